Background: an optimization exercise with open tools, aiming at small area. Do not read the settings as production practice. Only simulation tests tie the RTL to the original design; equivalence was not proved. Runs are listed by start time; runs that overlapped did not see each other's results, and the first one shown may already differ from the original design. Some runs may be left out. An edit can pass the tests and still lose a function that they never use. Power and IR drop assume default switching activity.

$ cat design/flow/design.v
`timescale 1 ns / 1 ps
module aurora_pe_FD
(
    input      D,
    input      C,
    output reg Q
);
    always @(posedge C)
        Q <= D;
endmodule
module aurora_pe_FDR
(
    input      D,
    input      C,
    input      R,
    output reg Q
);
    always @(posedge C)
        if (R) Q <= 1'b0;
        else   Q <= D;
endmodule
module aurora_pe_SRL16
(
    input      R,
    input      A0,
    input      A1,
    input      A2,
    input      A3,
    input      CLK,
    input      D,
    output     Q
);
    reg [15:0] sr;
    always @(posedge CLK)
        if (R) sr <= 16'h0000;
        else   sr <= {sr[14:0], D};
    assign Q = sr[{A3, A2, A1, A0}];
endmodule
`timescale 1 ns / 1 ps
module aurora_8b10b_CHBOND_COUNT_DEC_4BYTE (
    RX_STATUS,
    CHANNEL_BOND_LOAD,
    USER_CLK
);
    parameter CHANNEL_BOND_LOAD_CODE = 6'b100111;   
    input   [5:0]   RX_STATUS;
    output          CHANNEL_BOND_LOAD;
    input           USER_CLK;
    reg             CHANNEL_BOND_LOAD;
   always @(posedge USER_CLK)
        CHANNEL_BOND_LOAD <= (RX_STATUS == CHANNEL_BOND_LOAD_CODE);
endmodule
`timescale 1 ns / 1 ps
module aurora_8b10b_ERR_DETECT_4BYTE #
(
   parameter ENABLE_SOFT_ERR_MONITOR  =  1
)
(
    ENABLE_ERR_DETECT,
    HARD_ERR_RESET,
    SOFT_ERR,
    HARD_ERR,
    RX_BUF_ERR,
    RX_DISP_ERR,
    RX_NOT_IN_TABLE,
    TX_BUF_ERR,
    RX_REALIGN,
    USER_CLK
);
    input           ENABLE_ERR_DETECT;
    output          HARD_ERR_RESET;
    output  [1:0]   SOFT_ERR;
    output          HARD_ERR;
    input           RX_BUF_ERR;
    input   [3:0]   RX_DISP_ERR;
    input   [3:0]   RX_NOT_IN_TABLE;
    input           TX_BUF_ERR;
    input           RX_REALIGN;
    input           USER_CLK;
    reg     [1:0]   SOFT_ERR;
    reg             hard_err_gt;
    reg     [2:0]   err_cnt_r;
    reg     [3:0]   good_cnt_r;
    reg             start_r;    
    reg             cnt_soft_err_r;
    reg             cnt_good_code_r;   
    wire            next_start_c; 
    wire            next_soft_err_c;
    wire            next_good_code_c;
    reg     [3:0]   soft_err_r;
    reg             hard_err_frm_soft_err;
    always @(posedge USER_CLK)
    begin
        soft_err_r[3] <=     ENABLE_ERR_DETECT & (RX_DISP_ERR[3]|RX_NOT_IN_TABLE[3]);
        soft_err_r[2] <=     ENABLE_ERR_DETECT & (RX_DISP_ERR[2]|RX_NOT_IN_TABLE[2]);
        soft_err_r[1] <=     ENABLE_ERR_DETECT & (RX_DISP_ERR[1]|RX_NOT_IN_TABLE[1]);
        soft_err_r[0] <=     ENABLE_ERR_DETECT & (RX_DISP_ERR[0]|RX_NOT_IN_TABLE[0]);
    end
    always @(posedge USER_CLK)
    begin
        SOFT_ERR[1]  <=      |soft_err_r[3:2];
        SOFT_ERR[0]  <=      |soft_err_r[1:0];
    end
    always @(posedge USER_CLK)
        if(ENABLE_ERR_DETECT)
            hard_err_gt  <=      (RX_BUF_ERR | TX_BUF_ERR | RX_REALIGN);
        else
            hard_err_gt  <=      1'b0;
generate
  if(ENABLE_SOFT_ERR_MONITOR == 1)
    begin
      assign HARD_ERR        = hard_err_gt || (err_cnt_r[2] && !hard_err_frm_soft_err);
    end
  else
    begin
      assign HARD_ERR        = hard_err_gt;
    end
endgenerate
    assign HARD_ERR_RESET  = HARD_ERR;
    always @ (posedge USER_CLK)
      if(!ENABLE_ERR_DETECT)
        hard_err_frm_soft_err  <=    1'b0;
      else
        hard_err_frm_soft_err  <=    err_cnt_r[2];
    always @ (posedge USER_CLK)
      if(!ENABLE_ERR_DETECT)
        begin
          start_r          <=    1'b1;
          cnt_soft_err_r   <=    1'b0;
	  cnt_good_code_r  <=    1'b0;
        end
      else
        begin
          start_r          <=    next_start_c;
          cnt_soft_err_r   <=    next_soft_err_c;
	  cnt_good_code_r  <=    next_good_code_c;
        end  		
  assign  next_start_c      =  start_r && !(|soft_err_r) ||
	                       cnt_good_code_r && !(|soft_err_r) && (&good_cnt_r);	
  assign  next_soft_err_c   =  start_r && |soft_err_r ||
	                       cnt_soft_err_r && |soft_err_r ||
			       cnt_good_code_r && |soft_err_r ;
  assign  next_good_code_c  =  cnt_good_code_r && !(|soft_err_r) && !(&good_cnt_r) ||
	                       cnt_soft_err_r && !(|soft_err_r) ;
  always @ (posedge USER_CLK)
    if(!ENABLE_ERR_DETECT)	 
      err_cnt_r  <=    3'b000;
    else if(err_cnt_r[2] || (((good_cnt_r==4'b0100) || (good_cnt_r==4'b1000) || (good_cnt_r==4'b1100)) && (cnt_soft_err_r)))
      err_cnt_r  <=    err_cnt_r;
    else if((|err_cnt_r) && ((good_cnt_r==4'b0100) || (good_cnt_r==4'b1000) || (good_cnt_r==4'b1100)))
      err_cnt_r  <=    err_cnt_r - 1'b1;
    else if(cnt_soft_err_r)
      err_cnt_r  <=    err_cnt_r + 1'b1;
  always @ (posedge USER_CLK)
    if(!ENABLE_ERR_DETECT || cnt_soft_err_r || start_r)	 
      good_cnt_r  <=    4'b0000;
    else if(cnt_good_code_r)
      good_cnt_r  <=    good_cnt_r + 1'b1;
    else
      good_cnt_r  <=    4'b0000;
endmodule
`timescale 1 ns / 1 ps
module aurora_8b10b_LANE_INIT_SM_4BYTE
(
    RX_NOT_IN_TABLE,
    RX_DISP_ERR,
    RX_CHAR_IS_COMMA,
    RX_REALIGN,
    RX_RESET,
    TX_RESET,
    RX_POLARITY,
    ENA_COMMA_ALIGN,
    GEN_SP,
    GEN_SPA,
    RX_SP,
    RX_SPA,
    RX_NEG,
    DO_WORD_ALIGN,
    ENABLE_ERR_DETECT,
    HARD_ERR_RESET,
    LANE_UP,
    USER_CLK,
    RESET
);
    input   [3:0]   RX_NOT_IN_TABLE;      
    input   [3:0]   RX_DISP_ERR;          
    input   [3:0]   RX_CHAR_IS_COMMA;     
    input           RX_REALIGN;           
    output          RX_RESET;             
    output          TX_RESET;             
    output          RX_POLARITY;          
    output          ENA_COMMA_ALIGN;      
    output          GEN_SP;               
    output          GEN_SPA;              
    input           RX_SP;                
    input           RX_SPA;               
    input           RX_NEG;               
    output          DO_WORD_ALIGN;        
    input           HARD_ERR_RESET;     
    output          ENABLE_ERR_DETECT;  
    output          LANE_UP;              
    input           USER_CLK;             
    input           RESET;                
    reg             ENABLE_ERR_DETECT;
    reg   [3:0]     RX_CHAR_IS_COMMA_R;     
    reg     [7:0]   counter1_r;
    reg     [15:0]  counter2_r;
    reg     [3:0]   counter3_r;
    reg     [15:0]  counter4_r;
    reg     [15:0]  counter5_r;
    reg             rx_polarity_r;
    reg             prev_char_was_comma_r;
    reg             consecutive_commas_r;
    reg             prev_count_128d_done_r;
    reg             do_watchdog_count_r;
    reg     [31:0]  extend_r;
    reg             extend_n_r;   
    reg             reset_count_r;
    reg             begin_r;      
    reg             rst_r;           
    reg             align_r;         
    reg             realign_r;       
    reg             polarity_r;      
    reg             ack_r;           
    reg             ready_r;         
    wire            count_8d_done_r;
    wire            count_32d_done_r;
    wire            count_128d_done_r;
    wire            symbol_err_c;
    wire            txack_16d_done_r;
    wire            rxack_4d_done_r;
    wire            sp_polarity_c;
    wire            inc_count_c;
    wire            change_in_state_c;
    wire            watchdog_done_r;
    wire            extend_n_c;   
    wire            remote_reset_watchdog_done_r;
    wire            next_begin_c;
    wire            next_rst_c;
    wire            next_align_c;
    wire            next_realign_c;
    wire            next_polarity_c;
    wire            next_ack_c;
    wire            next_ready_c;
    always @(posedge USER_CLK)
        if(RESET|HARD_ERR_RESET)
            {begin_r,rst_r,align_r,realign_r,polarity_r,ack_r,ready_r}  <=      7'b1000000;
        else
        begin
            begin_r     <=      next_begin_c;
            rst_r       <=      next_rst_c;
            align_r     <=      next_align_c;
            realign_r   <=      next_realign_c;
            polarity_r  <=      next_polarity_c;
            ack_r       <=      next_ack_c;
            ready_r     <=      next_ready_c;
        end
   assign next_begin_c      =   (realign_r & RX_REALIGN)  |
                                (polarity_r & !sp_polarity_c)|
                                (ack_r & watchdog_done_r)|
                                (ready_r & remote_reset_watchdog_done_r);
    assign  next_rst_c      =   (rst_r & !count_8d_done_r)|begin_r;
    assign  next_align_c    =   (rst_r & count_8d_done_r)|
                                (align_r & !count_128d_done_r);
    assign  next_realign_c  =   (align_r & count_128d_done_r)|
                                (realign_r & !count_32d_done_r & !RX_REALIGN);
    assign  next_polarity_c =   (realign_r & count_32d_done_r & !RX_REALIGN);
    assign  next_ack_c      =   (polarity_r & sp_polarity_c)|
                                (ack_r & (!txack_16d_done_r|!rxack_4d_done_r) & !watchdog_done_r);
    assign  next_ready_c    =   (ack_r & txack_16d_done_r & rxack_4d_done_r & !watchdog_done_r)|
                                (ready_r & !remote_reset_watchdog_done_r);
    assign  ENA_COMMA_ALIGN =   align_r;
    assign  RX_RESET        =   rst_r;
    assign  TX_RESET        =   rst_r;
    aurora_pe_FDR lane_up_flop_i
    (
        .D(ready_r),
        .C(USER_CLK),
        .R(RESET),
        .Q(LANE_UP)
    );
    always @(posedge USER_CLK)
        ENABLE_ERR_DETECT <=      ack_r | ready_r;
    assign  GEN_SP   =   !(ack_r | ready_r);
    assign  GEN_SPA  =   ack_r;
    assign  DO_WORD_ALIGN   =   align_r || ready_r;
    always @(posedge USER_CLK)
        if(reset_count_r || ready_r)           counter1_r   <=      8'd1;
        else if(inc_count_c)        counter1_r   <=      counter1_r + 8'd1;
    assign  count_8d_done_r     =   counter1_r[3];
    assign  count_32d_done_r    =   counter1_r[5];
    assign  count_128d_done_r   =   counter1_r[7];
    always @(posedge USER_CLK)
        reset_count_r <=  RESET | change_in_state_c | (!rst_r & (symbol_err_c |!consecutive_commas_r));
    assign  change_in_state_c   =   rst_r != next_rst_c;
    assign  symbol_err_c  =   (RX_DISP_ERR != 4'h0) | (RX_NOT_IN_TABLE != 4'h0);
    always @(posedge USER_CLK)
        RX_CHAR_IS_COMMA_R <=      RX_CHAR_IS_COMMA;
    always @(posedge USER_CLK)
        prev_char_was_comma_r <=      (RX_CHAR_IS_COMMA_R[3] | RX_CHAR_IS_COMMA_R[2] |
                                           RX_CHAR_IS_COMMA_R[1] | RX_CHAR_IS_COMMA_R[0]);
    always @(posedge USER_CLK)
        consecutive_commas_r <=    (RX_CHAR_IS_COMMA_R[3] | RX_CHAR_IS_COMMA_R[2] |
                                        RX_CHAR_IS_COMMA_R[1] | RX_CHAR_IS_COMMA_R[0]) | !align_r;
    assign  inc_count_c =   !align_r | (align_r & (RX_CHAR_IS_COMMA_R[3] | RX_CHAR_IS_COMMA_R[2] |
                                                   RX_CHAR_IS_COMMA_R[1] | RX_CHAR_IS_COMMA_R[0]));
    always @(posedge USER_CLK)
        counter2_r  <=      {ack_r,counter2_r[15:1]};
    assign txack_16d_done_r = counter2_r[0];
    always @(posedge USER_CLK)
        if(RX_SPA|!ack_r)   counter3_r  <=      {ack_r,counter3_r[3:1]};
    assign rxack_4d_done_r = counter3_r[0];
    always @(posedge USER_CLK)
        if(RX_SP|!ready_r)  counter4_r  <=      {ready_r,counter4_r[15:1]};
    assign remote_reset_watchdog_done_r = counter4_r[0];
    always @(posedge USER_CLK)
        if(do_watchdog_count_r|!ack_r)  counter5_r  <=      {ack_r,counter5_r[15:1]};
    always @(posedge USER_CLK)
        prev_count_128d_done_r  <=      count_128d_done_r;
    always @(posedge USER_CLK)
            do_watchdog_count_r <=      count_128d_done_r & !prev_count_128d_done_r;
    assign watchdog_done_r = counter5_r[0];
    assign  sp_polarity_c   =   !RX_NEG;
    always @(posedge USER_CLK)
        if(RESET)                        rx_polarity_r <=      1'b0;
        else if(polarity_r & !sp_polarity_c)  rx_polarity_r <=      ~rx_polarity_r;
    assign  RX_POLARITY =   rx_polarity_r;
endmodule
`timescale 1 ns / 1 ps
module aurora_8b10b_SYM_DEC_4BYTE
(
    RX_PAD,
    RX_PE_DATA,
    RX_PE_DATA_V,
    RX_SCP,
    RX_ECP,
    DO_WORD_ALIGN,
    LANE_UP,
    RX_SP,
    RX_SPA,
    RX_NEG,
    GOT_A,
    GOT_V,
    RX_CC,
    RX_DATA,
    RX_CHAR_IS_K,
    RX_CHAR_IS_COMMA,
    USER_CLK,
    RESET
);
    parameter       K_CHAR_0        =   4'hb;
    parameter       K_CHAR_1        =   4'hc;
    parameter       SP_DATA_0       =   4'h4;
    parameter       SP_DATA_1       =   4'ha;
    parameter       SPA_DATA_0      =   4'h2;
    parameter       SPA_DATA_1      =   4'hc;
    parameter       SP_NEG_DATA_0   =   4'hb;
    parameter       SP_NEG_DATA_1   =   4'h5;
    parameter       SPA_NEG_DATA_0  =   4'hd;
    parameter       SPA_NEG_DATA_1  =   4'h3;
    parameter       PAD_0           =   4'h9;
    parameter       PAD_1           =   4'hc;
    parameter       SCP_0           =   4'h5;
    parameter       SCP_1           =   4'hc;
    parameter       SCP_2           =   4'hf;
    parameter       SCP_3           =   4'hb;
    parameter       ECP_0           =   4'hf;
    parameter       ECP_1           =   4'hd;
    parameter       ECP_2           =   4'hf;
    parameter       ECP_3           =   4'he;
    parameter       A_CHAR_0        =   4'h7;
    parameter       A_CHAR_1        =   4'hc;
    parameter       VER_DATA_0      =   4'he;
    parameter       VER_DATA_1      =   4'h8;
    parameter       CC_CHAR_0       =   4'hf;
    parameter       CC_CHAR_1       =   4'h7;
    output  [1:0]   RX_PAD;            
    output  [31:0]  RX_PE_DATA;        
    output  [1:0]   RX_PE_DATA_V;      
    output  [1:0]   RX_SCP;            
    output  [1:0]   RX_ECP;            
    input           DO_WORD_ALIGN;     
    input           LANE_UP;           
    output          RX_SP;             
    output          RX_SPA;            
    output          RX_NEG;            
    output  [3:0]   GOT_A;             
    output          GOT_V;             
    output          RX_CC;             
    input   [31:0]  RX_DATA;           
    input   [3:0]   RX_CHAR_IS_K;      
    input   [3:0]   RX_CHAR_IS_COMMA;  
    input           USER_CLK;          
    input           RESET;
    reg     [31:0]  RX_PE_DATA;
    reg     [1:0]   RX_PAD;
    reg     [1:0]   RX_PE_DATA_V;
    reg     [1:0]   RX_SCP;
    reg     [1:0]   RX_ECP;
    reg             RX_SP;
    reg             RX_SPA;
    reg             RX_NEG;
    reg     [3:0]   GOT_A;
    reg             GOT_V;
    reg             RX_CC;
    reg     [1:0]   left_align_select_r;
    reg     [23:0]  previous_cycle_data_r;
    reg     [2:0]   previous_cycle_control_r;
    reg     [31:0]  word_aligned_data_r;
    reg     [3:0]   word_aligned_control_bits_r;
    reg     [31:0]  rx_pe_data_r;
    reg     [3:0]   rx_pe_control_r;
    reg     [3:0]   rx_pad_d_r;
    reg     [7:0]   rx_scp_d_r;
    reg     [7:0]   rx_ecp_d_r;
    reg     [7:0]   rx_sp_r;
    reg     [7:0]   rx_spa_r;
    reg     [1:0]   rx_sp_neg_d_r;
    reg     [1:0]   rx_spa_neg_d_r;
    reg     [7:0]   rx_v_d_r;
    reg     [7:0]   got_a_d_r;
    reg             first_v_received_r;
    reg     [7:0]   rx_cc_r;
    wire            got_v_c;
    always @(posedge USER_CLK)
        if(RESET)
            left_align_select_r  <=      2'b00;
        else if(DO_WORD_ALIGN & !first_v_received_r)
            case(RX_CHAR_IS_K)
                4'b1000   :   left_align_select_r  <=      2'b00;
                4'b0100   :   left_align_select_r  <=      2'b01;
                4'b0010   :   left_align_select_r  <=      2'b10;
                4'b1100   :   left_align_select_r  <=      2'b01;
                4'b1110   :   left_align_select_r  <=      2'b10;
                4'b0001   :   left_align_select_r  <=      2'b11;
                default :     left_align_select_r  <=      left_align_select_r;
            endcase
    always @(posedge USER_CLK)
        previous_cycle_data_r       <=    RX_DATA[23:0];
    always @(posedge USER_CLK)
        previous_cycle_control_r    <=    RX_CHAR_IS_K[2:0];
    always @(posedge USER_CLK)
        case(left_align_select_r)
            2'b00   :   word_aligned_data_r[31:24]  <=      RX_DATA[31:24];
            2'b01   :   word_aligned_data_r[31:24]  <=      previous_cycle_data_r[23:16];
            2'b10   :   word_aligned_data_r[31:24]  <=      previous_cycle_data_r[15:8];
            2'b11   :   word_aligned_data_r[31:24]  <=      previous_cycle_data_r[7:0];
            default :   word_aligned_data_r[31:24]  <=      8'b00000000;
        endcase
    always @(posedge USER_CLK)
        case(left_align_select_r)
            2'b00   :   word_aligned_data_r[23:16]  <=      RX_DATA[23:16];
            2'b01   :   word_aligned_data_r[23:16]  <=      previous_cycle_data_r[15:8];
            2'b10   :   word_aligned_data_r[23:16]  <=      previous_cycle_data_r[7:0];
            2'b11   :   word_aligned_data_r[23:16]  <=      RX_DATA[31:24];
            default :   word_aligned_data_r[23:16]  <=      8'b00000000;
        endcase
    always @(posedge USER_CLK)
        case(left_align_select_r)
            2'b00   :   word_aligned_data_r[15:8]  <=      RX_DATA[15:8];
            2'b01   :   word_aligned_data_r[15:8]  <=      previous_cycle_data_r[7:0];
            2'b10   :   word_aligned_data_r[15:8]  <=      RX_DATA[31:24];
            2'b11   :   word_aligned_data_r[15:8]  <=      RX_DATA[23:16];
            default :   word_aligned_data_r[15:8]  <=      8'b00000000;
        endcase
    always @(posedge USER_CLK)
        case(left_align_select_r)
            2'b00   :   word_aligned_data_r[7:0]  <=      RX_DATA[7:0];
            2'b01   :   word_aligned_data_r[7:0]  <=      RX_DATA[31:24];
            2'b10   :   word_aligned_data_r[7:0]  <=      RX_DATA[23:16];
            2'b11   :   word_aligned_data_r[7:0]  <=      RX_DATA[15:8];
            default :   word_aligned_data_r[7:0]  <=      8'b00000000;
        endcase
    always @(posedge USER_CLK)
        case(left_align_select_r)
            2'b00   :   word_aligned_control_bits_r[3]  <=      RX_CHAR_IS_K[3];
            2'b01   :   word_aligned_control_bits_r[3]  <=      previous_cycle_control_r[2];
            2'b10   :   word_aligned_control_bits_r[3]  <=      previous_cycle_control_r[1];
            2'b11   :   word_aligned_control_bits_r[3]  <=      previous_cycle_control_r[0];
            default :   word_aligned_control_bits_r[3]  <=      1'b0;
        endcase
    always @(posedge USER_CLK)
        case(left_align_select_r)
            2'b00   :   word_aligned_control_bits_r[2]  <=      RX_CHAR_IS_K[2];
            2'b01   :   word_aligned_control_bits_r[2]  <=      previous_cycle_control_r[1];
            2'b10   :   word_aligned_control_bits_r[2]  <=      previous_cycle_control_r[0];
            2'b11   :   word_aligned_control_bits_r[2]  <=      RX_CHAR_IS_K[3];
            default :   word_aligned_control_bits_r[2]  <=      1'b0;
        endcase
    always @(posedge USER_CLK)
        case(left_align_select_r)
            2'b00   :   word_aligned_control_bits_r[1]  <=      RX_CHAR_IS_K[1];
            2'b01   :   word_aligned_control_bits_r[1]  <=      previous_cycle_control_r[0];
            2'b10   :   word_aligned_control_bits_r[1]  <=      RX_CHAR_IS_K[3];
            2'b11   :   word_aligned_control_bits_r[1]  <=      RX_CHAR_IS_K[2];
            default :   word_aligned_control_bits_r[1]  <=      1'b0;
        endcase
    always @(posedge USER_CLK)
        case(left_align_select_r)
            2'b00   :   word_aligned_control_bits_r[0]  <=      RX_CHAR_IS_K[0];
            2'b01   :   word_aligned_control_bits_r[0]  <=      RX_CHAR_IS_K[3];
            2'b10   :   word_aligned_control_bits_r[0]  <=      RX_CHAR_IS_K[2];
            2'b11   :   word_aligned_control_bits_r[0]  <=      RX_CHAR_IS_K[1];
            default :   word_aligned_control_bits_r[0]  <=      1'b0;
        endcase
    always @(posedge USER_CLK)
        rx_pe_data_r   <=      word_aligned_data_r;
    always @(posedge USER_CLK)
        RX_PE_DATA  <=    rx_pe_data_r;
    always @(posedge USER_CLK)
        rx_pe_control_r     <=      word_aligned_control_bits_r;
    always @(posedge USER_CLK)
    begin
        rx_pad_d_r[3]   <=      (word_aligned_data_r[23:20]     ==  PAD_0);
        rx_pad_d_r[2]   <=      (word_aligned_data_r[19:16]    ==  PAD_1);
        rx_pad_d_r[1]   <=      (word_aligned_data_r[7:4]    ==  PAD_0);
        rx_pad_d_r[0]   <=      (word_aligned_data_r[3:0]    ==  PAD_1);
    end
    always @(posedge USER_CLK)
    begin
        RX_PAD[1]      <=    (rx_pad_d_r[3:2]== 2'b11) & (rx_pe_control_r[3:2] == 2'b01);
        RX_PAD[0]      <=    (rx_pad_d_r[1:0]== 2'b11) & (rx_pe_control_r[1:0] == 2'b01);
    end
    always @(posedge USER_CLK)
    begin
        RX_PE_DATA_V[1]     <=      !rx_pe_control_r[3];
        RX_PE_DATA_V[0]     <=      !rx_pe_control_r[1];
    end
    always @(posedge USER_CLK)
    begin
        rx_scp_d_r[7]   <=      (word_aligned_data_r[31:28]   ==  SCP_0);
        rx_scp_d_r[6]   <=      (word_aligned_data_r[27:24]   ==  SCP_1);
        rx_scp_d_r[5]   <=      (word_aligned_data_r[23:20]  ==  SCP_2);
        rx_scp_d_r[4]   <=      (word_aligned_data_r[19:16] ==  SCP_3);
        rx_scp_d_r[3]   <=      (word_aligned_data_r[15:12] ==  SCP_0);
        rx_scp_d_r[2]   <=      (word_aligned_data_r[11:8] ==  SCP_1);
        rx_scp_d_r[1]   <=      (word_aligned_data_r[7:4] ==  SCP_2);
        rx_scp_d_r[0]   <=      (word_aligned_data_r[3:0] ==  SCP_3);
    end
    always @(posedge USER_CLK)
    begin
        RX_SCP[1]   <=      &{rx_pe_control_r[3:2], rx_scp_d_r[7:4]};
        RX_SCP[0]   <=      &{rx_pe_control_r[1:0], rx_scp_d_r[3:0]};
    end
    always @(posedge USER_CLK)
    begin
        rx_ecp_d_r[7]   <=      (word_aligned_data_r[31:28]   ==  ECP_0);
        rx_ecp_d_r[6]   <=      (word_aligned_data_r[27:24]   ==  ECP_1);
        rx_ecp_d_r[5]   <=      (word_aligned_data_r[23:20]  ==  ECP_2);
        rx_ecp_d_r[4]   <=      (word_aligned_data_r[19:16] ==  ECP_3);
        rx_ecp_d_r[3]   <=      (word_aligned_data_r[15:12] ==  ECP_0);
        rx_ecp_d_r[2]   <=      (word_aligned_data_r[11:8] ==  ECP_1);
        rx_ecp_d_r[1]   <=      (word_aligned_data_r[7:4] ==  ECP_2);
        rx_ecp_d_r[0]   <=      (word_aligned_data_r[3:0] ==  ECP_3);
    end
    always @(posedge USER_CLK)
    begin
        RX_ECP[1]   <=      &{rx_pe_control_r[3:2], rx_ecp_d_r[7:4]};
        RX_ECP[0]   <=      &{rx_pe_control_r[1:0], rx_ecp_d_r[3:0]};
    end
    always @(posedge USER_CLK)
    begin
        rx_sp_r[7]   <=      (word_aligned_data_r[31:28]   ==  K_CHAR_0);
        rx_sp_r[6]   <=      (word_aligned_data_r[27:24]   ==  K_CHAR_1);
        rx_sp_r[5]   <=      (word_aligned_data_r[23:20]  ==  SP_DATA_0)|
                                   (word_aligned_data_r[23:20]  ==  SP_NEG_DATA_0);
        rx_sp_r[4]   <=      (word_aligned_data_r[19:16] ==  SP_DATA_1)|
                                   (word_aligned_data_r[19:16] ==  SP_NEG_DATA_1);
        rx_sp_r[3]   <=      (word_aligned_data_r[15:12]   ==  SP_DATA_0)|
                                   (word_aligned_data_r[15:12]   ==  SP_NEG_DATA_0);
        rx_sp_r[2]   <=      (word_aligned_data_r[11:8]   ==  SP_DATA_1)|
                                   (word_aligned_data_r[11:8]   ==  SP_NEG_DATA_1);
        rx_sp_r[1]   <=      (word_aligned_data_r[7:4]  ==  SP_DATA_0)|
                                   (word_aligned_data_r[7:4]  ==  SP_NEG_DATA_0);
        rx_sp_r[0]   <=      (word_aligned_data_r[3:0] ==  SP_DATA_1)|
                                   (word_aligned_data_r[3:0] ==  SP_NEG_DATA_1);
    end
    always @(posedge USER_CLK)
        RX_SP   <=    (rx_pe_control_r == 4'b1000) & (rx_sp_r == 8'hFF);
    always @(posedge USER_CLK)
    begin
        rx_spa_r[7]   <=      (word_aligned_data_r[31:28]   ==  K_CHAR_0);
        rx_spa_r[6]   <=      (word_aligned_data_r[27:24]   ==  K_CHAR_1);
        rx_spa_r[5]   <=      (word_aligned_data_r[23:20]  ==  SPA_DATA_0);
        rx_spa_r[4]   <=      (word_aligned_data_r[19:16] ==  SPA_DATA_1);
        rx_spa_r[3]   <=      (word_aligned_data_r[15:12] ==  SPA_DATA_0);
        rx_spa_r[2]   <=      (word_aligned_data_r[11:8] ==  SPA_DATA_1);
        rx_spa_r[1]   <=      (word_aligned_data_r[7:4] ==  SPA_DATA_0);
        rx_spa_r[0]   <=      (word_aligned_data_r[3:0] ==  SPA_DATA_1);
    end
    always @(posedge USER_CLK)
        RX_SPA   <=    (rx_pe_control_r == 4'b1000) & (rx_spa_r == 8'hFF);
    always @(posedge USER_CLK)
    begin
        rx_sp_neg_d_r[1]   <=      (word_aligned_data_r[23:20]   ==  SP_NEG_DATA_0);
        rx_sp_neg_d_r[0]   <=      (word_aligned_data_r[19:16]  ==  SP_NEG_DATA_1);
        rx_spa_neg_d_r[1]   <=      (word_aligned_data_r[23:20]  ==  SPA_NEG_DATA_0);
        rx_spa_neg_d_r[0]   <=      (word_aligned_data_r[19:16] ==  SPA_NEG_DATA_1);
    end
    always @(posedge USER_CLK)
        RX_NEG   <=    !rx_pe_control_r[2] &
                           ((rx_sp_neg_d_r == 2'b11)|
                            (rx_spa_neg_d_r == 2'b11));
    always @(posedge USER_CLK)
    begin
        got_a_d_r[7]   <=      (RX_DATA[31:28]  ==  A_CHAR_0);
        got_a_d_r[6]   <=      (RX_DATA[27:24]  ==  A_CHAR_1);
        got_a_d_r[5]   <=      (RX_DATA[23:20]  ==  A_CHAR_0);
        got_a_d_r[4]   <=      (RX_DATA[19:16]  ==  A_CHAR_1);
        got_a_d_r[3]   <=      (RX_DATA[15:12]  ==  A_CHAR_0);
        got_a_d_r[2]   <=      (RX_DATA[11:8]   ==  A_CHAR_1);
        got_a_d_r[1]   <=      (RX_DATA[7:4]    ==  A_CHAR_0);
        got_a_d_r[0]   <=      (RX_DATA[3:0]    ==  A_CHAR_1);
    end
    always @(posedge USER_CLK)
    begin
        GOT_A[3]    <=   RX_CHAR_IS_K[3] & (got_a_d_r[7:6] == 2'b11);
        GOT_A[2]    <=   RX_CHAR_IS_K[2] & (got_a_d_r[5:4] == 2'b11);
        GOT_A[1]    <=   RX_CHAR_IS_K[1] & (got_a_d_r[3:2] == 2'b11);
        GOT_A[0]    <=   RX_CHAR_IS_K[0] & (got_a_d_r[1:0] == 2'b11);
    end
    always @(posedge USER_CLK)
    begin
        rx_v_d_r[7]     <=      (word_aligned_data_r[31:28]   ==  K_CHAR_0);
        rx_v_d_r[6]     <=      (word_aligned_data_r[27:24]   ==  K_CHAR_1);
        rx_v_d_r[5]     <=      (word_aligned_data_r[23:20]  ==  VER_DATA_0);
        rx_v_d_r[4]     <=      (word_aligned_data_r[19:16] ==  VER_DATA_1);
        rx_v_d_r[3]     <=      (word_aligned_data_r[15:12] ==  VER_DATA_0);
        rx_v_d_r[2]     <=      (word_aligned_data_r[11:8] ==  VER_DATA_1);
        rx_v_d_r[1]     <=      (word_aligned_data_r[7:4] ==  VER_DATA_0);
        rx_v_d_r[0]     <=      (word_aligned_data_r[3:0] ==  VER_DATA_1);
    end
    assign got_v_c  =   (rx_pe_control_r == 4'b1000) & (rx_v_d_r == 8'hFF);
    always @(posedge USER_CLK)
    begin
        GOT_V   <=      got_v_c;
    end
    always @(posedge USER_CLK)
        if(!LANE_UP)        first_v_received_r  <=      1'b0;
        else if(got_v_c)    first_v_received_r  <=      1'b1;
    always @(posedge USER_CLK)
    begin
        rx_cc_r[7]   <=       (word_aligned_data_r[31:28]   ==  CC_CHAR_0);
        rx_cc_r[6]   <=       (word_aligned_data_r[27:24]   ==  CC_CHAR_1);
        rx_cc_r[5]   <=       (word_aligned_data_r[23:20]  ==  CC_CHAR_0);
        rx_cc_r[4]   <=       (word_aligned_data_r[19:16] ==  CC_CHAR_1);
        rx_cc_r[3]   <=       (word_aligned_data_r[15:12] ==  CC_CHAR_0);
        rx_cc_r[2]   <=       (word_aligned_data_r[11:8] ==  CC_CHAR_1);
        rx_cc_r[1]   <=       (word_aligned_data_r[7:4] ==  CC_CHAR_0);
        rx_cc_r[0]   <=       (word_aligned_data_r[3:0] ==  CC_CHAR_1);
    end
    always @(posedge USER_CLK)
        RX_CC   <=     (rx_pe_control_r == 4'b1111) & (rx_cc_r == 8'hFF);
endmodule
`timescale 1 ns / 1 ps
module aurora_8b10b_SYM_GEN_4BYTE
(
    GEN_SCP,
    GEN_ECP,
    GEN_PAD,
    TX_PE_DATA,
    TX_PE_DATA_V,
    GEN_CC,
    GEN_A,
    GEN_K,
    GEN_R,
    GEN_V,
    GEN_SP,
    GEN_SPA,
    TX_CHAR_IS_K,
    TX_DATA,
    USER_CLK,
    RESET
);
    input   [1:0]   GEN_SCP;         
    input   [1:0]   GEN_ECP;         
    input   [1:0]   GEN_PAD;         
    input   [31:0]  TX_PE_DATA;      
    input   [1:0]   TX_PE_DATA_V;    
    input           GEN_CC;          
    input           GEN_A;           
    input   [3:0]   GEN_K;           
    input   [3:0]   GEN_R;           
    input   [3:0]   GEN_V;           
    input           GEN_SP;          
    input           GEN_SPA;         
    output  [3:0]   TX_CHAR_IS_K;    
    output  [31:0]  TX_DATA;         
    input           USER_CLK;        
    input           RESET;           
    reg     [31:0]  TX_DATA;
    reg     [3:0]   TX_CHAR_IS_K;
    reg     [1:0]   gen_scp_r;
    reg     [1:0]   gen_ecp_r;
    reg     [1:0]   gen_pad_r;
    reg     [31:0]  tx_pe_data_r;
    reg     [1:0]   tx_pe_data_v_r;
    reg             gen_cc_r;
    reg             gen_a_r;
    reg     [3:0]   gen_k_r;
    reg     [3:0]   gen_r_r;
    reg     [3:0]   gen_v_r;
    reg             gen_sp_r;
    reg             gen_spa_r;
    wire    [3:0]   idle_c;
    always @(posedge USER_CLK)
    begin
        gen_scp_r       <=      GEN_SCP;
        gen_ecp_r       <=      GEN_ECP;
        gen_pad_r       <=      GEN_PAD;
        tx_pe_data_r    <=      TX_PE_DATA;
        tx_pe_data_v_r  <=      TX_PE_DATA_V;
        gen_cc_r        <=      GEN_CC;
        gen_a_r         <=      GEN_A;
        gen_k_r         <=      GEN_K;
        gen_r_r         <=      GEN_R;
        gen_v_r         <=      GEN_V;
        gen_sp_r        <=      GEN_SP;
        gen_spa_r       <=      GEN_SPA;
    end
    assign  idle_c[3]   =   !(gen_scp_r[1]      |
                              gen_ecp_r[1]      |
                              tx_pe_data_v_r[1] |
                              gen_cc_r          |
                              gen_sp_r          |
                              gen_spa_r         |
                              gen_v_r[3]);
    always @ (posedge USER_CLK)
    begin
        if(gen_scp_r[1])                 TX_DATA[31:24] <=   8'h5c;              
        else if(gen_ecp_r[1])            TX_DATA[31:24] <=   8'hfd;              
        else if(tx_pe_data_v_r[1])       TX_DATA[31:24] <=   tx_pe_data_r[31:24];  
        else if(gen_cc_r)                TX_DATA[31:24] <=   8'hf7;              
        else if(idle_c[3] & gen_a_r)     TX_DATA[31:24] <=   8'h7c;              
        else if(idle_c[3] & gen_k_r[3])  TX_DATA[31:24] <=   8'hbc;              
        else if(idle_c[3] & gen_r_r[3])  TX_DATA[31:24] <=   8'h1c;              
        else if(gen_sp_r)                TX_DATA[31:24] <=   8'hbc;              
        else if(gen_spa_r   )            TX_DATA[31:24] <=   8'hbc;              
        else if(gen_v_r[3])              TX_DATA[31:24] <=   8'he8;              
    end
    always @(posedge USER_CLK)
    begin
        TX_CHAR_IS_K[3] <=      !(tx_pe_data_v_r[1] |
                                      gen_v_r[3]);
    end 
    assign  idle_c[2]   =   !(gen_scp_r[1]      |
                              gen_ecp_r[1]      |
                              tx_pe_data_v_r[1] |
                              gen_cc_r          |
                              gen_sp_r          |
                              gen_spa_r         |
                              gen_v_r[2]);
    always @ (posedge USER_CLK)
    begin
        if(gen_scp_r[1])                           TX_DATA[23:16] <=  8'hfb;                
        else if(gen_ecp_r[1])                      TX_DATA[23:16] <=  8'hfe;                
        else if(tx_pe_data_v_r[1] & gen_pad_r[1])  TX_DATA[23:16] <=  8'h9c;                
        else if(tx_pe_data_v_r[1] & !gen_pad_r[1]) TX_DATA[23:16] <=  tx_pe_data_r[23:16];   
        else if(gen_cc_r)                          TX_DATA[23:16] <=  8'hf7;                
        else if(idle_c[2] & gen_k_r[2])            TX_DATA[23:16] <=  8'hbc;                
        else if(idle_c[2] & gen_r_r[2])            TX_DATA[23:16] <=  8'h1c;                
        else if(gen_sp_r)                          TX_DATA[23:16] <=  8'h4a;                
        else if(gen_spa_r)                         TX_DATA[23:16] <=  8'h2c;                
        else if(gen_v_r[2])                        TX_DATA[23:16] <=  8'he8;                
    end
    always @(posedge USER_CLK)
    begin
        TX_CHAR_IS_K[2] <=  !((tx_pe_data_v_r[1] && !gen_pad_r[1]) |
                                  gen_sp_r          |
                                  gen_spa_r         |
                                  gen_v_r[2]);
    end
    assign  idle_c[1]   =   !(gen_scp_r[0]      |
                              gen_ecp_r[0]      |
                              tx_pe_data_v_r[0] |
                              gen_cc_r          |
                              gen_sp_r          |
                              gen_spa_r         |
                              gen_v_r[1]);
    always @ (posedge USER_CLK)
    begin
        if(gen_scp_r[0])                     TX_DATA[15:8] <=   8'h5c;              
        else if(gen_ecp_r[0])                TX_DATA[15:8] <=   8'hfd;              
        else if(tx_pe_data_v_r[0])           TX_DATA[15:8] <=   tx_pe_data_r[15:8];  
        else if(gen_cc_r)                    TX_DATA[15:8] <=   8'hf7;              
        else if(idle_c[1] & gen_k_r[1])      TX_DATA[15:8] <=   8'hbc;              
        else if(idle_c[1] & gen_r_r[1])      TX_DATA[15:8] <=   8'h1c;              
        else if(gen_sp_r)                    TX_DATA[15:8] <=   8'h4a;              
        else if(gen_spa_r)                   TX_DATA[15:8] <=   8'h2c;              
        else if(gen_v_r[1])                  TX_DATA[15:8] <=   8'he8;              
    end
    always @(posedge USER_CLK)
    begin
        TX_CHAR_IS_K[1] <=      !(tx_pe_data_v_r[0] |
                                      gen_sp_r          |
                                      gen_spa_r         |
                                      gen_v_r[1]);
    end
    assign  idle_c[0]   =   !(gen_scp_r[0]      |
                              gen_ecp_r[0]      |
                              tx_pe_data_v_r[0] |
                              gen_cc_r          |
                              gen_sp_r          |
                              gen_spa_r         |
                              gen_v_r[0]);
    always @ (posedge USER_CLK)
    begin
        if(gen_scp_r[0])                           TX_DATA[7:0]  <=  8'hfb;                
        else if(gen_ecp_r[0])                      TX_DATA[7:0]  <=  8'hfe;                
        else if(tx_pe_data_v_r[0] & gen_pad_r[0])  TX_DATA[7:0]  <=  8'h9c;                
        else if(tx_pe_data_v_r[0] & !gen_pad_r[0]) TX_DATA[7:0]  <=  tx_pe_data_r[7:0];  
        else if(gen_cc_r)                          TX_DATA[7:0]  <=  8'hf7;                
        else if(idle_c[0] & gen_k_r[0])            TX_DATA[7:0]  <=  8'hbc;                
        else if(idle_c[0] & gen_r_r[0])            TX_DATA[7:0]  <=  8'h1c;                
        else if(gen_sp_r)                          TX_DATA[7:0]  <=  8'h4a;                
        else if(gen_spa_r)                         TX_DATA[7:0]  <=  8'h2c;                
        else if(gen_v_r[0])                        TX_DATA[7:0]  <=  8'he8;                
    end
    always @(posedge USER_CLK)
    begin
        TX_CHAR_IS_K[0] <=  !((tx_pe_data_v_r[0] && !gen_pad_r[0]) |
                                   gen_sp_r          |
                                   gen_spa_r         |
                                   gen_v_r[0]);
    end
endmodule
`timescale 1 ns / 1 ps
module aurora_8b10b_AURORA_LANE_4BYTE
(
    RX_DATA,
    RX_NOT_IN_TABLE,
    RX_DISP_ERR,
    RX_CHAR_IS_K,
    RX_CHAR_IS_COMMA,
    RX_STATUS,
    RX_BUF_ERR,
    TX_BUF_ERR,
    RX_REALIGN,
    RX_POLARITY,
    RX_RESET,
    TX_CHAR_IS_K,
    TX_DATA,
    TX_RESET,
    LINK_RESET_OUT,
    ENA_COMMA_ALIGN,
    GEN_SCP,
    GEN_ECP,
    GEN_PAD,
    TX_PE_DATA,
    TX_PE_DATA_V,
    GEN_CC,
    RX_PAD,
    RX_PE_DATA,
    RX_PE_DATA_V,
    RX_SCP,
    RX_ECP,
    GEN_A,
    GEN_K,
    GEN_R,
    GEN_V,
    LANE_UP,
    SOFT_ERR,
    HARD_ERR,
    CHANNEL_BOND_LOAD,
    GOT_A,
    GOT_V,
    CHANNEL_UP,
    INIT_CLK,
    USER_CLK,
    RESET_SYMGEN,
    RESET
);
    input   [31:0]  RX_DATA;                 
    input   [3:0]   RX_NOT_IN_TABLE;         
    input   [3:0]   RX_DISP_ERR;             
    input   [3:0]   RX_CHAR_IS_K;            
    input   [3:0]   RX_CHAR_IS_COMMA;        
    input   [5:0]   RX_STATUS;               
    input           RX_BUF_ERR;              
    input           TX_BUF_ERR;              
    input           RX_REALIGN;              
    output          RX_POLARITY;             
    output          RX_RESET;                
    output  [3:0]   TX_CHAR_IS_K;            
    output  [31:0]  TX_DATA;                 
    output          TX_RESET;                
    input           INIT_CLK;
    output          LINK_RESET_OUT;          
    output          ENA_COMMA_ALIGN;         
    input   [1:0]   GEN_SCP;                 
    input   [1:0]   GEN_ECP;                 
    input   [1:0]   GEN_PAD;                 
    input   [31:0]  TX_PE_DATA;              
    input   [1:0]   TX_PE_DATA_V;            
    input           GEN_CC;                  
    output  [1:0]   RX_PAD;                  
    output  [31:0]  RX_PE_DATA;              
    output  [1:0]   RX_PE_DATA_V;            
    output  [1:0]   RX_SCP;                  
    output  [1:0]   RX_ECP;                  
    input           GEN_A;                   
    input   [3:0]   GEN_K;                   
    input   [3:0]   GEN_R;                   
    input   [3:0]   GEN_V;                   
    output          LANE_UP;                 
    output  [1:0]   SOFT_ERR;              
    output          HARD_ERR;              
    output          CHANNEL_BOND_LOAD;       
    output  [3:0]   GOT_A;                   
    output          GOT_V;                   
    input           CHANNEL_UP;
    input           USER_CLK;                
    input           RESET_SYMGEN;            
    input           RESET;                   
    wire            rx_cc_i;
    wire            ena_comma_align_i;
    wire            gen_sp_i;
    wire            gen_spa_i;
    wire            rx_sp_i;
    wire            rx_spa_i;
    wire            rx_neg_i;
    wire            enable_err_detect_i;
    wire            do_word_align_i;
    wire            hard_err_reset_i;
    aurora_8b10b_LANE_INIT_SM_4BYTE  aurora_8b10b_lane_init_sm_4byte_i
    (
        .RX_NOT_IN_TABLE(RX_NOT_IN_TABLE),
        .RX_DISP_ERR(RX_DISP_ERR),
        .RX_CHAR_IS_COMMA(RX_CHAR_IS_COMMA),
        .RX_REALIGN(RX_REALIGN),
        .RX_RESET(RX_RESET),
        .TX_RESET(TX_RESET),
        .RX_POLARITY(RX_POLARITY),
        .ENA_COMMA_ALIGN(ENA_COMMA_ALIGN),
        .GEN_SP(gen_sp_i),
        .GEN_SPA(gen_spa_i),
        .RX_SP(rx_sp_i),
        .RX_SPA(rx_spa_i),
        .RX_NEG(rx_neg_i),
        .DO_WORD_ALIGN(do_word_align_i),
        .HARD_ERR_RESET(hard_err_reset_i),
        .ENABLE_ERR_DETECT(enable_err_detect_i),
        .LANE_UP(LANE_UP),
        .USER_CLK(USER_CLK),
        .RESET(RESET)
    );
    aurora_8b10b_CHBOND_COUNT_DEC_4BYTE aurora_8b10b_chbond_count_dec_4byte_i
    (
        .RX_STATUS(RX_STATUS),
        .CHANNEL_BOND_LOAD(CHANNEL_BOND_LOAD),
        .USER_CLK(USER_CLK)
    );
    aurora_8b10b_SYM_GEN_4BYTE aurora_8b10b_sym_gen_4byte_i
    (
        .GEN_SCP(GEN_SCP),
        .GEN_ECP(GEN_ECP),
        .GEN_PAD(GEN_PAD),
        .TX_PE_DATA(TX_PE_DATA),
        .TX_PE_DATA_V(TX_PE_DATA_V),
        .GEN_CC(GEN_CC),
        .GEN_A(GEN_A),
        .GEN_K(GEN_K),
        .GEN_R(GEN_R),
        .GEN_V(GEN_V),
        .GEN_SP(gen_sp_i),
        .GEN_SPA(gen_spa_i),
        .TX_CHAR_IS_K({TX_CHAR_IS_K[0],TX_CHAR_IS_K[1],TX_CHAR_IS_K[2],TX_CHAR_IS_K[3]}),
        .TX_DATA({TX_DATA[7:0],TX_DATA[15:8],TX_DATA[23:16],TX_DATA[31:24]}),
        .USER_CLK(USER_CLK),
        .RESET(RESET_SYMGEN)
    );
    aurora_8b10b_SYM_DEC_4BYTE aurora_8b10b_sym_dec_4byte_i
    (
        .RX_PAD(RX_PAD),
        .RX_PE_DATA(RX_PE_DATA),
        .RX_PE_DATA_V(RX_PE_DATA_V),
        .RX_SCP(RX_SCP),
        .RX_ECP(RX_ECP),
        .DO_WORD_ALIGN(do_word_align_i),
        .LANE_UP(LANE_UP),
        .RX_SP(rx_sp_i),
        .RX_SPA(rx_spa_i),
        .RX_NEG(rx_neg_i),
        .GOT_A(GOT_A),
        .GOT_V(GOT_V),
        .RX_CC(rx_cc_i),
        .RX_DATA({RX_DATA[7:0],RX_DATA[15:8],RX_DATA[23:16],RX_DATA[31:24]}),
        .RX_CHAR_IS_K({RX_CHAR_IS_K[0],RX_CHAR_IS_K[1],RX_CHAR_IS_K[2],RX_CHAR_IS_K[3]}),
        .RX_CHAR_IS_COMMA({RX_CHAR_IS_COMMA[0],RX_CHAR_IS_COMMA[1],RX_CHAR_IS_COMMA[2],RX_CHAR_IS_COMMA[3]}),
        .USER_CLK(USER_CLK),
        .RESET(RESET)
    );
    aurora_8b10b_ERR_DETECT_4BYTE aurora_8b10b_err_detect_4byte_i
    (
        .ENABLE_ERR_DETECT(enable_err_detect_i),
        .HARD_ERR_RESET(hard_err_reset_i),
        .SOFT_ERR(SOFT_ERR),
        .HARD_ERR(HARD_ERR),
        .RX_DISP_ERR({RX_DISP_ERR[0],RX_DISP_ERR[1],RX_DISP_ERR[2],RX_DISP_ERR[3]}),
        .RX_NOT_IN_TABLE({RX_NOT_IN_TABLE[0],RX_NOT_IN_TABLE[1],RX_NOT_IN_TABLE[2],RX_NOT_IN_TABLE[3]}),
        .RX_BUF_ERR(RX_BUF_ERR),
        .TX_BUF_ERR(TX_BUF_ERR),
        .RX_REALIGN(RX_REALIGN),
        .USER_CLK(USER_CLK)
    );
    assign LINK_RESET_OUT = 1'b0;
endmodule
`timescale 1 ns / 1 ps
module aurora_8b10b_CHANNEL_ERR_DETECT
(
    SOFT_ERR,
    HARD_ERR,
    LANE_UP,
    USER_CLK,
    POWER_DOWN,
    CHANNEL_SOFT_ERR,
    CHANNEL_HARD_ERR,
    RESET_CHANNEL
);
input   [7:0]      SOFT_ERR;
input   [3:0]      HARD_ERR;
input   [3:0]      LANE_UP;
    input              USER_CLK;
    input              POWER_DOWN;
    output             CHANNEL_SOFT_ERR;
    output             CHANNEL_HARD_ERR;
    output             RESET_CHANNEL;
    reg                CHANNEL_SOFT_ERR;
    reg                CHANNEL_HARD_ERR;
    reg                RESET_CHANNEL;
reg     [7:0]      soft_err_r;
reg     [3:0]      hard_err_r;
reg     [3:0]      lane_up_r;
    wire               channel_soft_err_c;
    wire               channel_hard_err_c;
    wire               reset_channel_c;
    always @(posedge USER_CLK)
    begin
        soft_err_r    <=      SOFT_ERR;
        hard_err_r    <=      HARD_ERR;
    end
    assign channel_soft_err_c = soft_err_r[7] |
                                  soft_err_r[6] |
                                  soft_err_r[5] |
                                  soft_err_r[4] |
                                  soft_err_r[3] |
                                  soft_err_r[2] |
                                  soft_err_r[1] |
                                  soft_err_r[0];
    always @(posedge USER_CLK)
        CHANNEL_SOFT_ERR  <=      channel_soft_err_c;
    assign channel_hard_err_c = hard_err_r[3] |
                                  hard_err_r[2] |
                                  hard_err_r[1] |
                                  hard_err_r[0];
    always @(posedge USER_CLK)
        CHANNEL_HARD_ERR  <=      channel_hard_err_c;
    always @ (posedge USER_CLK)
      lane_up_r <=  LANE_UP;
    assign reset_channel_c = !lane_up_r[3] |
                             !lane_up_r[2] |
                             !lane_up_r[1] |
                             !lane_up_r[0];
    always @(posedge USER_CLK)
        RESET_CHANNEL    <=      reset_channel_c | POWER_DOWN;
endmodule
`timescale 1 ns / 1 ps
module aurora_8b10b_CHANNEL_INIT_SM #
(
     parameter   WATCHDOG_TIMEOUT =  14
)
(
    CH_BOND_DONE,
    EN_CHAN_SYNC,
    CHANNEL_BOND_LOAD,
    GOT_A,
    GOT_V,
    RESET_LANES,
    USER_CLK,
    RESET,
    CHANNEL_UP,
    START_RX,
    DID_VER,
    GEN_VER,
    GTRXRESET_OUT,
    RESET_CHANNEL
);
input   [3:0]      CH_BOND_DONE;
    output             EN_CHAN_SYNC;
input   [3:0]      CHANNEL_BOND_LOAD;
input   [15:0]     GOT_A;
input   [3:0]      GOT_V;
output  [3:0]      RESET_LANES;
    input              USER_CLK;
    input              RESET;
    output             CHANNEL_UP;
    output             START_RX;
    input              DID_VER;
    output             GEN_VER;
    output             GTRXRESET_OUT;
    input              RESET_CHANNEL;
    reg             START_RX;
    reg     [WATCHDOG_TIMEOUT-1:0]   free_count_r;
    reg     [15:0]  verify_watchdog_r;
    reg     [15:0]  bonding_watchdog_r;
    reg             all_ch_bond_done_r;
    reg             all_channel_bond_load_r;
    reg             bond_passed_r;
    reg             good_as_r;
    reg             bad_as_r;
    reg     [2:0]   a_count_r;
    reg     [3:0]  ch_bond_done_r;
    reg     [3:0]  channel_bond_load_r;
    reg             all_lanes_v_r;
    reg             got_first_v_r;
    reg     [15:0]  v_count_r;
    reg             bad_v_r;
    reg     [2:0]   rxver_count_r;
    reg     [7:0]   txver_count_r;
    reg             wait_for_lane_up_r;
    reg             channel_bond_r;
    reg             check_bond_r;
    reg             verify_r;
    reg             ready_r;
    reg             CHANNEL_UP;
    reg             ready_r2;
   wire               gtreset_c;
   wire               gtrxreset_nxt;
   reg   [7:0]        gtrxreset_extend_r;
   reg                GTRXRESET_OUT;
    wire            insert_ver_c;
    wire            verify_watchdog_done_r;
    wire            rxver_3d_done_r;
    wire            txver_8d_done_r;
    wire            reset_lanes_c;
    wire            free_count_done_w;
    wire            all_ch_bond_done_c;
    wire            all_channel_bond_load_c;
    wire    [3:0]   all_as_c;
    wire    [3:0]   any_as_c;
    wire            four_as_r;
    wire            bonding_watchdog_done_r;
    wire            all_lanes_v_c;
    wire            next_channel_bond_c;
    wire            next_check_bond_c;
    wire            next_verify_c;
    wire            next_ready_c;
    always @(posedge USER_CLK)
        if(RESET|RESET_CHANNEL)
        begin
            wait_for_lane_up_r <=      1'b1;
            channel_bond_r     <=      1'b0;
            check_bond_r       <=      1'b0;
            verify_r           <=      1'b0;
            ready_r            <=      1'b0;
        end
        else
        begin
            wait_for_lane_up_r <=      1'b0;
            channel_bond_r     <=      next_channel_bond_c;
            check_bond_r       <=      next_check_bond_c;
            verify_r           <=      next_verify_c;
            ready_r            <=      next_ready_c;
        end
    assign  next_channel_bond_c =   wait_for_lane_up_r |
                                    (channel_bond_r & !bond_passed_r)|
                                    (check_bond_r & bad_as_r);
    assign  next_check_bond_c   =   (channel_bond_r & bond_passed_r )|
                                    (check_bond_r & !four_as_r & !bad_as_r);
    assign  next_verify_c       =   (check_bond_r & four_as_r & !bad_as_r)|
                                    (verify_r & (!rxver_3d_done_r|!txver_8d_done_r));
    assign  next_ready_c        =   (verify_r & txver_8d_done_r & rxver_3d_done_r)|
                                    ready_r;
    always @(posedge USER_CLK)
      ready_r2          <=    ready_r;
    always @(posedge USER_CLK)
      CHANNEL_UP          <=    ready_r2;
    always @(posedge USER_CLK)
        if(RESET)   START_RX    <=      1'b0;
        else        START_RX    <=      !wait_for_lane_up_r;
    assign  GEN_VER             =   verify_r;
    assign reset_lanes_c =              (verify_r & verify_watchdog_done_r)|
                                        (verify_r & bad_v_r & !rxver_3d_done_r)|
                                        (channel_bond_r & bonding_watchdog_done_r)|
                                        (check_bond_r & bonding_watchdog_done_r)|
                                        (RESET_CHANNEL & !wait_for_lane_up_r)|
                                        RESET;
    aurora_pe_FD reset_lanes_flop_0_i
    (
        .D(reset_lanes_c),
        .C(USER_CLK),
        .Q(RESET_LANES[3])
    );
    aurora_pe_FD reset_lanes_flop_1_i
    (
        .D(reset_lanes_c),
        .C(USER_CLK),
        .Q(RESET_LANES[2])
    );
    aurora_pe_FD reset_lanes_flop_2_i
    (
        .D(reset_lanes_c),
        .C(USER_CLK),
        .Q(RESET_LANES[1])
    );
    aurora_pe_FD reset_lanes_flop_3_i
    (
        .D(reset_lanes_c),
        .C(USER_CLK),
        .Q(RESET_LANES[0])
    );
      assign gtreset_c =              (verify_r & verify_watchdog_done_r)|
                                      (verify_r & bad_v_r & !rxver_3d_done_r)|
                                      (channel_bond_r & bonding_watchdog_done_r)|
                                      (check_bond_r & bonding_watchdog_done_r);
    aurora_pe_FD gtreset_flop_0_i
    (
        .D(gtreset_c),
        .C(USER_CLK),
        .Q(gtrxreset_nxt)
    );
always @ (posedge USER_CLK)
begin
  if(RESET)
    gtrxreset_extend_r  <=   8'd0; 
  else
    gtrxreset_extend_r  <= {gtrxreset_nxt,gtrxreset_extend_r[7:1]}; 
end
always @ (posedge USER_CLK)
    GTRXRESET_OUT  <= |gtrxreset_extend_r; 
    always @ (posedge USER_CLK)
        if(RESET | RESET_CHANNEL)
            free_count_r <=  {WATCHDOG_TIMEOUT{1'b1}};
        else
            free_count_r <=  free_count_r - 1'b1;
    assign free_count_done_w = (free_count_r == 0);
    always @ (posedge USER_CLK)
        if(free_count_done_w | !verify_r)
            verify_watchdog_r   <=      {verify_r,verify_watchdog_r[15:1]};
    assign  verify_watchdog_done_r  =   verify_watchdog_r[0];
    always @(posedge USER_CLK)
        if(!(channel_bond_r || check_bond_r) || all_channel_bond_load_r || free_count_done_w)
            bonding_watchdog_r <=  {(channel_bond_r || check_bond_r),bonding_watchdog_r[15:1]};
    assign  bonding_watchdog_done_r =   bonding_watchdog_r[0];
    aurora_pe_FD en_chan_sync_flop_i
    (
        .D(channel_bond_r),
        .C(USER_CLK),
        .Q(EN_CHAN_SYNC)
    );
    always @(posedge USER_CLK)
        ch_bond_done_r  <=      CH_BOND_DONE;
    assign all_ch_bond_done_c = ch_bond_done_r[3] &
                                ch_bond_done_r[2] &
                                ch_bond_done_r[1] &
                                ch_bond_done_r[0];
    always @(posedge USER_CLK)
        if(!channel_bond_r)             all_ch_bond_done_r  <=      1'b0;
        else                            all_ch_bond_done_r  <=      all_ch_bond_done_c;
    always @ (posedge USER_CLK)
      channel_bond_load_r <=  CHANNEL_BOND_LOAD;
    assign all_channel_bond_load_c = channel_bond_load_r[3] &
                                     channel_bond_load_r[2] &
                                     channel_bond_load_r[1] &
                                     channel_bond_load_r[0];
    always @(posedge USER_CLK)
        all_channel_bond_load_r      <=      all_channel_bond_load_c;
    always @(posedge USER_CLK)
        bond_passed_r   <=      all_ch_bond_done_r;
    assign all_as_c[3] = GOT_A[15] &
                         GOT_A[11] &
                         GOT_A[7] &
                         GOT_A[3];
    assign all_as_c[2] = GOT_A[14] &
                         GOT_A[10] &
                         GOT_A[6] &
                         GOT_A[2];
    assign all_as_c[1] = GOT_A[13] &
                         GOT_A[9] &
                         GOT_A[5] &
                         GOT_A[1];
    assign all_as_c[0] = GOT_A[12] &
                         GOT_A[8] &
                         GOT_A[4] &
                         GOT_A[0];
    assign any_as_c[3] = GOT_A[15] |
                         GOT_A[11] |
                         GOT_A[7] |
                         GOT_A[3];
    assign any_as_c[2] = GOT_A[14] |
                         GOT_A[10] |
                         GOT_A[6] |
                         GOT_A[2];
    assign any_as_c[1] = GOT_A[13] |
                         GOT_A[9] |
                         GOT_A[5] |
                         GOT_A[1];
    assign any_as_c[0] = GOT_A[12] |
                         GOT_A[8] |
                         GOT_A[4] |
                         GOT_A[0];
    always @(posedge USER_CLK)
        good_as_r   <=      all_as_c[3] | all_as_c[2] | all_as_c[1] | all_as_c[0];
    always @(posedge USER_CLK)
        bad_as_r    <=      (any_as_c & ~all_as_c) != 4'b0000;
    always @(posedge USER_CLK)
        if(!check_bond_r)   a_count_r   <=      3'b000;
        else if(good_as_r)  a_count_r   <=      a_count_r + 3'b001;
    assign  four_as_r   =   a_count_r[2];
    assign all_lanes_v_c = GOT_V[3] &
                           GOT_V[2] &
                           GOT_V[1] &
                           GOT_V[0];
    always @(posedge USER_CLK)
        all_lanes_v_r <=    all_lanes_v_c;
    always @(posedge USER_CLK)
        if(!verify_r)                   got_first_v_r   <=      1'b0;
        else if(all_lanes_v_r)          got_first_v_r   <=      1'b1;
    assign  insert_ver_c    =   all_lanes_v_r & !got_first_v_r | (v_count_r[0] & verify_r);
    always @(posedge USER_CLK)
        v_count_r   <=      {insert_ver_c,v_count_r[15:1]};
    always @(posedge USER_CLK)
        bad_v_r     <=      (v_count_r[0] ^ all_lanes_v_r) & got_first_v_r;
    always @(posedge USER_CLK)
        if((v_count_r[0] & all_lanes_v_r) |!verify_r)
            rxver_count_r   <=      {verify_r,rxver_count_r[2:1]};
    assign  rxver_3d_done_r     =   rxver_count_r[0];
    always @(posedge USER_CLK)
        if(DID_VER |!verify_r)
            txver_count_r   <=      {verify_r,txver_count_r[7:1]};
    assign  txver_8d_done_r     =   txver_count_r[0];
endmodule
`timescale 1 ns / 1 ps
module aurora_8b10b_IDLE_AND_VER_GEN
(
    GEN_VER,
    DID_VER,
    GEN_A,
    GEN_K,
    GEN_R,
    GEN_V,
    RESET,
    USER_CLK
);
    input              GEN_VER;
    output             DID_VER;
output  [3:0]      GEN_A;
    output  [15:0]      GEN_K;
    output  [15:0]      GEN_R;
    output  [15:0]      GEN_V;
    input              RESET;
    input              USER_CLK;
    reg                DID_VER;
    reg     [3:0]      lfsr_reg;
    reg     [2:0]      down_count_r;
    reg     [2:0]      downcounter_r;
    reg                prev_cycle_gen_ver_r;
    wire    [3:0]      gen_k_c;
    wire    [3:0]      gen_r_c;
    wire               ver_counter_c;
    wire    [3:0]      gen_k_flop_c;
    wire    [3:0]      gen_r_flop_c;
    wire               gen_a_flop_c;
    wire               downcounter_done_c;
    wire               gen_ver_edge_c;
    wire               recycle_gen_ver_c;
    wire               insert_ver_c;
    always @(posedge USER_CLK) begin
      if (RESET) lfsr_reg <= 0;
      else begin
        lfsr_reg[3] <= lfsr_reg[2];
        lfsr_reg[2] <= lfsr_reg[1];
        lfsr_reg[1] <= lfsr_reg[0];
        lfsr_reg[0] <= (lfsr_reg[3] ^ lfsr_reg[0] ^ (~| lfsr_reg[2:0]));
      end
    end
    always @(posedge USER_CLK) begin
        case (lfsr_reg[2:0])
            3'b000: down_count_r <= 3;
            3'b001: down_count_r <= 4;
            3'b010: down_count_r <= 5;
            3'b011: down_count_r <= 6;
            3'b100: down_count_r <= 3;
            3'b101: down_count_r <= 4;
            3'b110: down_count_r <= 5;
            3'b111: down_count_r <= 6;
        endcase
    end
    always @(posedge USER_CLK) begin
        if (RESET) downcounter_r <=  0;
        else if (downcounter_done_c) downcounter_r <=  down_count_r;
        else downcounter_r <=  downcounter_r - 1;
    end
    assign downcounter_done_c = (downcounter_r == 3'b000);
    assign gen_r_c =  lfsr_reg;
    assign gen_k_c = ~lfsr_reg;
    always @(posedge USER_CLK)
        prev_cycle_gen_ver_r <=  GEN_VER;
    assign gen_ver_edge_c = GEN_VER & !prev_cycle_gen_ver_r;
    assign recycle_gen_ver_c = DID_VER & GEN_VER;
    assign insert_ver_c = gen_ver_edge_c | recycle_gen_ver_c;
    aurora_pe_SRL16 ver_counter_i
    (
        .R(RESET),
        .Q(ver_counter_c),
        .A0(1'b0),
        .A1(1'b1),
        .A2(1'b1),
        .A3(1'b1),
        .CLK(USER_CLK),
        .D(insert_ver_c)
    );
    always @(posedge USER_CLK)
        DID_VER <=  ver_counter_c;
    assign  GEN_V[15] = 1'b0;
    assign  GEN_V[11] = 1'b0;
    assign  GEN_V[7] = 1'b0;
    assign  GEN_V[3] = 1'b0;
    aurora_pe_FD gen_v_flop_1_i
    (
        .D(recycle_gen_ver_c),
        .C(USER_CLK),
        .Q(GEN_V[14])
    );
    aurora_pe_FD gen_v_flop_5_i
    (
        .D(recycle_gen_ver_c),
        .C(USER_CLK),
        .Q(GEN_V[10])
    );
    aurora_pe_FD gen_v_flop_9_i
    (
        .D(recycle_gen_ver_c),
        .C(USER_CLK),
        .Q(GEN_V[6])
    );
    aurora_pe_FD gen_v_flop_13_i
    (
        .D(recycle_gen_ver_c),
        .C(USER_CLK),
        .Q(GEN_V[2])
    );
    aurora_pe_FD gen_v_flop_2_i
    (
        .D(recycle_gen_ver_c),
        .C(USER_CLK),
        .Q(GEN_V[13])
    );
    aurora_pe_FD gen_v_flop_6_i
    (
        .D(recycle_gen_ver_c),
        .C(USER_CLK),
        .Q(GEN_V[9])
    );
    aurora_pe_FD gen_v_flop_10_i
    (
        .D(recycle_gen_ver_c),
        .C(USER_CLK),
        .Q(GEN_V[5])
    );
    aurora_pe_FD gen_v_flop_14_i
    (
        .D(recycle_gen_ver_c),
        .C(USER_CLK),
        .Q(GEN_V[1])
    );
    aurora_pe_FD gen_v_flop_3_i
    (
        .D(recycle_gen_ver_c),
        .C(USER_CLK),
        .Q(GEN_V[12])
    );
    aurora_pe_FD gen_v_flop_7_i
    (
        .D(recycle_gen_ver_c),
        .C(USER_CLK),
        .Q(GEN_V[8])
    );
    aurora_pe_FD gen_v_flop_11_i
    (
        .D(recycle_gen_ver_c),
        .C(USER_CLK),
        .Q(GEN_V[4])
    );
    aurora_pe_FD gen_v_flop_15_i
    (
        .D(recycle_gen_ver_c),
        .C(USER_CLK),
        .Q(GEN_V[0])
    );
    assign  gen_a_flop_c    =   downcounter_done_c & !recycle_gen_ver_c;
    aurora_pe_FD gen_a_flop_0_i
    (
        .D(gen_a_flop_c),
        .C(USER_CLK),
        .Q(GEN_A[3])
    );
    aurora_pe_FD gen_a_flop_1_i
    (
        .D(gen_a_flop_c),
        .C(USER_CLK),
        .Q(GEN_A[2])
    );
    aurora_pe_FD gen_a_flop_2_i
    (
        .D(gen_a_flop_c),
        .C(USER_CLK),
        .Q(GEN_A[1])
    );
    aurora_pe_FD gen_a_flop_3_i
    (
        .D(gen_a_flop_c),
        .C(USER_CLK),
        .Q(GEN_A[0])
    );
    assign gen_k_flop_c[3] = (gen_k_c[3] & !downcounter_done_c) | recycle_gen_ver_c;
    aurora_pe_FD gen_k_flop_0_i
    (
        .D(gen_k_flop_c[3]),
        .C(USER_CLK),
        .Q(GEN_K[15])
    );
    aurora_pe_FD gen_k_flop_4_i
    (
        .D(gen_k_flop_c[3]),
        .C(USER_CLK),
        .Q(GEN_K[11])
    );
    aurora_pe_FD gen_k_flop_8_i
    (
        .D(gen_k_flop_c[3]),
        .C(USER_CLK),
        .Q(GEN_K[7])
    );
    aurora_pe_FD gen_k_flop_12_i
    (
        .D(gen_k_flop_c[3]),
        .C(USER_CLK),
        .Q(GEN_K[3])
    );
    assign gen_k_flop_c[2] = gen_k_c[2];
    aurora_pe_FD gen_k_flop_1_i
    (
        .D(gen_k_flop_c[2]),
        .C(USER_CLK),
        .Q(GEN_K[14])
    );
    aurora_pe_FD gen_k_flop_5_i
    (
        .D(gen_k_flop_c[2]),
        .C(USER_CLK),
        .Q(GEN_K[10])
    );
    aurora_pe_FD gen_k_flop_9_i
    (
        .D(gen_k_flop_c[2]),
        .C(USER_CLK),
        .Q(GEN_K[6])
    );
    aurora_pe_FD gen_k_flop_13_i
    (
        .D(gen_k_flop_c[2]),
        .C(USER_CLK),
        .Q(GEN_K[2])
    );
    assign gen_k_flop_c[1] = gen_k_c[1];
    aurora_pe_FD gen_k_flop_2_i
    (
        .D(gen_k_flop_c[1]),
        .C(USER_CLK),
        .Q(GEN_K[13])
    );
    aurora_pe_FD gen_k_flop_6_i
    (
        .D(gen_k_flop_c[1]),
        .C(USER_CLK),
        .Q(GEN_K[9])
    );
    aurora_pe_FD gen_k_flop_10_i
    (
        .D(gen_k_flop_c[1]),
        .C(USER_CLK),
        .Q(GEN_K[5])
    );
    aurora_pe_FD gen_k_flop_14_i
    (
        .D(gen_k_flop_c[1]),
        .C(USER_CLK),
        .Q(GEN_K[1])
    );
    assign gen_k_flop_c[0] = gen_k_c[0];
    aurora_pe_FD gen_k_flop_3_i
    (
        .D(gen_k_flop_c[0]),
        .C(USER_CLK),
        .Q(GEN_K[12])
    );
    aurora_pe_FD gen_k_flop_7_i
    (
        .D(gen_k_flop_c[0]),
        .C(USER_CLK),
        .Q(GEN_K[8])
    );
    aurora_pe_FD gen_k_flop_11_i
    (
        .D(gen_k_flop_c[0]),
        .C(USER_CLK),
        .Q(GEN_K[4])
    );
    aurora_pe_FD gen_k_flop_15_i
    (
        .D(gen_k_flop_c[0]),
        .C(USER_CLK),
        .Q(GEN_K[0])
    );
    assign gen_r_flop_c[3] = gen_r_c[3] & !downcounter_done_c & !recycle_gen_ver_c;
    aurora_pe_FD gen_r_flop_0_i
    (
        .D(gen_r_flop_c[3]),
        .C(USER_CLK),
        .Q(GEN_R[15])
    );
    aurora_pe_FD gen_r_flop_4_i
    (
        .D(gen_r_flop_c[3]),
        .C(USER_CLK),
        .Q(GEN_R[11])
    );
    aurora_pe_FD gen_r_flop_8_i
    (
        .D(gen_r_flop_c[3]),
        .C(USER_CLK),
        .Q(GEN_R[7])
    );
    aurora_pe_FD gen_r_flop_12_i
    (
        .D(gen_r_flop_c[3]),
        .C(USER_CLK),
        .Q(GEN_R[3])
    );
    assign gen_r_flop_c[2] = gen_r_c[2];
    aurora_pe_FD gen_r_flop_1_i
    (
        .D(gen_r_flop_c[2]),
        .C(USER_CLK),
        .Q(GEN_R[14])
    );
    aurora_pe_FD gen_r_flop_5_i
    (
        .D(gen_r_flop_c[2]),
        .C(USER_CLK),
        .Q(GEN_R[10])
    );
    aurora_pe_FD gen_r_flop_9_i
    (
        .D(gen_r_flop_c[2]),
        .C(USER_CLK),
        .Q(GEN_R[6])
    );
    aurora_pe_FD gen_r_flop_13_i
    (
        .D(gen_r_flop_c[2]),
        .C(USER_CLK),
        .Q(GEN_R[2])
    );
    assign gen_r_flop_c[1] = gen_r_c[1];
    aurora_pe_FD gen_r_flop_2_i
    (
        .D(gen_r_flop_c[1]),
        .C(USER_CLK),
        .Q(GEN_R[13])
    );
    aurora_pe_FD gen_r_flop_6_i
    (
        .D(gen_r_flop_c[1]),
        .C(USER_CLK),
        .Q(GEN_R[9])
    );
    aurora_pe_FD gen_r_flop_10_i
    (
        .D(gen_r_flop_c[1]),
        .C(USER_CLK),
        .Q(GEN_R[5])
    );
    aurora_pe_FD gen_r_flop_14_i
    (
        .D(gen_r_flop_c[1]),
        .C(USER_CLK),
        .Q(GEN_R[1])
    );
    assign gen_r_flop_c[0] = gen_r_c[0];
    aurora_pe_FD gen_r_flop_3_i
    (
        .D(gen_r_flop_c[0]),
        .C(USER_CLK),
        .Q(GEN_R[12])
    );
    aurora_pe_FD gen_r_flop_7_i
    (
        .D(gen_r_flop_c[0]),
        .C(USER_CLK),
        .Q(GEN_R[8])
    );
    aurora_pe_FD gen_r_flop_11_i
    (
        .D(gen_r_flop_c[0]),
        .C(USER_CLK),
        .Q(GEN_R[4])
    );
    aurora_pe_FD gen_r_flop_15_i
    (
        .D(gen_r_flop_c[0]),
        .C(USER_CLK),
        .Q(GEN_R[0])
    );
endmodule
`timescale 1 ns / 1 ps
module aurora_8b10b_GLOBAL_LOGIC
(
    CH_BOND_DONE,
    EN_CHAN_SYNC,
    LANE_UP,
    SOFT_ERR,
    HARD_ERR,
    CHANNEL_BOND_LOAD,
    GOT_A,
    GOT_V,
    GEN_A,
    GEN_K,
    GEN_R,
    GEN_V,
    RESET_LANES,
    GTRXRESET_OUT,
    USER_CLK,
    RESET,
    POWER_DOWN,
    CHANNEL_UP,
    START_RX,
    CHANNEL_SOFT_ERR,
    CHANNEL_HARD_ERR
);
input   [3:0]      CH_BOND_DONE;
output             EN_CHAN_SYNC;
input   [7:0]      SOFT_ERR;
input   [3:0]      LANE_UP;
input   [3:0]      HARD_ERR;
input   [3:0]      CHANNEL_BOND_LOAD;
input   [15:0]     GOT_A;
input   [3:0]      GOT_V;
output  [3:0]      GEN_A;
output  [15:0]     GEN_K;
output  [15:0]     GEN_R;
output  [15:0]     GEN_V;
output  [3:0]      RESET_LANES;
output             GTRXRESET_OUT;
input              USER_CLK;
input              RESET;
input              POWER_DOWN;
output             CHANNEL_UP;
output             START_RX;
output             CHANNEL_SOFT_ERR;
output             CHANNEL_HARD_ERR;
wire               gen_ver_i;
wire               reset_channel_i;
wire               did_ver_i;
    aurora_8b10b_CHANNEL_INIT_SM channel_init_sm_i
    (
        .CH_BOND_DONE(CH_BOND_DONE),
        .EN_CHAN_SYNC(EN_CHAN_SYNC),
        .CHANNEL_BOND_LOAD(CHANNEL_BOND_LOAD),
        .GOT_A(GOT_A),
        .GOT_V(GOT_V),
        .RESET_LANES(RESET_LANES),
        .USER_CLK(USER_CLK),
        .RESET(RESET),
        .START_RX(START_RX),
        .CHANNEL_UP(CHANNEL_UP),
        .DID_VER(did_ver_i),
        .GEN_VER(gen_ver_i),
        .GTRXRESET_OUT(GTRXRESET_OUT),
        .RESET_CHANNEL(reset_channel_i)
    );
    aurora_8b10b_IDLE_AND_VER_GEN idle_and_ver_gen_i
    (
        .GEN_VER(gen_ver_i),
        .DID_VER(did_ver_i),
        .GEN_A(GEN_A),
        .GEN_K(GEN_K),
        .GEN_R(GEN_R),
        .GEN_V(GEN_V),
        .RESET(RESET),
        .USER_CLK(USER_CLK)
    );
    aurora_8b10b_CHANNEL_ERR_DETECT channel_err_detect_i
    (
        .SOFT_ERR(SOFT_ERR),
        .HARD_ERR(HARD_ERR),
        .LANE_UP(LANE_UP),
        .USER_CLK(USER_CLK),
        .POWER_DOWN(POWER_DOWN),
        .CHANNEL_SOFT_ERR(CHANNEL_SOFT_ERR),
        .CHANNEL_HARD_ERR(CHANNEL_HARD_ERR),
        .RESET_CHANNEL(reset_channel_i)
    );
endmodule
`timescale 1 ns/1 ps
module aurora_8b10b_AXI_TO_LL #
(
    parameter            DATA_WIDTH         = 16,  
    parameter            STRB_WIDTH         = 2,  
    parameter            BC                 =  DATA_WIDTH/8,  
    parameter            USE_4_NFC          = 0,  
    parameter            REM_WIDTH          = 1  
)
(
    AXI4_S_IP_TX_TVALID,
    AXI4_S_IP_TX_TREADY,
    AXI4_S_IP_TX_TDATA,
    AXI4_S_IP_TX_TKEEP,
    AXI4_S_IP_TX_TLAST,
    LL_OP_DATA,
    LL_OP_SOF_N,
    LL_OP_EOF_N,
    LL_OP_REM,
    LL_OP_SRC_RDY_N,
    LL_IP_DST_RDY_N,
    USER_CLK,
    RESET, 
    CHANNEL_UP
);
    input   [(DATA_WIDTH-1):0]     AXI4_S_IP_TX_TDATA;
    input   [(STRB_WIDTH-1):0]     AXI4_S_IP_TX_TKEEP;
    input                          AXI4_S_IP_TX_TVALID;
    input                          AXI4_S_IP_TX_TLAST;
    output                         AXI4_S_IP_TX_TREADY;
    output    [(DATA_WIDTH-1):0]   LL_OP_DATA;
    output    [(REM_WIDTH-1):0]    LL_OP_REM;
    output                         LL_OP_SRC_RDY_N;
    output                         LL_OP_SOF_N;
    output                         LL_OP_EOF_N;
    input                          LL_IP_DST_RDY_N;
    input                          USER_CLK;
    input                          RESET;
    input                          CHANNEL_UP;
    reg                            new_pkt_r;
    wire                           new_pkt;
    wire   [(STRB_WIDTH-1):0]     AXI4_S_IP_TX_TKEEP_i;
   assign AXI4_S_IP_TX_TREADY = !LL_IP_DST_RDY_N;
   assign LL_OP_DATA = AXI4_S_IP_TX_TDATA;
    assign AXI4_S_IP_TX_TKEEP_i =  AXI4_S_IP_TX_TKEEP;
   assign LL_OP_SRC_RDY_N = !AXI4_S_IP_TX_TVALID;
   assign LL_OP_EOF_N = !AXI4_S_IP_TX_TLAST;
   assign LL_OP_REM = (AXI4_S_IP_TX_TKEEP_i[1] + AXI4_S_IP_TX_TKEEP_i[0] + AXI4_S_IP_TX_TKEEP_i[-1] + AXI4_S_IP_TX_TKEEP_i[-2] + AXI4_S_IP_TX_TKEEP_i[-3] + AXI4_S_IP_TX_TKEEP_i[-4] + AXI4_S_IP_TX_TKEEP_i[-5] + AXI4_S_IP_TX_TKEEP_i[-6] + AXI4_S_IP_TX_TKEEP_i[-7] + AXI4_S_IP_TX_TKEEP_i[-8] + AXI4_S_IP_TX_TKEEP_i[-9] + AXI4_S_IP_TX_TKEEP_i[-10] + AXI4_S_IP_TX_TKEEP_i[-11] + AXI4_S_IP_TX_TKEEP_i[-12] + AXI4_S_IP_TX_TKEEP_i[-13] + AXI4_S_IP_TX_TKEEP_i[-14]) - 1'b1;
   assign new_pkt = ( AXI4_S_IP_TX_TVALID && AXI4_S_IP_TX_TREADY && AXI4_S_IP_TX_TLAST ) ? 1'b0 : ((AXI4_S_IP_TX_TVALID && AXI4_S_IP_TX_TREADY && !AXI4_S_IP_TX_TLAST ) ? 1'b1 : new_pkt_r);
   assign LL_OP_SOF_N  = ~ ( ( AXI4_S_IP_TX_TVALID && AXI4_S_IP_TX_TREADY && AXI4_S_IP_TX_TLAST ) ? ((new_pkt_r) ? 1'b0 : 1'b1) : (new_pkt && (!new_pkt_r)));
always @ (posedge USER_CLK)
begin
  if(RESET)
    new_pkt_r <=  1'b0;
  else if(CHANNEL_UP)
    new_pkt_r <=  new_pkt;
  else
    new_pkt_r <=  1'b0;
end
endmodule
`timescale 1 ns / 1 ps
module aurora_8b10b_TX_STREAM
(
    TX_D,
    TX_SRC_RDY_N,
    TX_DST_RDY_N,
    CHANNEL_UP,
    DO_CC,
    WARN_CC,
    GEN_SCP,
    GEN_ECP,
    TX_PE_DATA_V,
    GEN_PAD,
    TX_PE_DATA,
    GEN_CC,
    USER_CLK
);
input   [127:0]    TX_D;
input              TX_SRC_RDY_N;
output             TX_DST_RDY_N;
input              CHANNEL_UP;
input              DO_CC;
input              WARN_CC;
output             GEN_SCP;
output             GEN_ECP;
output  [7:0]      TX_PE_DATA_V;
output  [7:0]      GEN_PAD;
output  [127:0]    TX_PE_DATA;
output             GEN_CC;
input              USER_CLK;
reg                GEN_CC;
reg                rst_r;
reg                start_r;
reg                run_r;
reg                tx_dst_rdy_n_r;        
wire               next_start_c;
wire               next_run_c;
    always @(posedge USER_CLK)
        tx_dst_rdy_n_r  <=  !CHANNEL_UP || !run_r || DO_CC;
     assign  TX_DST_RDY_N           =   tx_dst_rdy_n_r;  
    always @(posedge USER_CLK)
        GEN_CC  <=  DO_CC;                               
    assign  GEN_SCP         =   start_r;
    assign  GEN_ECP         =   1'b0;
    assign  GEN_PAD         =   8'd0;
    assign  TX_PE_DATA      =   TX_D;
assign  TX_PE_DATA_V[7]    =   !tx_dst_rdy_n_r && !TX_SRC_RDY_N;
assign  TX_PE_DATA_V[6]    =   !tx_dst_rdy_n_r && !TX_SRC_RDY_N;
assign  TX_PE_DATA_V[5]    =   !tx_dst_rdy_n_r && !TX_SRC_RDY_N;
assign  TX_PE_DATA_V[4]    =   !tx_dst_rdy_n_r && !TX_SRC_RDY_N;
assign  TX_PE_DATA_V[3]    =   !tx_dst_rdy_n_r && !TX_SRC_RDY_N;
assign  TX_PE_DATA_V[2]    =   !tx_dst_rdy_n_r && !TX_SRC_RDY_N;
assign  TX_PE_DATA_V[1]    =   !tx_dst_rdy_n_r && !TX_SRC_RDY_N;
assign  TX_PE_DATA_V[0]    =   !tx_dst_rdy_n_r && !TX_SRC_RDY_N;
    always @(posedge USER_CLK)
        if(!CHANNEL_UP)
        begin
            rst_r       <=      1'b1;
            start_r     <=      1'b0;
            run_r       <=      1'b0;
        end
        else if(!DO_CC)
        begin
            rst_r       <=      1'b0;
            start_r     <=      next_start_c;
            run_r       <=      next_run_c;
        end
    assign  next_start_c    =   rst_r;
    assign  next_run_c      =   start_r ||
                                run_r;
endmodule
`timescale 1 ns/1 ps
module aurora_8b10b_LL_TO_AXI #
(
    parameter            DATA_WIDTH         = 16,  
    parameter            STRB_WIDTH         = 2,  
    parameter            USE_UFC_REM        = 0,  
    parameter            BC                 =  DATA_WIDTH/8,  
    parameter            REM_WIDTH          = 1  
)
(
    LL_IP_DATA,
    LL_IP_SOF_N,
    LL_IP_EOF_N,
    LL_IP_REM,
    LL_IP_SRC_RDY_N,
    LL_OP_DST_RDY_N,
    AXI4_S_OP_TVALID,
    AXI4_S_OP_TDATA,
    AXI4_S_OP_TKEEP,
    AXI4_S_OP_TLAST,
    AXI4_S_IP_TREADY
);
    output     [(DATA_WIDTH-1):0]     AXI4_S_OP_TDATA;
    output     [(STRB_WIDTH-1):0]     AXI4_S_OP_TKEEP;
    output                            AXI4_S_OP_TVALID;
    output                            AXI4_S_OP_TLAST;
    input                             AXI4_S_IP_TREADY;
    input      [(DATA_WIDTH-1):0]     LL_IP_DATA;
    input      [(REM_WIDTH-1):0]      LL_IP_REM;
    input                             LL_IP_SOF_N;
    input                             LL_IP_EOF_N;
    input                             LL_IP_SRC_RDY_N;
    output                            LL_OP_DST_RDY_N;
    wire     [(STRB_WIDTH-1):0]     AXI4_S_OP_TKEEP_i;
   assign AXI4_S_OP_TDATA  = LL_IP_DATA;
   assign AXI4_S_OP_TVALID = !LL_IP_SRC_RDY_N;
   assign AXI4_S_OP_TLAST  = !LL_IP_EOF_N;
   assign AXI4_S_OP_TKEEP_i  = (LL_IP_REM == {REM_WIDTH{1'b1}})? ({STRB_WIDTH{1'b1}}) :
                             (~({STRB_WIDTH{1'b1}}>>(LL_IP_REM + 1'b1)));
    assign AXI4_S_OP_TKEEP = !LL_IP_EOF_N? AXI4_S_OP_TKEEP_i : {STRB_WIDTH{1'b1}};
   assign LL_OP_DST_RDY_N  = !AXI4_S_IP_TREADY;
endmodule
`timescale 1 ns / 1 ps
module aurora_8b10b_RX_STREAM
(
    RX_D,
    RX_SRC_RDY_N,
    START_RX,
    RX_PAD,
    RX_PE_DATA,
    RX_PE_DATA_V,
    RX_SCP,
    RX_ECP,
    USER_CLK
);
output  [127:0]    RX_D;
output             RX_SRC_RDY_N;
input              START_RX;
input   [7:0]      RX_PAD;
input   [127:0]    RX_PE_DATA;
input   [7:0]      RX_PE_DATA_V;
input   [7:0]      RX_SCP;
input   [7:0]      RX_ECP;
input              USER_CLK;
reg                infinite_frame_started_r;
    always @(posedge USER_CLK)
        if(!START_RX)
            infinite_frame_started_r    <=   1'b0;
        else if(RX_SCP > 8'd0)
            infinite_frame_started_r    <=   1'b1;
    assign  RX_D     =   RX_PE_DATA;
assign  RX_SRC_RDY_N   =   !(RX_PE_DATA_V[7] && infinite_frame_started_r);
endmodule
`timescale 1 ns / 1 ps
module aurora_8b10b_pe
(
    input   [127:0]    s_axi_tx_tdata,
    input              s_axi_tx_tvalid,
    output             s_axi_tx_tready,
    output  [127:0]    m_axi_rx_tdata,
    output             m_axi_rx_tvalid,
    input              do_cc,
    input              warn_cc,
    output             hard_err,
    output             soft_err,
    output             channel_up,
    output  [3:0]      lane_up,
    input              user_clk,
    input              reset,
    input              power_down,
    input   [127:0]    rx_data,
    input   [15:0]     rx_not_in_table,
    input   [15:0]     rx_disp_err,
    input   [15:0]     rx_char_is_k,
    input   [15:0]     rx_char_is_comma,
    input   [3:0]      rx_buf_err,
    input   [3:0]      tx_buf_err,
    input   [3:0]      rx_realign,
    input   [3:0]      ch_bond_done,
    output  [127:0]    tx_data,
    output  [15:0]     tx_char_is_k,
    output  [3:0]      rx_polarity,
    output  [3:0]      rx_reset,
    output  [3:0]      tx_reset,
    output  [3:0]      ena_comma_align,
    output             en_chan_sync,
    output             gtrxreset
);
wire    [3:0]      gen_a_i;
wire               gen_cc_i;
wire               gen_ecp_i;
wire    [15:0]     gen_k_i;
wire    [7:0]      gen_pad_i;
wire    [7:0]      gen_pad_striped_i;
wire    [15:0]     gen_r_i;
wire               gen_scp_i;
wire    [1:0]      gen_scp_striped_i;
wire    [15:0]     gen_v_i;
wire    [15:0]     got_a_i;
wire    [3:0]      got_v_i;
wire    [3:0]      hard_err_i;
wire    [3:0]      lane_up_i;
wire    [3:0]      reset_lanes_i;
wire    [7:0]      rx_ecp_i;
wire    [7:0]      rx_ecp_striped_i;
wire    [7:0]      rx_pad_i;
wire    [7:0]      rx_pad_striped_i;
wire    [127:0]    rx_pe_data_i;
wire    [127:0]    rx_pe_data_striped_i;
wire    [7:0]      rx_pe_data_v_i;
wire    [7:0]      rx_pe_data_v_striped_i;
wire    [7:0]      rx_scp_i;
wire    [7:0]      rx_scp_striped_i;
wire    [7:0]      soft_err_i;
wire               start_rx_i;
wire               channel_up_i;
wire               en_chan_sync_i;
wire    [31:0]     tied_to_ground_vec_i;
wire    [127:0]    tx_pe_data_i;
wire    [127:0]    tx_pe_data_striped_i;
wire    [7:0]      tx_pe_data_v_i;
wire    [7:0]      tx_pe_data_v_striped_i;
reg     [3:0]      ch_bond_done_r1;
reg     [3:0]      ch_bond_done_r2;
reg     [3:0]      ch_bond_load_pulse_i;
reg     [3:0]      ch_bond_done_dly_i;
wire    [127:0]    tx_data_ll;
wire               tx_src_rdy;
wire               tx_dst_rdy;
wire    [127:0]    rx_data_ll;
wire               rx_src_rdy;
wire               system_reset_i;
    assign  tied_to_ground_vec_i = 32'd0;
    assign  system_reset_i       = reset;
    assign  channel_up           = channel_up_i;
    assign  en_chan_sync         = en_chan_sync_i;
    assign  lane_up              = {lane_up_i[0], lane_up_i[1], lane_up_i[2], lane_up_i[3]};
    assign  gen_scp_striped_i    = {gen_scp_i,1'b0};
    assign  gen_pad_striped_i[7:6]  =  {gen_pad_i[7],gen_pad_i[3]};
    assign  tx_pe_data_striped_i[127:96]   =   {tx_pe_data_i[127:112],tx_pe_data_i[63:48]};
    assign  tx_pe_data_v_striped_i[7:6]  =   {tx_pe_data_v_i[7],tx_pe_data_v_i[3]};
    assign  {rx_pad_i[7],rx_pad_i[3]}    =   rx_pad_striped_i[7:6];
    assign  {rx_pe_data_i[127:112],rx_pe_data_i[63:48]}   =   rx_pe_data_striped_i[127:96];
    assign  {rx_pe_data_v_i[7],rx_pe_data_v_i[3]}  = rx_pe_data_v_striped_i[7:6];
    assign  {rx_scp_i[7],rx_scp_i[3]}  =   rx_scp_striped_i[7:6];
    assign  {rx_ecp_i[7],rx_ecp_i[3]}  =   rx_ecp_striped_i[7:6];
    aurora_8b10b_AURORA_LANE_4BYTE aurora_8b10b_aurora_lane_4byte_0_i
    (
        .RX_DATA(rx_data[31:0]),
        .RX_NOT_IN_TABLE(rx_not_in_table[3:0]),
        .RX_DISP_ERR(rx_disp_err[3:0]),
        .RX_CHAR_IS_K(rx_char_is_k[3:0]),
        .RX_CHAR_IS_COMMA(rx_char_is_comma[3:0]),
        .RX_STATUS(tied_to_ground_vec_i[5:0]),
        .TX_BUF_ERR(tx_buf_err[0]),
        .RX_BUF_ERR(rx_buf_err[0]),
        .RX_REALIGN(rx_realign[0]),
        .RX_POLARITY(rx_polarity[0]),
        .RX_RESET(rx_reset[0]),
        .TX_CHAR_IS_K(tx_char_is_k[3:0]),
        .TX_DATA(tx_data[31:0]),
        .TX_RESET(tx_reset[0]),
        .INIT_CLK(1'b0),
        .LINK_RESET_OUT(),
        .ENA_COMMA_ALIGN(ena_comma_align[0]),
        .GEN_SCP(gen_scp_striped_i),
        .GEN_ECP(tied_to_ground_vec_i[1:0]),
        .GEN_PAD(gen_pad_striped_i[7:6]),
        .TX_PE_DATA(tx_pe_data_striped_i[127:96]),
        .TX_PE_DATA_V(tx_pe_data_v_striped_i[7:6]),
        .GEN_CC(gen_cc_i),
        .RX_PAD(rx_pad_striped_i[7:6]),
        .RX_PE_DATA(rx_pe_data_striped_i[127:96]),
        .RX_PE_DATA_V(rx_pe_data_v_striped_i[7:6]),
        .RX_SCP(rx_scp_striped_i[7:6]),
        .RX_ECP(rx_ecp_striped_i[7:6]),
        .GEN_A(gen_a_i[3]),
        .GEN_K(gen_k_i[15:12]),
        .GEN_R(gen_r_i[15:12]),
        .GEN_V(gen_v_i[15:12]),
        .LANE_UP(lane_up_i[3]),
        .SOFT_ERR(soft_err_i[7:6]),
        .HARD_ERR(hard_err_i[3]),
        .CHANNEL_BOND_LOAD(),
        .GOT_A(got_a_i[15:12]),
        .GOT_V(got_v_i[3]),
        .CHANNEL_UP(channel_up_i),
        .USER_CLK(user_clk),
        .RESET_SYMGEN(system_reset_i),
        .RESET(reset_lanes_i[3])
    );
    assign  gen_pad_striped_i[5:4]  =  {gen_pad_i[6],gen_pad_i[2]};
    assign  tx_pe_data_striped_i[95:64]   =   {tx_pe_data_i[111:96],tx_pe_data_i[47:32]};
    assign  tx_pe_data_v_striped_i[5:4]  =   {tx_pe_data_v_i[6],tx_pe_data_v_i[2]};
    assign  {rx_pad_i[6],rx_pad_i[2]}    =   rx_pad_striped_i[5:4];
    assign  {rx_pe_data_i[111:96],rx_pe_data_i[47:32]}   =   rx_pe_data_striped_i[95:64];
    assign  {rx_pe_data_v_i[6],rx_pe_data_v_i[2]}  = rx_pe_data_v_striped_i[5:4];
    assign  {rx_scp_i[6],rx_scp_i[2]}  =   rx_scp_striped_i[5:4];
    assign  {rx_ecp_i[6],rx_ecp_i[2]}  =   rx_ecp_striped_i[5:4];
    aurora_8b10b_AURORA_LANE_4BYTE aurora_8b10b_aurora_lane_4byte_1_i
    (
        .RX_DATA(rx_data[63:32]),
        .RX_NOT_IN_TABLE(rx_not_in_table[7:4]),
        .RX_DISP_ERR(rx_disp_err[7:4]),
        .RX_CHAR_IS_K(rx_char_is_k[7:4]),
        .RX_CHAR_IS_COMMA(rx_char_is_comma[7:4]),
        .RX_STATUS(tied_to_ground_vec_i[5:0]),
        .TX_BUF_ERR(tx_buf_err[1]),
        .RX_BUF_ERR(rx_buf_err[1]),
        .RX_REALIGN(rx_realign[1]),
        .RX_POLARITY(rx_polarity[1]),
        .RX_RESET(rx_reset[1]),
        .TX_CHAR_IS_K(tx_char_is_k[7:4]),
        .TX_DATA(tx_data[63:32]),
        .TX_RESET(tx_reset[1]),
        .INIT_CLK(1'b0),
        .LINK_RESET_OUT(),
        .ENA_COMMA_ALIGN(ena_comma_align[1]),
        .GEN_SCP(tied_to_ground_vec_i[1:0]),
        .GEN_ECP(tied_to_ground_vec_i[1:0]),
        .GEN_PAD(gen_pad_striped_i[5:4]),
        .TX_PE_DATA(tx_pe_data_striped_i[95:64]),
        .TX_PE_DATA_V(tx_pe_data_v_striped_i[5:4]),
        .GEN_CC(gen_cc_i),
        .RX_PAD(rx_pad_striped_i[5:4]),
        .RX_PE_DATA(rx_pe_data_striped_i[95:64]),
        .RX_PE_DATA_V(rx_pe_data_v_striped_i[5:4]),
        .RX_SCP(rx_scp_striped_i[5:4]),
        .RX_ECP(rx_ecp_striped_i[5:4]),
        .GEN_A(gen_a_i[2]),
        .GEN_K(gen_k_i[11:8]),
        .GEN_R(gen_r_i[11:8]),
        .GEN_V(gen_v_i[11:8]),
        .LANE_UP(lane_up_i[2]),
        .SOFT_ERR(soft_err_i[5:4]),
        .HARD_ERR(hard_err_i[2]),
        .CHANNEL_BOND_LOAD(),
        .GOT_A(got_a_i[11:8]),
        .GOT_V(got_v_i[2]),
        .CHANNEL_UP(channel_up_i),
        .USER_CLK(user_clk),
        .RESET_SYMGEN(system_reset_i),
        .RESET(reset_lanes_i[2])
    );
    assign  gen_pad_striped_i[3:2]  =  {gen_pad_i[5],gen_pad_i[1]};
    assign  tx_pe_data_striped_i[63:32]   =   {tx_pe_data_i[95:80],tx_pe_data_i[31:16]};
    assign  tx_pe_data_v_striped_i[3:2]  =   {tx_pe_data_v_i[5],tx_pe_data_v_i[1]};
    assign  {rx_pad_i[5],rx_pad_i[1]}    =   rx_pad_striped_i[3:2];
    assign  {rx_pe_data_i[95:80],rx_pe_data_i[31:16]}   =   rx_pe_data_striped_i[63:32];
    assign  {rx_pe_data_v_i[5],rx_pe_data_v_i[1]}  = rx_pe_data_v_striped_i[3:2];
    assign  {rx_scp_i[5],rx_scp_i[1]}  =   rx_scp_striped_i[3:2];
    assign  {rx_ecp_i[5],rx_ecp_i[1]}  =   rx_ecp_striped_i[3:2];
    aurora_8b10b_AURORA_LANE_4BYTE aurora_8b10b_aurora_lane_4byte_2_i
    (
        .RX_DATA(rx_data[95:64]),
        .RX_NOT_IN_TABLE(rx_not_in_table[11:8]),
        .RX_DISP_ERR(rx_disp_err[11:8]),
        .RX_CHAR_IS_K(rx_char_is_k[11:8]),
        .RX_CHAR_IS_COMMA(rx_char_is_comma[11:8]),
        .RX_STATUS(tied_to_ground_vec_i[5:0]),
        .TX_BUF_ERR(tx_buf_err[2]),
        .RX_BUF_ERR(rx_buf_err[2]),
        .RX_REALIGN(rx_realign[2]),
        .RX_POLARITY(rx_polarity[2]),
        .RX_RESET(rx_reset[2]),
        .TX_CHAR_IS_K(tx_char_is_k[11:8]),
        .TX_DATA(tx_data[95:64]),
        .TX_RESET(tx_reset[2]),
        .INIT_CLK(1'b0),
        .LINK_RESET_OUT(),
        .ENA_COMMA_ALIGN(ena_comma_align[2]),
        .GEN_SCP(tied_to_ground_vec_i[1:0]),
        .GEN_ECP(tied_to_ground_vec_i[1:0]),
        .GEN_PAD(gen_pad_striped_i[3:2]),
        .TX_PE_DATA(tx_pe_data_striped_i[63:32]),
        .TX_PE_DATA_V(tx_pe_data_v_striped_i[3:2]),
        .GEN_CC(gen_cc_i),
        .RX_PAD(rx_pad_striped_i[3:2]),
        .RX_PE_DATA(rx_pe_data_striped_i[63:32]),
        .RX_PE_DATA_V(rx_pe_data_v_striped_i[3:2]),
        .RX_SCP(rx_scp_striped_i[3:2]),
        .RX_ECP(rx_ecp_striped_i[3:2]),
        .GEN_A(gen_a_i[1]),
        .GEN_K(gen_k_i[7:4]),
        .GEN_R(gen_r_i[7:4]),
        .GEN_V(gen_v_i[7:4]),
        .LANE_UP(lane_up_i[1]),
        .SOFT_ERR(soft_err_i[3:2]),
        .HARD_ERR(hard_err_i[1]),
        .CHANNEL_BOND_LOAD(),
        .GOT_A(got_a_i[7:4]),
        .GOT_V(got_v_i[1]),
        .CHANNEL_UP(channel_up_i),
        .USER_CLK(user_clk),
        .RESET_SYMGEN(system_reset_i),
        .RESET(reset_lanes_i[1])
    );
    assign  gen_pad_striped_i[1:0]  =  {gen_pad_i[4],gen_pad_i[0]};
    assign  tx_pe_data_striped_i[31:0]   =   {tx_pe_data_i[79:64],tx_pe_data_i[15:0]};
    assign  tx_pe_data_v_striped_i[1:0]  =   {tx_pe_data_v_i[4],tx_pe_data_v_i[0]};
    assign  {rx_pad_i[4],rx_pad_i[0]}    =   rx_pad_striped_i[1:0];
    assign  {rx_pe_data_i[79:64],rx_pe_data_i[15:0]}   =   rx_pe_data_striped_i[31:0];
    assign  {rx_pe_data_v_i[4],rx_pe_data_v_i[0]}  = rx_pe_data_v_striped_i[1:0];
    assign  {rx_scp_i[4],rx_scp_i[0]}  =   rx_scp_striped_i[1:0];
    assign  {rx_ecp_i[4],rx_ecp_i[0]}  =   rx_ecp_striped_i[1:0];
    aurora_8b10b_AURORA_LANE_4BYTE aurora_8b10b_aurora_lane_4byte_3_i
    (
        .RX_DATA(rx_data[127:96]),
        .RX_NOT_IN_TABLE(rx_not_in_table[15:12]),
        .RX_DISP_ERR(rx_disp_err[15:12]),
        .RX_CHAR_IS_K(rx_char_is_k[15:12]),
        .RX_CHAR_IS_COMMA(rx_char_is_comma[15:12]),
        .RX_STATUS(tied_to_ground_vec_i[5:0]),
        .TX_BUF_ERR(tx_buf_err[3]),
        .RX_BUF_ERR(rx_buf_err[3]),
        .RX_REALIGN(rx_realign[3]),
        .RX_POLARITY(rx_polarity[3]),
        .RX_RESET(rx_reset[3]),
        .TX_CHAR_IS_K(tx_char_is_k[15:12]),
        .TX_DATA(tx_data[127:96]),
        .TX_RESET(tx_reset[3]),
        .INIT_CLK(1'b0),
        .LINK_RESET_OUT(),
        .ENA_COMMA_ALIGN(ena_comma_align[3]),
        .GEN_SCP(tied_to_ground_vec_i[1:0]),
        .GEN_ECP(tied_to_ground_vec_i[1:0]),
        .GEN_PAD(gen_pad_striped_i[1:0]),
        .TX_PE_DATA(tx_pe_data_striped_i[31:0]),
        .TX_PE_DATA_V(tx_pe_data_v_striped_i[1:0]),
        .GEN_CC(gen_cc_i),
        .RX_PAD(rx_pad_striped_i[1:0]),
        .RX_PE_DATA(rx_pe_data_striped_i[31:0]),
        .RX_PE_DATA_V(rx_pe_data_v_striped_i[1:0]),
        .RX_SCP(rx_scp_striped_i[1:0]),
        .RX_ECP(rx_ecp_striped_i[1:0]),
        .GEN_A(gen_a_i[0]),
        .GEN_K(gen_k_i[3:0]),
        .GEN_R(gen_r_i[3:0]),
        .GEN_V(gen_v_i[3:0]),
        .LANE_UP(lane_up_i[0]),
        .SOFT_ERR(soft_err_i[1:0]),
        .HARD_ERR(hard_err_i[0]),
        .CHANNEL_BOND_LOAD(),
        .GOT_A(got_a_i[3:0]),
        .GOT_V(got_v_i[0]),
        .CHANNEL_UP(channel_up_i),
        .USER_CLK(user_clk),
        .RESET_SYMGEN(system_reset_i),
        .RESET(reset_lanes_i[0])
    );
    always @(posedge user_clk)
        ch_bond_done_r1  <=      ch_bond_done;
    always @(posedge user_clk)
        ch_bond_done_r2  <=      ch_bond_done_r1;
    always @(posedge user_clk)
       if (system_reset_i)
         ch_bond_done_dly_i <= 4'b0;
       else if (en_chan_sync_i)
         ch_bond_done_dly_i <= ch_bond_done_r2;
       else
         ch_bond_done_dly_i <= 4'b0;
    always @(posedge user_clk)
      if (system_reset_i)
        ch_bond_load_pulse_i <= 4'b0;
      else if(en_chan_sync_i)
        ch_bond_load_pulse_i <= ch_bond_done_r2 & ~ch_bond_done_dly_i;
      else
        ch_bond_load_pulse_i <= 4'b0;
    aurora_8b10b_GLOBAL_LOGIC    aurora_8b10b_global_logic_i
    (
        .CH_BOND_DONE(ch_bond_done),
        .EN_CHAN_SYNC(en_chan_sync_i),
        .LANE_UP(lane_up_i),
        .SOFT_ERR(soft_err_i),
        .HARD_ERR(hard_err_i),
        .CHANNEL_BOND_LOAD(ch_bond_load_pulse_i),
        .GOT_A(got_a_i),
        .GOT_V(got_v_i),
        .GEN_A(gen_a_i),
        .GEN_K(gen_k_i),
        .GEN_R(gen_r_i),
        .GEN_V(gen_v_i),
        .RESET_LANES(reset_lanes_i),
        .GTRXRESET_OUT(gtrxreset),
        .USER_CLK(user_clk),
        .RESET(system_reset_i),
        .POWER_DOWN(power_down),
        .CHANNEL_UP(channel_up_i),
        .START_RX(start_rx_i),
        .CHANNEL_SOFT_ERR(soft_err),
        .CHANNEL_HARD_ERR(hard_err)
    );
    aurora_8b10b_AXI_TO_LL #
    (
       .DATA_WIDTH(128),
       .STRB_WIDTH(16),
       .USE_4_NFC (0),
       .REM_WIDTH (4)
    )
    axi_to_ll_pdu_i
    (
     .AXI4_S_IP_TX_TVALID(s_axi_tx_tvalid),
     .AXI4_S_IP_TX_TREADY(s_axi_tx_tready),
     .AXI4_S_IP_TX_TDATA(s_axi_tx_tdata),
     .AXI4_S_IP_TX_TKEEP(),
     .AXI4_S_IP_TX_TLAST(),
     .LL_OP_DATA(tx_data_ll),
     .LL_OP_SOF_N(),
     .LL_OP_EOF_N(),
     .LL_OP_REM(),
     .LL_OP_SRC_RDY_N(tx_src_rdy),
     .LL_IP_DST_RDY_N(tx_dst_rdy),
     .USER_CLK(user_clk),
     .RESET(system_reset_i),
     .CHANNEL_UP(channel_up_i)
    );
    aurora_8b10b_TX_STREAM aurora_8b10b_tx_stream_i
    (
        .TX_D(tx_data_ll),
        .TX_SRC_RDY_N(tx_src_rdy),
        .TX_DST_RDY_N(tx_dst_rdy),
        .CHANNEL_UP(channel_up_i),
        .DO_CC(do_cc),
        .WARN_CC(warn_cc),
        .GEN_SCP(gen_scp_i),
        .GEN_ECP(gen_ecp_i),
        .TX_PE_DATA_V(tx_pe_data_v_i),
        .GEN_PAD(gen_pad_i),
        .TX_PE_DATA(tx_pe_data_i),
        .GEN_CC(gen_cc_i),
        .USER_CLK(user_clk)
    );
    aurora_8b10b_LL_TO_AXI #
    (
       .DATA_WIDTH(128),
       .STRB_WIDTH(16),
       .REM_WIDTH (4)
    )
    ll_to_axi_pdu_i
    (
     .LL_IP_DATA(rx_data_ll),
     .LL_IP_SOF_N(),
     .LL_IP_EOF_N(),
     .LL_IP_REM(),
     .LL_IP_SRC_RDY_N(rx_src_rdy),
     .LL_OP_DST_RDY_N(),
     .AXI4_S_OP_TVALID(m_axi_rx_tvalid),
     .AXI4_S_OP_TDATA(m_axi_rx_tdata),
     .AXI4_S_OP_TKEEP(),
     .AXI4_S_OP_TLAST(),
     .AXI4_S_IP_TREADY()
    );
    aurora_8b10b_RX_STREAM aurora_8b10b_rx_stream_i
    (
        .RX_D(rx_data_ll),
        .RX_SRC_RDY_N(rx_src_rdy),
        .START_RX(start_rx_i),
        .RX_PAD(rx_pad_i),
        .RX_PE_DATA(rx_pe_data_i),
        .RX_PE_DATA_V(rx_pe_data_v_i),
        .RX_SCP(rx_scp_i),
        .RX_ECP(rx_ecp_i),
        .USER_CLK(user_clk)
    );
endmodule
$ cat design/flow/run.sh
#!/bin/bash
# synth_recipe.tcl (not shown) runs the flow's synth.tcl, then flattens the netlist and writes it again
# the make line also repeats each setting of config.mk as NAME=value (left out here)
make -C /OpenROAD-flow-scripts/flow DESIGN_CONFIG=/design/flow/config.mk WORK_HOME=/design/flow/orfs CLKGATE_MAP_FILE= SYNTH_SCRIPT=/design/flow/synth_recipe.tcl finish
$ cat design/flow/config.mk
export PLATFORM = sky130hd
export DESIGN_NAME = aurora_8b10b_pe
export DESIGN_NICKNAME = aurora_8b10b_pe
export VERILOG_FILES = /design/flow/design.v
export SDC_FILE = /design/flow/constraint.sdc
export NUM_CORES = 4
export LEC_CHECK = 0
export CAP_MARGIN = 20
export CORE_MARGIN = 2
export CORE_UTILIZATION = 40
export PLACE_DENSITY = 0.6
export SLEW_MARGIN = 20
$ cat design/flow/constraint.sdc
create_clock -name core_clock -period 5.0 [get_ports {user_clk}]
set_input_delay 1.0000 -clock core_clock [delete_from_list [all_inputs] [get_ports {user_clk}]]
set_output_delay 1.0000 -clock core_clock [all_outputs]
set_load 0.01 [all_outputs]
==> run summary, run 1 <==
- The run finished with no timing, DRC or antenna violations.
- The first global-routing pass estimated 166000 µm of wire.
- Across the whole layout, storage elements account for 34600 µm².
- After global routing the overflow that remains totals 0.
- The total iterations of the first detailed-routing run is 5.
- The worst-skew pair later-pin latency is 0.75 ns.
- The region available for standard cell placement spans approximately 120000 µm².
- The number of nets at the end of the flow is 4359.
- Clock tree synthesis inserted a total of 160 buffers.
- By startpoint and endpoint, the worst setup path is classified as flop to primary output.
- 641 I/O pins were placed.
- For this configuration, the core starts out at a cell density of 0.404.
- The maximum number of pins on one net before global-route repair is 69.
- In the layout the commonest cells are dfxtp_1, clkdlybuf4s50_1, edfxtp_1.
- The clock tree root buffer cell is clkbuf_16.
- The buffers plus inverters on the worst setup path is 1.
- TritonCTS built the clock tree.
- Gates resized during post-CTS repair numbered 0.
- Synthesis handed over a netlist of 3313 instances.
- The synthesized area per cell is 14.2 µm².
- Setup repair after global routing left no endpoint under its margin.
- The number of enable flip-flop cells after synthesis is 299.
- The measured slew at the worst slew-check pin is 1.11 ns.
- The final-report setup violation count is 0.
- The largest driver fanout on the critical path is 12.
- The share of the Yosys chip area taken by registers is 0.734.
- The clock transition time at the flip-flop clock pins of the worst setup and hold paths is 0.06 ns.
- The net count of the mapped netlist is 3678.
- At the worst endpoint, the required time is about 4.0 ns.
- The yosys synthesis warning count is 29.
- For this design the static power due to leakage is 22.9 nW.
- In the routed layout, each cell is associated on average with a via count of between 4 and 5.
- The total count of hold-check failures in the final report came to 0.
- Power comes to ~27 mW.
- The type of the worst min-delay path is flop to flop.
- For this run, asynchronously set or reset flops after synthesis account for 0.
- The clock arrives with roughly 0.023 ns of skew.
- The detailed router finished its first iteration with 1544 violations.
- For this run, the top clock speed supported by timing is 0.314 GHz.
- The signal arrival time at the worst endpoint is 2.19 ns.
- For the final routed database, the setup TNS stands at 0 ns.
- The delay of the slowest cell on the worst path is 0.74 ns.
- The standard cell with the maximum stage delay on the critical path is clkdlybuf4s50_1.
- The synthesized flop and latch total is 1576.
- The die extent in x is 347 µm.
- The worst setup path is captured at a primary output.
- The number of distinct library cells after synthesis is 64.
- The hold-fix buffer count after cts is 0.
- For this design the ratio of total power to cell area is 447 nW/µm².
- The signal on the critical path passes through clkdlybuf4s50_1.
- After legalization and detailed placement, the total HPWL measured approximately 81000 µm.
- From synthesis to final layout, the design area changed by 27.9%.
- In the final layout, the multi-input gates occupy 11500 µm².
- The total count of max-transition violations in the final report is 0.
- The remaining antenna violation count after routing is 0.
- Max-cap violations in this run came to 0.
- The clock net in this run drives a total of 1576 sinks.
- In the synthesized netlist the dominant register cell turns out to be dfxtp_1.
- The die covers 120000 µm².
- The final critical-path share of the clock period is 0.638.
- Dividing the detail-routed wire length by the instance count gives between 15 and 20 µm.
- The initialized floorplan defines 125 standard-cell rows.
- The die is 347 µm tall.
- The cell area after technology mapping is 47100 µm².
- The final layout contains routed wiring with a total length of 112000 µm.
- The filler cells instantiated in the layout total 9759.
- The number of global-route vias before repair is 26770.
- The fraction of layout instances using a drive strength above 1 is 0.116.
- The number of buffer cells added on primary ports is roughly 640.
- The startpoint type of the worst setup path is a flop.
- Counting I/O delays and the setup requirement, the final critical path takes 3.19 ns.
- On the critical path the largest part of the delay comes from buffers and inverters.
- Across every metal layer, demand over resource in global routing totals 0.183.
- After detailed routing, the number of remaining DRC violations is 0.
- The routed layout has between 20000 and 30000 vias.
- The clock passes through at most 3 buffers.
- The worst slew slack as a fraction of its limit is 0.255.
- The final weighted congestion in routability-driven placement is 0.816.
- The number of post-CTS setup repair buffers is 0.
- The number of antenna violations at the first check in global routing is 14.
- The most common library cell in the layout ignoring fill and taps is dfxtp_1.
- In this run the number of H-tree levels came out at 4.
- The worst vdd rail ir drop is 305 µV.
-- logic make-up (layout without fill, tap and decap cells) --
family	Yosys count	after routing	share of synthesized area
simple gates	967	967	0.111
buf+inv	218	1030	0.0208
mux	146	146	0.0694
compound gates	328	328	0.0476
xor+xnor	55	55	0.0102
fa+ha+maj	23	23	0.00675
other cells	0	10	0
flops	1576	1576	0.734
-- worst paths after layout --
path                   endpoint  slack (ns)  cells after the start
min reg2reg                flop        0.31                      0
max reg2reg                flop        2.48                      2
min                        flop        0.31                      0
max          ena_comma_align[2]        1.81                      1
-- metrics by stage --
stage	std cells	utilization	setup slack, ns	hold slack (ns)	area (µm²)
6_report	5659	0.517	1.81	0.312	60200
5_1_grt	5657	0.517	1.69	0.318	60200
4_1_cts	5649	0.517	1.75	0.313	60100
3_5_place_dp	5356	0.471	2.14	0.312	54800
3_3_place_gp	5356	0.471	2.15	0.310	54800
2_1_floorplan	3313	-	2.95	0.310	47100
-- synth_stat cells (8+ instances only) --
master,n,area (µm²)
dfxtp_1,1277,25600
edfxtp_1,299,8980
nand2_1,243,912
nor2_1,179,672
mux4_2,144,3240
inv_1,85,319
nor3_1,76,380
nor2b_1,74,463
o21ai_0,66,330
a21oi_1,60,300
nand3_1,60,300
clkbuf_1,59,221
nand2b_1,54,338
a2bb2oi_1,46,403
xnor2_1,41,359
or2_2,38,238
buf_2,36,180
nand4_1,35,219
buf_4,31,233
o21a_1,31,233
nor3b_1,30,225
and4b_1,28,280
nor4_1,25,156
and3_1,23,144
nor4b_1,22,193
and2_1,21,131
ha_1,19,238
a31oi_1,18,113
a211oi_1,17,128
nor4bb_1,17,170
xor2_1,14,123
a2111oi_0,11,96.3
o21bai_1,11,82.6
a22oi_1,10,75.1
o22ai_1,10,62.6
a21o_1,8,60.1
o311a_1,8,80.1
o31a_1,8,70.1
-- final cells by class --
cell class	instances	share of cell area
multi-input cells	1519	0.192
inverters	86	0.00537
repair buffers	651	0.108
clock buffers	228	0.0764
well taps	1524	0.0317
diodes	10	0.000416
clock inverters	65	0.0119
flip-flops and latches	1576	0.575
-- report_power, final --
group	switching, mW	total, mW	internal (mW)
clock	4.97	11.8	6.79
combinational	0.499	1.27	0.770
sequential	0.359	13.9	13.5
-- layer usage --
metal  up-vias  wire [µm]  track usage
met5         -         39            0
met4         6       3130       0.0665
met3       167       6810       0.0467
met2       788      54200        0.301
met1     13288      47800        0.232
li1      13132          -            -
==> run 2: changes to the inputs <==
--- a/design/flow/config.mk
+++ b/design/flow/config.mk
@@ -10,2 +10,3 @@
 export CORE_UTILIZATION = 40
+export CTS_BUF_LIST = sky130_fd_sc_hd__clkbuf_4
 export PLACE_DENSITY = 0.6
==> run summary, run 2 <==
- The initial cell density of the core came to 0.404 (unchanged).
- The number of global-route vias before repair is 28952 (was 26770).
- The final weighted congestion in routability-driven placement is 0.816 (unchanged).
- The signal arrival time at the worst endpoint is 2.62 ns (was 2.19 ns).
- The total iterations of the first detailed-routing run is 5 (unchanged).
- The yosys synthesis warning count is 29 (unchanged).
- The total count of hold-check failures in the final report is 0 (unchanged).
- The worst-case clock buffer depth came to 4 (was 3).
- The number of post-CTS setup repair buffers is 0 (unchanged).
- CP cell instances: clkdlybuf4s50_1 (unchanged).
- The via count is 28966 (was 27381).
- The routed wire length is 114000 µm (was 112000 µm).
- The worst-skew pair later-pin latency is 1.23 ns (was 0.75 ns).
- The worst vdd rail ir drop is 258 µV (was 305 µV).
- The number of antenna violations at the first check in global routing is 12 (was 14).
- The worst endpoint required time was 4.00 ns (about the same).
- The number of resized instances in the post-cts repair step is 0 (unchanged).
- The remaining global-route overflow was 0 (unchanged).
- The sequential element share of the synthesized area was 0.734 (unchanged).
- The fraction of layout instances using a drive strength above 1 is 0.189 (was 0.116).
- The total count of max-transition violations in the final report is 0 (unchanged).
- The filler cell count in the final layout is 10069 (was 9759).
- The final-report setup violation count is 0 (unchanged).
- The cell row count was 125 (unchanged).
- The instance area at placement came to 54800 µm² (unchanged).
- The number of enable flip-flop cells after synthesis was 299 (unchanged).
- The sequential share of power is 0.541 (was 0.515).
- The measured slew at the worst slew-check pin is 1.09 ns (was 1.11 ns).
- The total chip power is 25.6 mW (was 26.9 mW).
- The switching power of the nets was 5.75 mW (was 5.82 mW).
- The startpoint type of the worst setup path is a flop (unchanged).
- The post-detailed-placement half-perimeter wirelength is 81000 µm (unchanged).
- The buffers plus inverters on the worst setup path was 1 (unchanged).
- The maximum number of pins on one net before global-route repair is 69 (unchanged).
- The dominant cell type by area after synthesis is dfxtp_1 (unchanged).
- The max-cap check violation count came to 0 (unchanged).
- Most frequent cells in the layout: dfxtp_1, clkdlybuf4s50_1, clkbuf_4 (was dfxtp_1, clkdlybuf4s50_1, edfxtp_1).
- The timing-limited maximum frequency is 0.276 GHz (was 0.314 GHz).
- The type of the worst min-delay path is primary input to flop (was flop to flop).
- The logic gate share of total power is 0.050 (was 0.047).
- The net count of the mapped netlist is 3678 (unchanged).
- The power per cell area is 428 nW/µm² (was 447 nW/µm²).
- The CTS tree is done (unchanged).
- The largest driver fanout on the critical path is 12 (unchanged).
- The standard cell with the maximum stage delay on the critical path is clkdlybuf4s50_1 (unchanged).
- The via count normalized by instance count is 4.79 (was 4.84).
- The synthesized flop and latch total came to 1576 (unchanged).
- The part of the power in the clock network was 0.410 (was 0.437).
- The core box area was 116000 µm² (unchanged).
- The most common library cell in the layout ignoring fill and taps was dfxtp_1 (unchanged).
- The final critical path time including I/O delays and setup is 3.62 ns (was 3.19 ns).
- The H-tree depth reported by CTS is 5 (was 4).
- The area taken by flip-flops and latches is 34600 µm² (unchanged).
- The synthesized area per cell came to 14.2 µm² (unchanged).
- The global-route wire length before repair is 171000 µm (was 166000 µm).
- The total area of multi-input combinational cells is 11500 µm² (unchanged).
- The number of buffer cells added on primary ports was 639 (unchanged).
- The clock sink count came to 1576 (unchanged).
- The worst slew slack as a fraction of its limit is 0.271 (was 0.255).
- The die extent in y is 347 µm (unchanged).
- The count of unresolved DRC violations after routing was 0 (unchanged).
- The element type at the critical path end was a primary output (unchanged).
- The leakage component of the power came to 23.3 nW (was 22.9 nW).
- The layout overhead on the synthesized area was 27.1% (was 27.9%).
- The most frequently used flop master after synthesis was dfxtp_1 (unchanged).
- The initial DRC count was 1354 (was 1544).
- The number of clock buffers inserted by TritonCTS is 402 (was 160).
- The clock tree root buffer cell was clkbuf_4 (was clkbuf_16).
- The finished layout cell area is 59800 µm² (was 60200 µm²).
- The global routing usage summed across all routing layers was 0.187 (was 0.183).
- The top-level I/O count is 641 (unchanged).
- The number of nets at the end of the flow came to 4601 (was 4359).
- The largest clock skew in the final design is 0.0810 ns (was 0.0231 ns).
- The share of total power consumed by net switching came to 0.224 (was 0.217).
- The internal power came to 19.9 mW (was 21.1 mW).
- The kind of cell adding the most delay to the critical path was buffers and inverters (unchanged).
- The smallest hold slack came to 0.199 ns (was 0.312 ns).
- Unrepaired setup endpoints after global routing: false (unchanged).
- The final critical-path share of the clock period is 0.724 (was 0.638).
- The remaining antenna violation count after routing is 0 (unchanged).
- The post-route setup TNS came to 0 ns (unchanged).
- The hold-fix buffer count after cts was 0 (unchanged).
- The start-to-end type of the worst setup path is flop to primary output (unchanged).
- Leading post-synthesis cells by cell area: dfxtp_1, edfxtp_1, mux4_2 (unchanged).
- The overall die area is 120000 µm² (unchanged).
- The die extent in x is 347 µm (unchanged).
- The most instantiated library cell after synthesis is dfxtp_1 (unchanged).
- The average wire per cell in the routed design is 18.8 µm (was 19.8 µm).
- The delay of the slowest cell on the worst path is 0.73 ns (was 0.74 ns).
- Outcome: complete, no violations (unchanged).
- The area share of the leading cell type in the synthesized netlist is 0.543 (unchanged).
- Synth cell count leaders: dfxtp_1, edfxtp_1, nand2_1, nor2_1, mux4_2 (unchanged).
- The synthesized netlist cell count is 3313 (unchanged).
- The clock transition time at the flip-flop clock pins of the worst setup and hold paths was 0.07 ns (was 0.06 ns).
- The number of distinct library cells after synthesis is 64 (unchanged).
- The cell area after technology mapping is 47100 µm² (unchanged).
- The fraction of registers with async set/reset was 0 (unchanged).
## run 2: path summary, 6_finish.rpt
path                                    startpoint            endpoint  cells after the start  slack (ns)
worst max-delay path                          flop  ena_comma_align[2]                      1        1.38
worst min-delay path            s_axi_tx_tdata[78]                flop                      1        0.20
worst min register to register                flop                flop                      0        0.26
worst max register to register                flop                flop                      2        2.39
## run 2: kinds of logic after synthesis
kind of cell | count (synthesis) | synth area share
flip-flops | 1576 | 0.734
AND/OR/NAND/NOR | 967 | 0.111
AO/OA/AOI/OAI | 328 | 0.0476
buffers and inverters | 218 | 0.0208
multiplexers | 146 | 0.0694
XOR/XNOR | 55 | 0.0102
adder cells (fa/ha/maj) | 23 | 0.00675
## run 2: cell type report
| type | count | share of cell area |
|---|---|---|
| multi-input cells | 1519 | 0.193 |
| repair buffers | 651 | 0.108 |
| flip-flops and latches | 1576 | 0.578 |
| well taps | 1524 | 0.0319 |
| inverters | 86 | 0.00540 |
| diodes | 13 | 0.000544 |
| clock buffers | 594 | 0.0746 |
| clock inverters | 88 | 0.00787 |
## run 2: routing by layer
layer  routed length [µm]  track usage
met4                 3520       0.0862
met3                 7690       0.0578
met2                55000        0.303
met1                47800        0.227
met5                   40            0
## run 2: power by group through the flow
stage | clock, mW | sequential (mW) | combinational, mW
2_1_floorplan | 0 | 14.0 | 0.522
3_3_place_gp | 0 | 14.1 | 1.27
3_5_place_dp | 0 | 14.1 | 1.28
4_1_cts | 10.9 | 13.9 | 1.28
5_1_grt | 11.6 | 13.9 | 1.35
6_report | 10.5 | 13.8 | 1.27
## run 2: through the flow
step / utilization / worst slack (ns) / cells
2_1_floorplan: - / 2.95 / 3313
3_3_place_gp: 0.471 / 2.15 / 5356
3_5_place_dp: 0.471 / 2.14 / 5356
4_1_cts: 0.513 / 1.13 / 6038
5_1_grt: 0.514 / 1.09 / 6049
6_report: 0.514 / 1.38 / 6051
==> run 3: changes to the inputs <==
--- a/design/flow/config.mk
+++ b/design/flow/config.mk
@@ -7,2 +7,3 @@
 export LEC_CHECK = 0
+export ABC_AREA = 1
 export CAP_MARGIN = 20
@@ -10,3 +11,2 @@
 export CORE_UTILIZATION = 40
-export CTS_BUF_LIST = sky130_fd_sc_hd__clkbuf_4
 export PLACE_DENSITY = 0.6
==> run summary, run 3 <==
- The total count of max-transition violations in the final report is 0 (unchanged).
- The worst vdd rail ir drop came to 322 µV (was 258 µV).
- The measured slew at the worst slew-check pin is 1.06 ns (was 1.09 ns).
- The max-cap check violation count is 0 (unchanged).
- The clock tree root buffer cell is clkbuf_16 (was clkbuf_4).
- Synth cell count leaders: dfxtp_1, nand2_1, inv_1, nor2_1, edfxtp_1 (was dfxtp_1, edfxtp_1, nand2_1, nor2_1, mux4_2).
- The standard cell with the maximum stage delay on the critical path was dfxtp_1 (was clkdlybuf4s50_1).
- The final critical path time including I/O delays and setup is 3.05 ns (was 3.62 ns).
- The clock transition time at the flip-flop clock pins of the worst setup and hold paths is 0.06 ns (was 0.07 ns).
- The signal arrival time at the worst endpoint is 2.05 ns (was 2.62 ns).
- The highest-utilization routing layer at the global route stage was met2 (unchanged).
- The leakage component of the power is 24.3 nW (was 23.3 nW).
- The initial DRC count was 2042 (was 1354).
- The initial cell density of the core is 0.404 (about the same).
- The total iterations of the first detailed-routing run is 5 (unchanged).
- The start-to-end type of the worst setup path was flop to primary output (unchanged).
- The average wire per cell in the routed design is 17.6 µm (was 18.8 µm).
- The final-report setup violation count is 0 (unchanged).
- The timing-limited maximum frequency came to 0.328 GHz (was 0.276 GHz).
- The number of clock buffers inserted by TritonCTS was 160 (was 402).
- The type of the worst min-delay path is flop to flop (was primary input to flop).
- CP cell instances: clkdlybuf4s50_1 (unchanged).
- The most common library cell in the layout ignoring fill and taps is dfxtp_1 (unchanged).
- The logic depth of the worst path, buffers included is 1 (unchanged).
- The kind of cell adding the most delay to the critical path is flip-flops (was buffers and inverters).
- The global-route wire length before repair is 177000 µm (was 171000 µm).
- The sequential element share of the synthesized area is 0.734 (about the same).
- The via count was 31518 (was 28966).
- The total chip power is 26.6 mW (was 25.6 mW).
- The H-tree depth reported by CTS was 4 (was 5).
- Unrepaired setup endpoints after global routing: false (unchanged).
- The buffers plus inverters on the worst setup path was 1 (unchanged).
- The yosys synthesis warning count came to 29 (unchanged).
- The count of unresolved DRC violations after routing is 0 (unchanged).
- The synthesized netlist cell count is 4292 (was 3313).
- The overall die area is 120000 µm² (about the same).
- The via count normalized by instance count is 4.73 (was 4.79).
- Leading post-synthesis cells by cell area: dfxtp_1, edfxtp_1, nand2_1 (was dfxtp_1, edfxtp_1, mux4_2).
- The remaining antenna violation count after routing is 0 (unchanged).
- The worst-case clock buffer depth was 3 (was 4).
- The worst-skew pair later-pin latency is 0.75 ns (was 1.23 ns).
- The cell area after technology mapping is 47100 µm² (about the same).
- The largest clock skew in the final design was 0.0230 ns (was 0.0810 ns).
- The routed wire length is 117000 µm (was 114000 µm).
- The number of distinct library cells after synthesis is 46 (was 64).
- The smallest hold slack came to 0.315 ns (was 0.199 ns).
- The number of post-CTS setup repair buffers is 0 (unchanged).
- The cell row count was 125 (unchanged).
- The final weighted congestion in routability-driven placement is 0.869 (was 0.816).
- The delay of the slowest cell on the worst path is 0.65 ns (was 0.73 ns).
- The number of antenna violations at the first check in global routing is 12 (unchanged).
- The number of buffer cells added on primary ports is 639 (unchanged).
- The filler cell count in the final layout is 10256 (was 10069).
- The clock sink count is 1576 (unchanged).
- The global routing usage on met3 is 0.0419 (was 0.0578).
- The number of enable flip-flop cells after synthesis was 299 (unchanged).
- The synthesized area per cell is 11.0 µm² (was 14.2 µm²).
- The post-route setup TNS came to 0 ns (unchanged).
- The met1 global-route usage is 0.249 (was 0.227).
- The post-detailed-placement half-perimeter wirelength is 85200 µm (was 81000 µm).
- The CTS tree is done (unchanged).
- The number of resized instances in the post-cts repair step is 0 (unchanged).
- The global routing usage summed across all routing layers is 0.191 (was 0.187).
- The core box area was 117000 µm² (was 116000 µm²).
- The cell depth of the worst hold path is 0 (was 1).
- The net count of the mapped netlist was 4657 (was 3678).
- The number of global-route vias before repair is 30409 (was 28952).
- The power per cell area was 441 nW/µm² (was 428 nW/µm²).
- The synthesized flop and latch total is 1576 (unchanged).
- The dominant cell type by area after synthesis is dfxtp_1 (unchanged).
- The fraction of layout instances using a drive strength above 1 is 0.0628 (was 0.189).
- The remaining global-route overflow is 0 (unchanged).
- The hold-fix buffer count after cts is 0 (unchanged).
- The final critical-path share of the clock period is 0.611 (was 0.724).
- Outcome: complete, no violations (unchanged).
- The worst endpoint required time is 4.00 ns (about the same).
- The startpoint type of the worst setup path was a flop (unchanged).
- The top-level I/O count is 641 (unchanged).
- The die extent in x is 347 µm (about the same).
- The area share of the leading cell type in the synthesized netlist is 0.543 (about the same).
- The fraction of registers with async set/reset is 0 (unchanged).
- The element type at the critical path end is a primary output (unchanged).
- The number of nets at the end of the flow is 5358 (was 4601).
- The most instantiated library cell after synthesis is dfxtp_1 (unchanged).
- The most frequently used flop master after synthesis is dfxtp_1 (unchanged).
- The total count of hold-check failures in the final report is 0 (unchanged).
- The maximum number of pins on one net before global-route repair is 65 (was 69).
- The worst slew slack as a fraction of its limit is 0.290 (was 0.271).
- The global routing usage on met2 was 0.308 (was 0.303).
- The length in cells of the worst reg-to-reg path came to 6 (was 2).
- The die extent in y is 347 µm (about the same).
- Most frequent cells in the layout: dfxtp_1, nand2_1, clkdlybuf4s50_1 (was dfxtp_1, clkdlybuf4s50_1, clkbuf_4).
- The largest driver fanout on the critical path is 3 (was 12).
- The layout overhead on the synthesized area is 28.1% (was 27.1%).
## run 3: changes by cell type after synthesis, moves of 46 or more
cell       previous run  this run
nand2b_1             54         0
nor2_1              179       423
a21oi_1              60       160
inv_1                85       424
a2bb2oi_1            46         0
o2111ai_1             1        72
nand2_1             243       821
mux4_2              144         0
o21ai_0              66       170
nor2b_1              74         0
## run 3: path summary, 6_finish.rpt
kind	startpoint	endpoint	slack, ns
worst min-delay path	flop	flop	0.32
worst max register to register	flop	flop	1.96
worst max-delay path	flop	lane_up[1]	1.95
worst min register to register	flop	flop	0.32
## run 3: per-layer routing
layer	vias to the layer above	routed length [µm]
met5	-	50
met4	8	3580
met3	221	7740
met2	1068	54000
met1	14686	51600
li1	15535	-
## run 3: power breakdown
group	switching, mW	internal (mW)	total, mW
Sequential	0.258	13.4	13.6
Combinational	0.463	0.526	0.989
Clock	4.91	7.10	12.0
Total	5.63	21.0	26.6
## run 3: layout make-up
type / count / area (µm²) / area share
flip-flops and latches: 1576 / 34500 / 0.573
repair buffers: 655 / 6520 / 0.108
clock buffers: 223 / 4570 / 0.0757
clock inverters: 76 / 831 / 0.0138
inverters: 429 / 1610 / 0.0267
well taps: 1524 / 1910 / 0.0316
diodes: 3 / 7.51 / 0.000124
multi-input cells: 2171 / 10300 / 0.171
## run 3: metrics by stage
| stage | cells | util | setup slack (ns) | area [µm²] |
|---|---|---|---|---|
| after floorplan | 4292 | - | 3.19 | 47100 |
| after global placement | 6355 | 0.471 | 1.90 | 54900 |
| after detailed placement | 6355 | 0.471 | 1.90 | 54900 |
| after CTS | 6654 | 0.518 | 1.86 | 60300 |
| after global routing | 6657 | 0.518 | 1.76 | 60300 |
| final | 6657 | 0.518 | 1.95 | 60300 |
## run 3: cell families after synthesis
| group | synth area share |
|---|---|
| DFF | 0.734 |
| and+or+nand+nor | 0.144 |
| adders and majority gates | 0.00675 |
| AOI/OAI and AO/OA | 0.0661 |
| xor gates and xnor gates | 0.00260 |
| buffers and inverters | 0.0467 |

afterwards: timing with drivers on the ports:
How much do the figures lean on ideal ports? The routed layouts below were timed once more, with nothing changed but the port constraints.
Step 1 assumes that a clkbuf_16 drives the clock port and a buf_2 every other input.
Step 2 times the ports against the registers' clock, not the clock port: input delays grow and output delays shrink by t, the midpoint of the rising clock arrivals with the driver on.
a / b / c = ideal / step 1 / step 2; a / b = the first two.
| run | shift t [ns] | setup slack, ns | latest minus earliest clock arrival (ns) |
|---|---|---|---|
| run 1 | 0.810 | 1.811 / 1.742 / 2.241 | 0.032 / 0.032 |
| run 2 | 1.257 | 1.380 / 1.314 / 2.193 | 0.098 / 0.098 |
| run 3 | 0.806 | 1.947 / 1.879 / 1.915 | 0.034 / 0.035 |
After both steps setup and hold are still met in every run listed. For run 3, which loses most, drivers alone change the setup slack by -0.068 ns; drivers and shift together by -0.032 ns.
